From an optimization exercise on the open Yosys and OpenROAD flow, aimed at small area and a short achievable clock period; shortcuts taken in it are not production practice. RTL that was checked went through simulation tests only; none was proved equivalent to the original. Order is by start time. A run may have started before the one above it ended, and the first run may already hold edits. The series may have gaps, and a smaller design here may also do less where the tests do not look. No functional check of the RTL was part of run 3.

--- config.mk ---
export PLATFORM = sky130hd
export DESIGN_NAME = LedCPUwithRAM
export DESIGN_NICKNAME = LedCPUwithRAM
export VERILOG_FILES = /design/flow/design.v
export SDC_FILE = /design/flow/constraint.sdc
export NUM_CORES = 4
export LEC_CHECK = 0
export CAP_MARGIN = 20
export CORE_MARGIN = 2
export CORE_UTILIZATION = 40
export SLEW_MARGIN = 20
export SYNTH_MEMORY_MAX_BITS = 8192
--- run.sh ---
#!/bin/bash
# synth_recipe.tcl (not shown) runs the flow's synth.tcl, then flattens the netlist and writes it again
# the make line also repeats each setting of config.mk as NAME=value (left out here)
make -C /OpenROAD-flow-scripts/flow DESIGN_CONFIG=/design/flow/config.mk WORK_HOME=/design/flow/orfs CLKGATE_MAP_FILE= SYNTH_SCRIPT=/design/flow/synth_recipe.tcl finish
--- design.v ---
module debounce (rst, clk, noisy, clean);
   input rst, clk, noisy;
   output clean;
   parameter NDELAY = 650000;
   parameter NBITS = 20;
   reg [NBITS-1:0] count;
   reg xnew, clean;
   always @(posedge clk)
		if(NDELAY != 0)
			if (rst) begin xnew <= noisy; clean <= noisy; count <= 0; end
			else if (noisy != xnew) begin xnew <= noisy; count <= 0; end
			else if (count == NDELAY) clean <= xnew;
			else count <= count+1;
		else
			clean <= noisy;
endmodule
`timescale 1ns / 1ps
module progLogic(clk,rst,switch,enter,dataWr,addrWr,wrEn);
input clk,rst,enter;
input [7:0] switch;
output reg [15:0] dataWr;
output reg [7:0] addrWr;
output reg wrEn;
reg wrEnNext;
reg [7:0] addrWrNext;
reg [15:0] dataWrNext;
reg count,countNext;
reg enterPrev;
wire PosButton;
assign PosButton= enterPrev & ~ enter;
always @(posedge clk)begin
	enterPrev <= enter;
	wrEn <= wrEnNext;
	dataWr <= dataWrNext;
	addrWr <= addrWrNext;
	count <= countNext;
end
always @(*)begin
	addrWrNext=addrWr;
	dataWrNext=dataWr;
	wrEnNext=wrEn;
	countNext=count;
	if(rst)begin
		wrEnNext=0;
		addrWrNext=0;
		dataWrNext=0;
		countNext=0;
	end
	else if(PosButton) begin
		if(count==0)begin
			dataWrNext[15:8]=switch; 
			addrWrNext=addrWr;
			countNext=count+1;
		end
		else if(count==1)begin
			dataWrNext[7:0]=switch; 
			addrWrNext=addrWr;
			wrEnNext=1;
		end
	end
	else if(wrEn)begin
		addrWrNext=addrWr+1;
		wrEnNext=0;
		countNext=0;
	end
end
endmodule
module mem1R1W(
		clk,
		addrRd,
		dataRd,
		addrWr,
		dataWr,
		wrEn
);
input clk;
input [7:0] addrRd;
output reg [15:0] dataRd;
input [7:0] addrWr;
input [15:0] dataWr;
input wrEn;
reg [15:0] array [0:255];
always@(posedge clk) begin
	dataRd <= array[addrRd];
	if(wrEn)
		array[addrWr] <= dataWr;
end
endmodule
`timescale 1ns / 1ps
module LedCPUcore(clk,rst,addrRd,dataRd,outPattern );
input  clk,rst;
output reg [7:0] addrRd;
input [15:0] dataRd;
output reg [7:0] outPattern; 
parameter FREQ = 5;
reg [7:0] addrRdNext;
reg [7:0] outPatternNext;
reg [7:0] count, countNext;
reg [7:0] processTime, processTimeNext;
always@(posedge clk) begin
	addrRd <= addrRdNext;
	outPattern <= outPatternNext;
	count <= countNext;
	processTime <= processTimeNext;
end
always@(*)begin
	outPatternNext = outPattern;
	countNext = count+1;
	processTimeNext = processTime;
	addrRdNext = addrRd;
	if(rst)begin
		addrRdNext = 0;
		outPatternNext = 0;
		countNext = 0;
		processTimeNext = 0;
	end
	else if(dataRd[7:0]!=0)begin
		outPatternNext=dataRd[15:8];	
		if(count==FREQ)begin
			countNext=0;
			processTimeNext=processTime+1;
		end
		if(processTime==dataRd[7:0]) begin
			addrRdNext=addrRd+1;
			processTimeNext=0;
		end
	end
	else if(dataRd[7:0]==0) begin
		addrRdNext=dataRd[15:8];
	end
end
endmodule
module LedCPUwithRAM(
	clk,
	rst,
	switch,
	enter,
	outPattern
);
input clk, rst;
input [7:0] switch;
input enter;
output [7:0] outPattern;
parameter NDELAY = 4;
parameter FREQ = 5;
wire enterDB, wrEn;
wire [7:0] addrWr,  addrRd;
wire [15:0] dataWr, dataRd;
debounce #(NDELAY)debounce_1(.rst(rst), .clk(clk), .noisy(enter), .clean(enterDB));
progLogic progLogic_1(.clk(clk), .rst(rst), .switch(switch), .enter(enterDB), .addrWr(addrWr), .dataWr(dataWr), .wrEn(wrEn));
mem1R1W mem1R1W_1(.clk(clk), .addrRd(addrRd), .dataRd(dataRd), .addrWr(addrWr), .dataWr(dataWr), .wrEn(wrEn));
LedCPUcore #(FREQ)LedCPUcore_1(.clk(clk), .rst(rst), .addrRd(addrRd), .dataRd(dataRd), .outPattern(outPattern));
endmodule
--- constraint.sdc ---
create_clock -name core_clock -period 5.5 [get_ports {clk}]
set_input_delay 1.1000 -clock core_clock [delete_from_list [all_inputs] [get_ports {clk}]]
set_output_delay 1.1000 -clock core_clock [all_outputs]
set_load 0.01 [all_outputs]
==> qor.txt, run 1 <==
Syn Area/Cell: 21.8 um2
PostCTS Resize Cnt: 0
CTS Hold Bufs: 0
most frequent cells in the layout: 4098 x edfxtp_1, 996 x mux4_2, 437 x buf_4
synthesized area: 0.162 mm2
relative slew slack: 8.64%
first-pass GRT wire length: 629 mm
Tcrit/Tclk final: 92.3%
most frequent CP cell: mux4_2
max_cap viols: 0
WP data arrival: 5.93 ns
Worst R2R End: mem1R1W_1.dataRd[10]
DR vias: 80900
Hold Path Class: reg2reg
post-route setup TNS: 0 ns
met1 WL: 180 mm
CTS buffer count: 415
worst flop-to-flop path startpoint: LedCPUcore_1.addrRd[1]
top layer in use: met5
FP Rows: 233
CTS sink cnt: 4193
Critical Path Max Stage Delay: 1.14 ns
RSZ-0062 raised after global routing: false
Die Span Y: 641 um
Post-synth ARST share: 0%
clock latency (worst-skew pair): 0.97 ns
Hold Fails Final Rpt: 0
critical path, cell by cell: buf_12, mux4_2, mux4_2, a211oi_1, a22oi_1, o211a_1
share of cells above drive strength 1: 26.9%
CP Class: reg2reg
# DRC: 0
Post-Route WL: 451 mm
number of I/O port buffers: 18
Mapped Cells: 7437
startpoint types: register
Detail Placement HPWL: 261 mm
Finished Core Util: 45.7%
largest area contributor in the netlist: edfxtp_1
DRT Pass-1 Iters: 6
CTS tree: yes
status: complete, no violations
vias in the first global route: 79800
placer's final routability congestion estimate: 0.874
Synth Warn #: 4
commonest non-fill, non-tap cell in the layout: edfxtp_1
Max Transition Viols Final: 0
clock root buffer: clkbuf_16
Reg clk slew, reported paths: 0.06 ns
EDFF count, synth: 4098
WL met3: 43.2 mm
Synth Net Count: 7458
DIE WIDTH: 641 um
boundary pin count: 19
Max Fclk: 0.197 GHz
overall routing resource usage: 21.7%
Initial Util: 40.2%
GRT overflow: 0
H-Tree Depth: 5
Synth Flop Type: edfxtp_1
maximum fanout along the worst path: 118
Reg2Reg Depth: 6
largest net degree at the start of global routing: 209
met2 routed WL: 211 mm
worst setup path end: mem1R1W_1.dataRd[10]
core area: 0.403 mm2
Yosys reg bits: 4193
antenna viol nets, final: 0
Worst Path Required: 6.35 ns
clock buffer depth: 4
Die Footprint: 0.410 mm2
nets: 7949
actual slew at the worst max-slew pin: 1.37 ns
launch point of the critical path: LedCPUcore_1.addrRd[1]
synth unique cells: 74
drt initial violations: 12200
worst reg2reg setup slack: 0.42 ns
Max Clock Skew: 0.0562 ns
endpoints failing setup: 0
top cells by area, synth: edfxtp_1 76%, mux4_2 14%, mux2i_1 2.3%
register area share after synthesis: 77.1%
Synth top area share: 75.9%
drt via density: 5.90
Final min period: 5.08 ns
WL/cell: 33.0 um
Setup Buffers After CTS: 0
Area Growth Syn to Fin: 13.6%
antenna violations before repair: 24
crit path capture type: register
Slowest-stage cell, CP: dfxtp_4
[synth_stat cells (all sizes together), types with 54 or more instances]
| library cell | instances |
|---|---|
| nand2 | 199 |
| nor2 | 377 |
| nand3 | 54 |
| mux2i | 376 |
| dfxtp | 95 |
| clkbuf | 185 |
| a22oi | 61 |
| a21oi | 158 |
| o21ai | 89 |
| buf | 251 |
| edfxtp | 4098 |
| mux4 | 996 |
| a221oi | 64 |
[cells by family (layout without fill, tap and decap cells)]
kind of cell,count (synthesis),in the layout,synth area share (%)
multiplexers,1390,1390,16.3
flip-flops,4193,4193,77.1
AND/OR/NAND/NOR,753,753,1.97
AO/OA/AOI/OAI,593,593,2.51
XOR/XNOR,51,51,0.276
other,0,8,0
adder cells (fa/ha/maj),10,10,0.0772
buffers and inverters,447,1295,1.77
[registers in the layout, indices dropped and copies added (netlist names)]
register and count:
mem1R1W_1.array 4096, debounce_1.count 20, mem1R1W_1.dataRd 16, progLogic_1.dataWr 16, LedCPUcore_1.addrRd 8, LedCPUcore_1.count 8, LedCPUcore_1.outPattern 8, LedCPUcore_1.processTime 8
progLogic_1.addrWr 8, debounce_1.clean 1, debounce_1.xnew 1, progLogic_1.count 1, progLogic_1.enterPrev 1, progLogic_1.wrEn 1
[area by class of cell]
type                    count  area, um2
diodes                      8       20.0
clock buffers             517      11000
clock inverters           257       2140
fillers                 33100     219000
inverters                  11       58.8
multi-input cells        2797      34500
flip-flops and latches   4193     125000
well taps                5405       6760
repair buffers            510       4590
[worst min path at each step]
stage | cells past startpoint | startpoint | to | slack [ns]
finish | 0 | debounce_1.clean | progLogic_1.enterPrev | 0.39
global route | 0 | debounce_1.clean | progLogic_1.enterPrev | 0.41
CTS | 0 | debounce_1.clean | progLogic_1.enterPrev | 0.39
detailed placement | 0 | debounce_1.clean | progLogic_1.enterPrev | 0.38
global placement | 0 | debounce_1.clean | progLogic_1.enterPrev | 0.37
floorplan | 0 | debounce_1.clean | progLogic_1.enterPrev | 0.36
[routing by layer]
layer | GRT usage (%) | vias to the layer above
li1 | - | 32200
met1 | 30.7 | 43800
met2 | 33.9 | 4244
met3 | 4.18 | 678
met4 | 7.41 | 2
met5 | 0 | -
[critical path: cells and delay by family (launching register included)]
family / cells / cell delay [ns]
AOI/OAI and AO/OA: 3 / 1.94
buffers and inverters: 1 / 0.51
DFF: 1 / 1.14
muxes: 2 / 1.05
[metrics by stage]
step / hold slack, ns / setup WS (ns) / area (um2) / cells
2_1_floorplan: 0.362 / 1.25 / 162000 / 7437
3_3_place_gp: 0.373 / 0.561 / 171000 / 12900
3_5_place_dp: 0.376 / 0.764 / 171000 / 12900
4_1_cts: 0.389 / 0.721 / 184000 / 13700
5_1_grt: 0.412 / 0.422 / 184000 / 13700
6_report: 0.387 / 0.423 / 184000 / 13700
Power of run 1 is not shown: the default activity estimate is doubtful for this run.
==> run 2: changes to the inputs <==
==> design.v (replaced) <==
module debounce (rst, clk, noisy, clean);
   input rst, clk, noisy;
   output reg clean;
   parameter NDELAY = 4;
   parameter NBITS = 3;
   reg [NBITS-1:0] count;
   reg xnew;
   always @(posedge clk)
      if (rst) begin xnew <= noisy; clean <= noisy; count <= 0; end
      else if (noisy != xnew) begin xnew <= noisy; count <= 0; end
      else if (count == NDELAY) clean <= xnew;
      else count <= count+1;
endmodule
module progLogic(clk,rst,switch,enter,dataWr,addrWr,wrEn);
input clk,rst,enter;
input [7:0] switch;
output reg [15:0] dataWr;
output reg [7:0] addrWr;
output reg wrEn;
reg [7:0] hi;
reg count;
reg enterPrev;
wire press = enterPrev & ~enter;
always @(posedge clk) begin
	enterPrev <= enter;
	if (rst) begin
		wrEn <= 1'b0;
		addrWr <= 8'd0;
		count <= 1'b0;
	end else if (press) begin
		if (!count) begin
			hi <= switch;
			count <= 1'b1;
		end else begin
			dataWr <= {hi, switch};
			wrEn <= 1'b1;
		end
	end else if (wrEn) begin
		addrWr <= addrWr + 8'd1;
		wrEn <= 1'b0;
		count <= 1'b0;
	end
end
endmodule
module mem1R1W(clk, rst, jump, step, target, dataRd, addrWr, dataWr, wrEn);
input clk, rst;
input jump;              
input step;              
input [7:0] target;
output reg [15:0] dataRd;
input [7:0] addrWr;
input [15:0] dataWr;
input wrEn;
localparam K = 8;
reg [4095:0] ring;
reg [7:0] rot;           
reg [7:0] physRd;        
reg [7:0] pphys;         
reg pv;                  
wire [7:0] nrot = ~rot;   
always @(posedge clk)
	dataRd <= (pv && physRd == pphys) ? dataWr : ring[physRd*16 +: 16];
always @(posedge clk) begin
	rot <= rot + 8'd1;
	if (rst)
		physRd <= nrot;
	else if (jump)
		physRd <= target + nrot;
	else if (!step)
		physRd <= physRd - 8'd1;
end
wire land = pphys[2:0] == 3'd1;
always @(posedge clk) begin
	pv <= wrEn | (pv & ~land);
	pphys <= wrEn ? addrWr + nrot : pphys - 8'd1;
end
integer j;
always @(posedge clk) begin
	ring <= {ring[15:0], ring[4095:16]};
	for (j = 0; j < 256; j = j + K)
		if (pv && land && pphys[7:3] == j/K)
			ring[j*16 +: 16] <= dataWr;
end
endmodule
module LedCPUcore(clk,rst,dataRd,jump,step,target,outPattern);
input  clk,rst;
input [15:0] dataRd;
output jump, step;
output [7:0] target;
output reg [7:0] outPattern;
parameter FREQ = 5;
reg [7:0] count;
reg [7:0] processTime;
wire show = dataRd[7:0] != 0;
wire done = processTime == dataRd[7:0];
assign jump = !show;
assign step = show && done;
assign target = dataRd[15:8];
always @(posedge clk) begin
	if (rst) begin
		outPattern <= 0;
		count <= 0;
		processTime <= 0;
	end else if (show) begin
		outPattern <= dataRd[15:8];
		count <= (count == FREQ) ? 8'd0 : count + 8'd1;
		if (done)
			processTime <= 0;
		else if (count == FREQ)
			processTime <= processTime + 8'd1;
	end else
		count <= count + 8'd1;
end
endmodule
module LedCPUwithRAM(
	clk,
	rst,
	switch,
	enter,
	outPattern
);
input clk, rst;
input [7:0] switch;
input enter;
output [7:0] outPattern;
parameter NDELAY = 4;
parameter FREQ = 5;
wire enterDB, wrEn, jump, step;
wire [7:0] addrWr, target;
wire [15:0] dataWr, dataRd;
debounce #(NDELAY) debounce_1(.rst(rst), .clk(clk), .noisy(enter), .clean(enterDB));
progLogic progLogic_1(.clk(clk), .rst(rst), .switch(switch), .enter(enterDB), .addrWr(addrWr), .dataWr(dataWr), .wrEn(wrEn));
mem1R1W mem1R1W_1(.clk(clk), .rst(rst), .jump(jump), .step(step), .target(target), .dataRd(dataRd), .addrWr(addrWr), .dataWr(dataWr), .wrEn(wrEn));
LedCPUcore #(FREQ) LedCPUcore_1(.clk(clk), .rst(rst), .dataRd(dataRd), .jump(jump), .step(step), .target(target), .outPattern(outPattern));
endmodule
==> run 2 against run 1 <==
Effect of this change:
- cell count is 9.8% lower
- area after synthesis fell by 22%
- die area shrank 22%
- final area decreased by 21%
- hold slack got worse by 0.072 ns
- synthesized cell count grew 3.5%
- clock-buffer cell count is 87 higher
- register-to-register slack better by 0.62 ns
- sequential share of layout area shrank 9.8 points
- via count down 19%
- maximum frequency is 14% higher
==> qor.txt, run 2 <==
status: complete, no violations
Filler Cells Inserted: 26700 (-19%)
actual slew at the worst max-slew pin: 1.11 ns (-0.256 ns)
Cell Area, Placed: 0.131 mm2 (-23%)
H-Tree Depth: 5 (unchanged)
WL/cell: 26.6 um (-19%)
EDFF count, synth: 34 (-99%)
most used standard cell by instance count after synthesis: dfxtp_1
RSZ-0062 raised after global routing: false
drt via density: 5.32 (-9.9%)
Final min period: 4.46 ns (-0.622 ns)
Top reg by flops: mem1R1W_1.ring
Die Span Y: 565 um (-12%)
Initial Util: 40.1% (-0.11 points)
PostCTS Resize Cnt: 0 (unchanged)
Max Fclk: 0.224 GHz (+14%)
antenna violations before repair: 23 (-4.2%)
Synth Flop Type: dfxtp_1
GRT overflow: 0 (unchanged)
post-route setup TNS: 0 ns (unchanged)
most frequent cells in the layout: 4167 x dfxtp_1, 974 x mux4_2, 531 x mux2_2
DR vias: 65800 (-19%)
maximum fanout along the worst path: 40 (-66%)
Multi-input gate area: 0.0391 mm2 (+13%)
Area Growth Syn to Fin: 15.4%
antenna viol nets, final: 0 (unchanged)
clock root buffer: clkbuf_16
vias in the first global route: 69800 (-13%)
startpoint types: register
synth unique cells: 69 (-6.8%)
Syn Area/Cell: 16.4 um2 (-25%)
drt initial violations: 5007 (-59%)
Post-Route WL: 329 mm (-27%)
DRT Pass-1 Iters: 5 (-1)
Die Footprint: 0.319 mm2 (-22%)
WP data arrival: 5.24 ns (-0.69 ns)
Synth Warn #: 4 (unchanged)
Post-synth ARST share: 0% (unchanged)
Setup Buffers After CTS: 0 (unchanged)
Worst Path Required: 6.28 ns (-0.07 ns)
share of cells above drive strength 1: 29.7% (+2.8 points)
FP Rows: 206 (-12%)
core area: 0.314 mm2 (-22%)
worst reg2reg setup slack: 1.04 ns (+0.62 ns)
commonest non-fill, non-tap cell in the layout: dfxtp_1
DIE WIDTH: 565 um (-12%)
first-pass GRT wire length: 482 mm (-23%)
synthesized area: 0.126 mm2 (-22%)
# DRC: 0 (unchanged)
placer's final routability congestion estimate: 0.826 (-5.6%)
Max Transition Viols Final: 0 (unchanged)
top flop regs: mem1R1W_1.ring (4096), mem1R1W_1.dataRd (16), progLogic_1.dataWr (16)
clock buffer depth: 4 (unchanged)
largest area contributor in the netlist: dfxtp_1
Reg clk slew, reported paths: 0.06 ns (about the same)
boundary pin count: 19 (unchanged)
CTS sink cnt: 4201 (+0.19%)
top cells by area, synth: dfxtp_1 66%, mux4_2 17%, mux2_2 4.7%
nets: 7886 (-0.79%)
CP Class: reg2reg
Synth top cells by count: 4167 x dfxtp_1, 974 x mux4_2, 531 x mux2_2, 341 x mux2i_1, 226 x clkbuf_1
overall routing resource usage: 20.5% (-1.2 points)
crit path capture type: register
Hold Path Class: reg2reg
largest net degree at the start of global routing: 120 (-43%)
Synth Net Count: 7738 (+3.8%)
CTS buffer count: 410 (-1.2%)
number of flip-flops under the largest register name: 4096 (unchanged)
endpoints failing setup: 0 (unchanged)
Tcrit/Tclk final: 81.0% (-11 points)
number of I/O port buffers: 18 (unchanged)
Detail Placement HPWL: 197 mm (-25%)
CTS tree: yes
Yosys reg bits: 4201 (+0.19%)
Max Clock Skew: 0.0636 ns (+0.00748 ns)
design area: 0.145 mm2 (-21%)
register area share after synthesis: 67.0% (-10 points)
relative slew slack: 25.7% (+17 points)
Reg area: 0.0844 mm2 (-32%)
Synth top area share: 66.2% (-9.7 points)
CTS Hold Bufs: 0 (unchanged)
clock latency (worst-skew pair): 0.92 ns (-0.05 ns)
Mapped Cells: 7701 (+3.5%)
max_cap viols: 0 (unchanged)
Hold Fails Final Rpt: 0 (unchanged)
run 2: cell types whose count changed in the layout (fill, tap and decap cells not counted), sizes merged, moves of 35 or more:
cell	previous run	this run
dfxtp	95	4167
clkbuf	517	604
o22ai	23	58
a22oi	61	140
nand2	199	119
mux2i	376	341
nor2	377	100
clkinv	209	78
mux2	18	531
o21ai	89	46
edfxtp	4098	34
buf	493	198
run 2: worst max-delay path, stage by stage, from the launching register on:
cell	delay, ns
edfxtp_1	1.05
buf_12	0.29
buf_12	0.20
buf_12	0.29
mux4_2	0.55
mux2i_1	0.26
o22ai_1	0.14
a2111oi_0	0.83
nand3_1	0.39
nand3_1	0.18
nand3_1	0.09
run 2: cells by family after synthesis:
family	count (synthesis)	synth area share (%)
flops	4201	67.0
mux	1846	24.9
compound gates	644	3.59
buf+inv	506	2.20
simple gates	413	1.57
xor+xnor	65	0.452
fa+ha+maj	26	0.270
run 2: final cells by class:
cell class	count	area share, %
Multi-Input combinational cell	2994	26.9
Sequential cell	4201	58.1
Timing Repair Buffer	216	1.48
Clock buffer	604	8.33
Antenna cell	11	0.0189
Clock inverter	150	1.50
Inverter	26	0.0732
Tap cell	4160	3.58
run 2: worst paths after layout:
kind                                      startpoint                   end  depth (start not counted)
worst max-delay path             mem1R1W_1.physRd[1]  mem1R1W_1.dataRd[15]                         10
worst min-delay path            mem1R1W_1.ring[4069]  mem1R1W_1.ring[4053]                          0
worst max register to register   mem1R1W_1.physRd[1]  mem1R1W_1.dataRd[15]                         10
worst min register to register  mem1R1W_1.ring[4069]  mem1R1W_1.ring[4053]                          0
run 2: stage by stage:
step	util (%)	instances	worst slack (ns)	hold WS [ns]
2_1_floorplan	-	7701	2.87	0.324
3_3_place_gp	41.7	11600	1.18	0.327
3_5_place_dp	41.7	11600	1.15	0.329
4_1_cts	46.2	12400	1.10	0.307
5_1_grt	46.2	12400	1.10	0.306
6_report	46.2	12400	1.04	0.315
run 2: per-layer routing:
| metal | up-vias | share of wire [%] | wire length (um) | global-route usage, % |
|---|---|---|---|---|
| li1 | 28900 | - | - | - |
| met1 | 34600 | 46 | 150000 | 29.0 |
| met2 | 1827 | 46 | 152000 | 32.5 |
| met3 | 479 | 5.5 | 18100 | 3.16 |
| met4 | 0 | 2.6 | 8550 | 5.93 |
| met5 | - | 0 | 0 | 0 |
Power of run 2 is not shown: the default activity estimate is doubtful for this run.
==> run 3: changes to the inputs <==
--- a/design.v
+++ b/design.v
@@ -52,5 +52,5 @@
 input [15:0] dataWr;
 input wrEn;
-localparam K = 8;
+localparam NP = 22;
 reg [4095:0] ring;
 reg [7:0] rot;           
@@ -59,6 +59,20 @@
 reg pv;                  
 wire [7:0] nrot = ~rot;   
-always @(posedge clk)
-	dataRd <= (pv && physRd == pphys) ? dataWr : ring[physRd*16 +: 16];
+wire [255:0] sel = 256'd1 << physRd;
+reg [63:0] part;
+reg byp;
+reg [15:0] g;
+integer i, k;
+always @(posedge clk) begin
+	byp <= pv && physRd == pphys;
+	for (k = 0; k < 4; k = k + 1) begin
+		g = 16'd0;
+		for (i = 64*k; i < 64*k + 64; i = i + 1)
+			g = g | (ring[i*16 +: 16] & {16{sel[i]}});
+		part[k*16 +: 16] <= g;
+	end
+end
+always @(*)
+	dataRd = byp ? dataWr : part[15:0] | part[31:16] | part[47:32] | part[63:48];
 always @(posedge clk) begin
 	rot <= rot + 8'd1;
@@ -70,15 +84,24 @@
 		physRd <= physRd - 8'd1;
 end
-wire land = pphys[2:0] == 3'd1;
+function [7:0] port(input integer j);
+	port = (j * 256) / NP;
+endfunction
+reg land;
+integer j;
+always @(*) begin
+	land = 1'b0;
+	for (j = 0; j < NP; j = j + 1)
+		if (pphys == port(j) + 8'd1)
+			land = 1'b1;
+end
 always @(posedge clk) begin
 	pv <= wrEn | (pv & ~land);
 	pphys <= wrEn ? addrWr + nrot : pphys - 8'd1;
 end
-integer j;
 always @(posedge clk) begin
 	ring <= {ring[15:0], ring[4095:16]};
-	for (j = 0; j < 256; j = j + K)
-		if (pv && land && pphys[7:3] == j/K)
-			ring[j*16 +: 16] <= dataWr;
+	for (j = 0; j < NP; j = j + 1)
+		if (pv && pphys == port(j) + 8'd1)
+			ring[port(j)*16 +: 16] <= dataWr;
 end
 endmodule
--- a/config.mk
+++ b/config.mk
@@ -8,5 +8,8 @@
 export CAP_MARGIN = 20
 export CORE_MARGIN = 2
-export CORE_UTILIZATION = 40
+export CORE_UTILIZATION = 55
+export CTS_BUF_LIST = sky130_fd_sc_hd__clkbuf_8
+export CTS_CLUSTER_SIZE = 30
+export SETUP_SLACK_MARGIN = 2.5
 export SLEW_MARGIN = 20
 export SYNTH_MEMORY_MAX_BITS = 8192
==> run 3 against run 2 <==
Effect of this change:
- now fails the layout checks on max-capacitance violations, max-slew violations
- final area down 1.8%
- die area down 32%
- routed wire length up 56%
- cell count up 4.4%
- non-clock buffer count up 468
- register-to-register slack better by 0.51 ns
- first-iteration DRC count rose to 2.7 times the previous value
- highest routed layer is now met5
==> qor.txt, run 3 <==
top flop regs: mem1R1W_1.ring (4096), mem1R1W_1.part (64), progLogic_1.dataWr (16)
Max Fclk: 0.254 GHz (+13%)
FP Rows: 169 (-18%)
Final Non-Filler Cells: 12900 (+4.4%)
met1 GRT Util: 58.1% (+29 points)
CP Class: reg2reg
Synth Warn #: 4 (unchanged)
EDFF count, synth: 34 (unchanged)
Filler Cells Inserted: 15500 (-42%)
RSZ-0062 raised after global routing: true
Tcrit/Tclk final: 71.7% (-9.3 points)
Top reg by flops: mem1R1W_1.ring
vias in the first global route: 85600 (+23%)
clock latency (worst-skew pair): 1.13 ns (+0.21 ns)
Die Footprint: 0.217 mm2 (-32%)
top cells by area, synth: dfxtp_1 72%, a22oi_1 6.4%, mux2_2 3.3%
boundary pin count: 19 (unchanged)
share of cells above drive strength 1: 23.3% (-6.5 points)
commonest non-fill, non-tap cell in the layout: dfxtp_1
antenna violations before repair: 62 (+170%)
Worst Path Required: 6.00 ns (-0.28 ns)
actual slew at the worst max-slew pin: 1.52 ns (+0.406 ns)
maximum fanout along the worst path: 43 (+7.5%)
drt via density: 6.83 (+28%)
WP data arrival: 4.45 ns (-0.79 ns)
Hold Fails Final Rpt: 0 (unchanged)
max_cap viols: 1 (+1)
Post-synth ARST share: 0% (unchanged)
Max Transition Viols Final: 9 (+9)
met2 global-route usage: 64.6% (+32 points)
Finished Core Util: 67.2% (+21 points)
Yosys reg bits: 4250 (+1.2%)
clock root buffer: clkbuf_8
DRT Pass-1 Iters: 9 (+4)
GRT overflow: 0 (unchanged)
register area share after synthesis: 72.7% (+5.6 points)
CTS buffer count: 645 (+57%)
routing usage on met3: 15.9% (+13 points)
Die Span Y: 466 um (-17%)
relative slew slack: -1.64% (-27 points)
busiest grt layer: met2
CTS sink cnt: 4250 (+1.2%)
endpoints failing setup: 0 (unchanged)
Detail Placement HPWL: 268 mm (+36%)
largest area contributor in the netlist: dfxtp_1
startpoint types: register
Reg clk slew, reported paths: 0.07 ns (about the same)
synthesized area: 0.118 mm2 (-6.7%)
Synth Flop Type: dfxtp_1
Mapped Cells: 8833 (+15%)
Max Clock Skew: 0.0614 ns (-0.00223 ns)
Synth Net Count: 8876 (+15%)
placed cells: 11400 (-2.1%)
first-pass GRT wire length: 690 mm (+43%)
DR vias: 88200 (+34%)
Syn Area/Cell: 13.3 um2 (-19%)
overall routing resource usage: 45.6% (+25 points)
number of flip-flops under the largest register name: 4096 (unchanged)
post-route setup TNS: 0 ns (unchanged)
Synth top cells by count: 4216 x dfxtp_1, 999 x a22oi_1, 374 x a221oi_1, 348 x mux2_2, 289 x a22o_1
number of I/O port buffers: 18 (unchanged)
Initial Util: 55.4% (+15 points)
Area Growth Syn to Fin: 21.4%
WL/cell: 39.8 um (+50%)
most used standard cell by instance count after synthesis: dfxtp_1
synth unique cells: 82 (+19%)
most frequent cells in the layout: 4212 x dfxtp_1, 949 x a22oi_1, 818 x clkbuf_8
largest net degree at the start of global routing: 71 (-41%)
CTS tree: yes
Post-Route WL: 513 mm (+56%)
H-Tree Depth: 6 (+1)
status: finished with violations
nets: 9631 (+22%)
Hold Path Class: in2reg
clock buffer depth: 4 (unchanged)
DIE WIDTH: 466 um (-17%)
Failed Checks: max-capacitance violations, max-slew violations
# DRC: 0 (unchanged)
crit path capture type: register
drt initial violations: 13700 (+170%)
antenna viol nets, final: 0 (unchanged)
Synth top area share: 71.8% (+5.6 points)
placer's final routability congestion estimate: 0.926 (+12%)
Final min period: 3.94 ns (-0.511 ns)
core area: 0.212 mm2 (-32%)
-- run 3: cell type report --
class                      instances  area (um2)  share of cell area, %
sequential                      4250       85400                   59.9
antenna                           40         100                 0.0701
inverter                          28         115                 0.0807
tap                             2821        3530                   2.47
clock buffer                     817       11200                   7.88
multi-input combinational       3979       32000                   22.4
timing repair buffer             684        8940                   6.26
clock inverter                   289        1370                  0.957
-- run 3: final timing paths --
kind / endpoint / cells past startpoint / slack [ns] / from
max: mem1R1W_1.part[41] / 8 / 1.56 / mem1R1W_1.physRd[0]
min: progLogic_1.wrEn / 3 / 0.24 / rst
max reg2reg: mem1R1W_1.part[41] / 8 / 1.56 / mem1R1W_1.physRd[0]
min reg2reg: mem1R1W_1.ring[704] / 0 / 0.30 / mem1R1W_1.ring[720]
-- run 3: logic make-up (layout without fill, tap and decap cells) --
logic type	Yosys count	after routing	synth area share, %
flops	4250	4250	72.7
buf+inv	619	1818	2.30
compound gates	2435	2435	15.9
fa+ha+maj	32	32	0.353
other cells	0	40	0
mux	366	366	3.49
simple gates	1074	1089	4.83
xor+xnor	57	57	0.425
-- run 3: repair_timing --
| action | CTS | global route |
|---|---|---|
| pin swaps | 163 | 174 |
| hold buffers | 0 | 0 |
| setup buffers | 269 | 64 |
| hold endpoints to repair | 0 | 0 |
| gates resized for setup | 500 | 242 |
| gates cloned | 60 | 11 |
| setup endpoints to repair | 103 | 73 |
-- run 3: through the flow --
step                      setup WS (ns)  area, um2  hold slack, ns
final                              1.56     143000           0.237
after detailed placement          0.858     122000           0.335
after floorplan                    2.52     118000           0.323
after CTS                          2.08     141000           0.179
after global placement            0.821     122000           0.329
after global routing               1.95     143000           0.240
-- run 3: critical path, stage by stage (launching register included) --
cell and delay [ns]:
edfxtp_1 0.49, ha_4 0.27, buf_12 0.15, nor4bb_4 0.18, buf_12 0.19, a22oi_2 0.26
a41oi_1 0.14, nor3_2 0.25, nand4_1 1.16
-- run 3: per-layer routing --
layer | vias up | share of wire, %
met5 | - | 0.051
met3 | 2092 | 14
li1 | 35000 | -
met4 | 38 | 9.0
met1 | 43500 | 36
met2 | 7574 | 40
Power of run 3 is not shown: the default activity estimate is doubtful for this run.
==> run 4: changes to the inputs <==
--- a/design.v
+++ b/design.v
@@ -48,5 +48,5 @@
 input step;              
 input [7:0] target;
-output reg [15:0] dataRd;
+output [15:0] dataRd;
 input [7:0] addrWr;
 input [15:0] dataWr;
@@ -55,52 +55,58 @@
 reg [4095:0] ring;
 reg [7:0] rot;           
-reg [7:0] physRd;        
+reg [15:0] selLo;        
+reg [15:0] selHi;        
 reg [7:0] pphys;         
 reg pv;                  
 wire [7:0] nrot = ~rot;   
-wire [255:0] sel = 256'd1 << physRd;
+wire [7:0] jt = target + nrot;
+always @(posedge clk) begin
+	rot <= rot + 8'd1;
+	if (rst) begin
+		selLo <= 16'd1 << nrot[3:0];
+		selHi <= 16'd1 << nrot[7:4];
+	end else if (jump) begin
+		selLo <= 16'd1 << jt[3:0];
+		selHi <= 16'd1 << jt[7:4];
+	end else if (!step) begin
+		selLo <= {selLo[0], selLo[15:1]};
+		if (selLo[0])
+			selHi <= {selHi[0], selHi[15:1]};
+	end
+end
 reg [63:0] part;
 reg byp;
 reg [15:0] g;
 integer i, k;
+wire [15:0] pLo = 16'd1 << pphys[3:0];
+wire [15:0] pHi = 16'd1 << pphys[7:4];
 always @(posedge clk) begin
-	byp <= pv && physRd == pphys;
+	byp <= pv && (selLo & pLo) != 0 && (selHi & pHi) != 0;
 	for (k = 0; k < 4; k = k + 1) begin
 		g = 16'd0;
 		for (i = 64*k; i < 64*k + 64; i = i + 1)
-			g = g | (ring[i*16 +: 16] & {16{sel[i]}});
+			g = g | (ring[i*16 +: 16] & {16{selLo[i%16] & selHi[i/16]}});
 		part[k*16 +: 16] <= g;
 	end
 end
-always @(*)
-	dataRd = byp ? dataWr : part[15:0] | part[31:16] | part[47:32] | part[63:48];
-always @(posedge clk) begin
-	rot <= rot + 8'd1;
-	if (rst)
-		physRd <= nrot;
-	else if (jump)
-		physRd <= target + nrot;
-	else if (!step)
-		physRd <= physRd - 8'd1;
-end
+assign dataRd = byp ? dataWr : part[15:0] | part[31:16] | part[47:32] | part[63:48];
 function [7:0] port(input integer j);
 	port = (j * 256) / NP;
 endfunction
-reg land;
+wire [7:0] pphysNext = wrEn ? addrWr + nrot : pphys - 8'd1;
+wire land = en != 0;
+wire pvNext = wrEn | (pv & ~land);
+reg [NP-1:0] en;
 integer j;
-always @(*) begin
-	land = 1'b0;
+always @(posedge clk) begin
+	pv <= pvNext;
+	pphys <= pphysNext;
 	for (j = 0; j < NP; j = j + 1)
-		if (pphys == port(j) + 8'd1)
-			land = 1'b1;
-end
-always @(posedge clk) begin
-	pv <= wrEn | (pv & ~land);
-	pphys <= wrEn ? addrWr + nrot : pphys - 8'd1;
+		en[j] <= pvNext && pphysNext == port(j) + 8'd1;
 end
 always @(posedge clk) begin
 	ring <= {ring[15:0], ring[4095:16]};
 	for (j = 0; j < NP; j = j + 1)
-		if (pv && pphys == port(j) + 8'd1)
+		if (en[j])
 			ring[port(j)*16 +: 16] <= dataWr;
 end
--- a/config.mk
+++ b/config.mk
@@ -8,8 +8,8 @@
 export CAP_MARGIN = 20
 export CORE_MARGIN = 2
-export CORE_UTILIZATION = 55
-export CTS_BUF_LIST = sky130_fd_sc_hd__clkbuf_8
-export CTS_CLUSTER_SIZE = 30
-export SETUP_SLACK_MARGIN = 2.5
+export CORE_UTILIZATION = 60
+export CTS_CLUSTER_DIAMETER = 80
+export CTS_CLUSTER_SIZE = 24
+export SETUP_SLACK_MARGIN = 3.0
 export SLEW_MARGIN = 20
 export SYNTH_MEMORY_MAX_BITS = 8192
==> run 4 against run 3 <==
Effect of this change:
- the run now finishes clean
- largest cell class unchanged
- global-route usage grew 0.089 points
- critical endpoint is now LedCPUcore_1.outPattern[0]
- highest routed layer unchanged
- critical path type unchanged
- routed wire length down 7.6%
- non-clock buffer count decreased by 225
==> qor.txt, run 4 <==
status: complete, no violations
Hold Path Class: reg2reg
Filler Cells Inserted: 14100 (-8.9%)
most frequent cells in the layout: 4199 x dfxtp_1, 1029 x a22o_1, 876 x a221oi_1
commonest non-fill, non-tap cell in the layout: dfxtp_1
antenna viol nets, final: 0 (unchanged)
startpoint types: register
antenna violations before repair: 38 (-39%)
share of cells above drive strength 1: 18.1% (-5.2 points)
endpoints failing setup: 0 (unchanged)
relative slew slack: 34.9% (+37 points)
CTS tree: yes
boundary pin count: 19 (unchanged)
number of flip-flops under the largest register name: 4096 (unchanged)
RSZ-0062 raised after global routing: true
DRT Pass-1 Iters: 9 (unchanged)
synth unique cells: 74 (-9.8%)
# DRC: 0 (unchanged)
Synth Warn #: 4 (unchanged)
WP data arrival: 3.67 ns (-0.78 ns)
CTS sink cnt: 4296 (+1.1%)
top flop regs: mem1R1W_1.ring (4096), mem1R1W_1.part (64), mem1R1W_1.en (22)
first-pass GRT wire length: 629 mm (-8.8%)
final worst slack: 2.62 ns (+1.06 ns)
Synth top cells by count: 4238 x dfxtp_1, 1029 x a22o_1, 1028 x a221oi_1, 613 x clkbuf_1, 355 x mux2_2
DIE WIDTH: 448 um (-3.9%)
WL/cell: 42.4 um (+6.6%)
clock root buffer: clkbuf_16
Die Footprint: 0.201 mm2 (-7.7%)
post-route setup TNS: 0 ns (unchanged)
nets: 8559 (-11%)
CP Class: reg2reg
largest net degree at the start of global routing: 44 (-38%)
Area Growth Syn to Fin: 11.2%
Tcrit/Tclk final: 52.4% (-19 points)
core area: 0.195 mm2 (-8.0%)
Hold Fails Final Rpt: 0 (unchanged)
FP Rows: 162 (-4.1%)
design area: 0.132 mm2 (-7.8%)
maximum fanout along the worst path: 2 (-95%)
Detail Placement HPWL: 271 mm (+1.1%)
Syn Area/Cell: 13.9 um2 (+4.7%)
EDFF count, synth: 58 (+71%)
register area share after synthesis: 73.2% (+0.52 points)
top cells by area, synth: dfxtp_1 72%, a22o_1 7.6%, a221oi_1 7.6%
H-Tree Depth: 4 (-2)
most used standard cell by instance count after synthesis: dfxtp_1
actual slew at the worst max-slew pin: 0.975 ns (-0.545 ns)
Final min period: 2.88 ns (-1.06 ns)
Yosys reg bits: 4296 (+1.1%)
clock buffer depth: 3 (-1)
placer's final routability congestion estimate: 0.957 (+3.3%)
synthesized area: 0.118 mm2 (+0.64%)
crit path capture type: register
Post-Route WL: 475 mm (-7.6%)
clock latency (worst-skew pair): 0.91 ns (-0.22 ns)
Top reg by flops: mem1R1W_1.ring
Finished Core Util: 67.3% (+0.11 points)
Reg clk slew, reported paths: 0.09 ns (+0.02 ns)
largest area contributor in the netlist: dfxtp_1
CTS buffer count: 199 (-69%)
Max Clock Skew: 0.0397 ns (-0.0217 ns)
max_cap viols: 0 (-1)
Synth Flop Type: dfxtp_1
Place WS: 2.11 ns (+1.25 ns)
Max Fclk: 0.347 GHz (+37%)
vias in the first global route: 77400 (-9.7%)
GRT overflow: 0 (unchanged)
Post-synth ARST share: 0% (unchanged)
drt initial violations: 12400 (-8.9%)
Initial Util: 60.5% (+5.2 points)
Cell Area, Placed: 0.121 mm2 (-0.78%)
Synth top area share: 71.7% (-0.082 points)
number of I/O port buffers: 18 (unchanged)
DR vias: 80900 (-8.3%)
CTS Hold Bufs: 0 (unchanged)
overall routing resource usage: 45.7% (+0.089 points)
Die Span Y: 448 um (-3.9%)
drt via density: 7.23 (+5.8%)
Worst Path Required: 6.29 ns (+0.29 ns)
Mapped Cells: 8493 (-3.8%)
Synth Net Count: 8537 (-3.8%)
Max Transition Viols Final: 0 (-9)
## run 4: repair_timing
item                                    4_1_cts  5_1_grt
setup buffers                               151       88
gates cloned                                  4        8
gates resized for setup                     457      364
pin swaps                                    33       58
endpoints found under the setup margin      176      138
## run 4: layout make-up
cell class	count	area (um2)	area share, %
Clock buffer	214	5210	3.96
Inverter	29	123	0.0932
Antenna cell	28	70.1	0.0533
Timing Repair Buffer	459	4780	3.63
Multi-Input combinational cell	3530	31200	23.7
Sequential cell	4296	86700	65.9
Clock inverter	13	185	0.141
Tap cell	2624	3280	2.50
## run 4: cells by family after synthesis
kind of cell	share of synthesized area, %
DFF	73.2
AOI/OAI and AO/OA	16.0
adders and majority gates	0.362
muxes	3.52
xor gates and xnor gates	0.318
and+or+nand+nor	4.46
buffers and inverters	2.16
## run 4: worst max-delay path, cell delays in order, from the launching register on
cell and delay [ns]:
dfxtp_4 0.40, nor4_4 0.28, o21ai_2 0.09, buf_4 0.15
buf_4 0.12, buf_4 0.12, buf_4 0.12, buf_4 0.12
buf_4 0.12, buf_4 0.12, buf_4 0.12, buf_4 0.12
buf_4 0.13, buf_4 0.14, buf_6 0.11, buf_4 0.12
buf_4 0.12, buf_4 0.13, nand2_4 0.07, a21oi_2 0.05
## run 4: worst paths after layout
path              cells after the start                  from                    endpoint  slack (ns)
setup reg to reg                     19    mem1R1W_1.part[56]  LedCPUcore_1.outPattern[0]        2.62
setup / recovery                     19    mem1R1W_1.part[56]  LedCPUcore_1.outPattern[0]        2.62
hold reg to reg                       0  mem1R1W_1.ring[2646]        mem1R1W_1.ring[2630]        0.33
hold / removal                        0  mem1R1W_1.ring[2646]        mem1R1W_1.ring[2630]        0.33
## run 4: stage by stage
stage	cells	hold slack [ns]
finish	11200	0.326
global route	11200	0.341
CTS	11100	0.332
detailed placement	10700	0.335
global placement	10700	0.332
floorplan	8493	0.331
## run 4: metal layers
layer	GRT usage [%]	vias to the layer above	share of wire, %
met4	28.6	22	8.2
met2	65.1	6970	40
met1	59.3	39900	36
li1	-	31900	-
met3	16.0	2064	15
met5	0.120	-	0.043
Power of run 4 is not shown: the default activity estimate is doubtful for this run.
==> run 5: changes to the inputs <==
--- a/design.v
+++ b/design.v
@@ -12,8 +12,9 @@
       else count <= count+1;
 endmodule
-module progLogic(clk,rst,switch,enter,dataWr,addrWr,wrEn);
+module progLogic(clk,rst,switch,enter,dataWr,nDataWr,addrWr,wrEn);
 input clk,rst,enter;
 input [7:0] switch;
 output reg [15:0] dataWr;
+output reg [15:0] nDataWr;    
 output reg [7:0] addrWr;
 output reg wrEn;
@@ -34,4 +35,5 @@
 		end else begin
 			dataWr <= {hi, switch};
+			nDataWr <= ~{hi, switch};
 			wrEn <= 1'b1;
 		end
@@ -43,5 +45,5 @@
 end
 endmodule
-module mem1R1W(clk, rst, jump, step, target, dataRd, addrWr, dataWr, wrEn);
+module mem1R1W(clk, rst, jump, step, target, dataRd, addrWr, dataWr, nDataWr, wrEn);
 input clk, rst;
 input jump;              
@@ -51,4 +53,5 @@
 input [7:0] addrWr;
 input [15:0] dataWr;
+input [15:0] nDataWr;     
 input wrEn;
 localparam NP = 22;
@@ -60,5 +63,11 @@
 reg pv;                  
 wire [7:0] nrot = ~rot;   
-wire [7:0] jt = target + nrot;
+wire [3:0] jtLo = target[3:0] + nrot[3:0];
+wire [3:0] jtHi = target[7:4] + nrot[7:4];
+wire [15:0] tLo = 16'd1 << target[3:0];
+wire [15:0] leLo = ~(16'hfffe << rot[3:0]);    
+wire carry = (tLo & ~leLo) != 16'd0;
+wire [15:0] jHi0 = 16'd1 << jtHi;
+wire [15:0] jHi = carry ? {jHi0[14:0], jHi0[15]} : jHi0;
 always @(posedge clk) begin
 	rot <= rot + 8'd1;
@@ -67,6 +76,6 @@
 		selHi <= 16'd1 << nrot[7:4];
 	end else if (jump) begin
-		selLo <= 16'd1 << jt[3:0];
-		selHi <= 16'd1 << jt[7:4];
+		selLo <= 16'd1 << jtLo;
+		selHi <= jHi;
 	end else if (!step) begin
 		selLo <= {selLo[0], selLo[15:1]};
@@ -75,5 +84,5 @@
 	end
 end
-reg [63:0] part;
+reg [63:0] nPart;
 reg byp;
 reg [15:0] g;
@@ -87,8 +96,8 @@
 		for (i = 64*k; i < 64*k + 64; i = i + 1)
 			g = g | (ring[i*16 +: 16] & {16{selLo[i%16] & selHi[i/16]}});
-		part[k*16 +: 16] <= g;
+		nPart[k*16 +: 16] <= ~g;
 	end
 end
-assign dataRd = byp ? dataWr : part[15:0] | part[31:16] | part[47:32] | part[63:48];
+assign dataRd = byp ? ~nDataWr : ~(nPart[15:0] & nPart[31:16] & nPart[47:32] & nPart[63:48]);
 function [7:0] port(input integer j);
 	port = (j * 256) / NP;
@@ -157,8 +166,8 @@
 wire enterDB, wrEn, jump, step;
 wire [7:0] addrWr, target;
-wire [15:0] dataWr, dataRd;
+wire [15:0] dataWr, nDataWr, dataRd;
 debounce #(NDELAY) debounce_1(.rst(rst), .clk(clk), .noisy(enter), .clean(enterDB));
-progLogic progLogic_1(.clk(clk), .rst(rst), .switch(switch), .enter(enterDB), .addrWr(addrWr), .dataWr(dataWr), .wrEn(wrEn));
-mem1R1W mem1R1W_1(.clk(clk), .rst(rst), .jump(jump), .step(step), .target(target), .dataRd(dataRd), .addrWr(addrWr), .dataWr(dataWr), .wrEn(wrEn));
+progLogic progLogic_1(.clk(clk), .rst(rst), .switch(switch), .enter(enterDB), .addrWr(addrWr), .dataWr(dataWr), .nDataWr(nDataWr), .wrEn(wrEn));
+mem1R1W mem1R1W_1(.clk(clk), .rst(rst), .jump(jump), .step(step), .target(target), .dataRd(dataRd), .addrWr(addrWr), .dataWr(dataWr), .nDataWr(nDataWr), .wrEn(wrEn));
 LedCPUcore #(FREQ) LedCPUcore_1(.clk(clk), .rst(rst), .dataRd(dataRd), .jump(jump), .step(step), .target(target), .outPattern(outPattern));
 endmodule
--- a/config.mk
+++ b/config.mk
@@ -14,2 +14,3 @@
 export SLEW_MARGIN = 20
 export SYNTH_MEMORY_MAX_BITS = 8192
+export TNS_END_PERCENT = 10
==> run 5 against run 4 <==
Effect of this change:
- still clean on timing, DRC and antenna
- critical path type unchanged
- register-to-register slack better by 0.19 ns
- critical path depth is 13 lower
- non-clock buffer count is 6 lower
- cell count is 0.30% higher
- sequential share of layout area is 0.96 points higher
- hold slack better by 0.011 ns
- largest cell class unchanged
==> qor.txt, run 5 <==
Synth Flop Type: dfxtp_1
number of I/O port buffers: 18 (unchanged)
clock root buffer: clkbuf_16
vias in the first global route: 77100 (-0.43%)
Reg clk slew, reported paths: 0.10 ns (about the same)
top cells by area, synth: dfxtp_1 71%, a221oi_1 7.5%, a22o_1 7.5%
Synth Net Count: 8568 (+0.36%)
Critical Path Max Stage Delay: 0.57 ns (+0.17 ns)
hold slack: 0.338 ns (+0.0115 ns)
Synth top cells by count: 4238 x dfxtp_1, 1024 x a221oi_1, 1024 x a22o_1, 598 x clkbuf_1, 354 x mux2_2
Max Transition Viols Final: 0 (unchanged)
WP data arrival: 3.45 ns (-0.22 ns)
drt initial violations: 11500 (-7.5%)
top layer in use: met5
final worst slack: 2.81 ns (+0.192 ns)
status: complete, no violations
endpoints failing setup: 0 (unchanged)
CTS buffer count: 199 (unchanged)
antenna viol nets, final: 0 (unchanged)
met1 WL: 169 mm (-2.2%)
Post-Route WL: 456 mm (-3.8%)
WL/cell: 40.7 um (-4.1%)
Max Clock Skew: 0.0287 ns (-0.0109 ns)
Area Growth Syn to Fin: 9.70%
Yosys reg bits: 4312 (+0.37%)
Synth Warn #: 4 (unchanged)
Max Fclk: 0.372 GHz (+7.2%)
maximum fanout along the worst path: 16 (+14)
clock latency (worst-skew pair): 0.92 ns (about the same)
Final min period: 2.69 ns (-0.192 ns)
Final Non-Filler Cells: 11200 (+0.30%)
Hold Path Class: reg2reg
Place WS: 1.89 ns (-0.220 ns)
Mapped Cells: 8522 (+0.34%)
largest area contributor in the netlist: dfxtp_1
Hold Fails Final Rpt: 0 (unchanged)
Synth top area share: 71.4% (-0.33 points)
Die Span Y: 449 um (+0.23%)
top flop regs: mem1R1W_1.ring (4096), mem1R1W_1.nPart (64), mem1R1W_1.en (22)
Syn Area/Cell: 13.9 um2 (+0.13%)
largest net degree at the start of global routing: 33 (-25%)
commonest non-fill, non-tap cell in the layout: dfxtp_1
Detail Placement HPWL: 262 mm (-3.1%)
Slowest-stage cell, CP: edfxtp_1
boundary pin count: 19 (unchanged)
nets: 8574 (+0.18%)
DR vias: 80100 (-0.97%)
met2 routed WL: 189 mm (-1.5%)
first-pass GRT wire length: 617 mm (-1.9%)
post-route setup TNS: 0 ns (unchanged)
# DRC: 0 (unchanged)
startpoint types: register
critical path, cell by cell: and2_1, buf_4, a22o_1, a221oi_1, nand4_1, nor4_2
clock buffer depth: 3 (unchanged)
register area share after synthesis: 73.3% (about the same)
Die Footprint: 0.202 mm2 (+0.46%)
actual slew at the worst max-slew pin: 1.11 ns (+0.138 ns)
EDFF count, synth: 74 (+28%)
CP Class: reg2reg
Post-synth ARST share: 0% (unchanged)
DIE WIDTH: 449 um (+0.23%)
GRT overflow: 0 (unchanged)
number of flip-flops under the largest register name: 4096 (unchanged)
FP Rows: 163 (+0.62%)
most used standard cell by instance count after synthesis: dfxtp_1
crit path capture type: register
synth unique cells: 78 (+5.4%)
WL met3: 63.5 mm (-10%)
share of cells above drive strength 1: 14.9% (-3.2 points)
placed cells: 10800 (+1.3%)
core area: 0.197 mm2 (+0.83%)
Worst Path Required: 6.26 ns (-0.03 ns)
placer's final routability congestion estimate: 0.959 (+0.20%)
most frequent cells in the layout: 4200 x dfxtp_1, 1024 x a22o_1, 998 x a221oi_1
CTS sink cnt: 4312 (+0.37%)
Worst Path Buf+Inv: 1 (-14)
RSZ-0062 raised after global routing: true
max_cap viols: 0 (unchanged)
critical path's top delay family: simple AND/OR/NAND/NOR gates
CTS tree: yes
Initial Util: 60.3% (-0.22 points)
H-Tree Depth: 4 (unchanged)
antenna violations before repair: 31 (-18%)
Tcrit/Tclk final: 48.9% (-3.5 points)
DRT Pass-1 Iters: 8 (-1)
overall routing resource usage: 43.8% (-1.9 points)
relative slew slack: 25.9% (-9.1 points)
synthesized area: 0.119 mm2 (+0.47%)
drt via density: 7.14 (-1.3%)
Top reg by flops: mem1R1W_1.ring
CTS Hold Bufs: 0 (unchanged)
run 5: changes by cell type in the layout (fill, tap and decap cells not counted), sizes merged, moves of 16 or more:
cell / delta
a22oi: +22
nor4: +55
or4: -68
inv: +16
nand4: +16
nor2: -34
edfxtp: +16
run 5: layout make-up:
cell class | count | area (um2)
flip-flops and latches | 4312 | 87100
fillers | 14300 | 66600
multi-input cells | 3516 | 30200
clock buffers | 217 | 5210
repair buffers | 453 | 4020
well taps | 2640 | 3300
inverters | 46 | 193
clock inverters | 13 | 184
diodes | 30 | 75.1
run 5: routing by layer:
layer  global-route usage, %  vias to the layer above
li1                        -                    32000
met1                    57.1                    39700
met2                    63.3                     6549
met3                    14.3                     1860
met4                    27.0                       24
met5                       0                        -
run 5: timing repair:
item | 4_1_cts | 5_1_grt
gates resized for setup | 218 | 172
cloned | 1 | 0
endpoints found under the hold margin | 0 | 0
setup endpoints to repair | 214 | 160
buffers inserted | 100 | 41
pin swaps | 35 | 54
run 5: logic make-up after synthesis:
family / after synthesis / synth area share (%)
simple gates: 851 / 4.23
xor+xnor: 42 / 0.325
buf+inv: 695 / 2.26
flops: 4312 / 73.3
compound gates: 2224 / 16.1
fa+ha+maj: 35 / 0.387
mux: 363 / 3.44
run 5: path summary, 6_finish.rpt:
check                       start              endpoint  slack, ns  depth (start not counted)
max            mem1R1W_1.selHi[4]   mem1R1W_1.nPart[27]       2.81                          6
min          mem1R1W_1.ring[2180]  mem1R1W_1.ring[2164]       0.34                          0
max reg2reg    mem1R1W_1.selHi[4]   mem1R1W_1.nPart[27]       2.81                          6
min reg2reg  mem1R1W_1.ring[2180]  mem1R1W_1.ring[2164]       0.34                          0
run 5: worst register-to-register path: cells and delay by family, from the launching register on:
family	cells	cell delay [ns]
AO/OA/AOI/OAI	2	0.71
buffers and inverters	1	0.28
flip-flops	1	0.57
AND/OR/NAND/NOR	3	0.99
run 5: stage by stage:
| stage | cell area (um2) | util, % |
|---|---|---|
| global route | 130000 | 66.1 |
| CTS | 129000 | 65.6 |
| global placement | 122000 | 62.0 |
| detailed placement | 122000 | 62.0 |
| floorplan | 119000 | - |
| finish | 130000 | 66.2 |
Power of run 5 is not shown: the default activity estimate is doubtful for this run.
==> run 6: changes to the inputs <==
--- a/config.mk
+++ b/config.mk
@@ -8,5 +8,5 @@
 export CAP_MARGIN = 20
 export CORE_MARGIN = 2
-export CORE_UTILIZATION = 60
+export CORE_UTILIZATION = 66
 export CTS_CLUSTER_DIAMETER = 80
 export CTS_CLUSTER_SIZE = 24
==> run 6 against run 5 <==
Effect of this change:
- routed wire length decreased by 1.5%
- worst setup slack got worse by 0.17 ns
- global-route usage increased by 3.7 points
- hold slack got worse by 0.0091 ns
- largest cell class unchanged
- die area decreased by 9.0%
- clock-buffer cell count decreased by 1
- area after synthesis unchanged
==> qor.txt, run 6 <==
clock buffer depth: 3 (unchanged)
relative slew slack: 30.0% (+4.1 points)
top flop regs: mem1R1W_1.ring (4096), mem1R1W_1.nPart (64), mem1R1W_1.en (22)
CP Class: reg2reg
Initial Util: 66.5% (+6.2 points)
met2 global-route usage: 67.0% (+3.7 points)
boundary pin count: 19 (unchanged)
drt initial violations: 13200 (+15%)
Top reg by flops: mem1R1W_1.ring
Syn Area/Cell: 13.9 um2 (unchanged)
nets: 8555 (-0.22%)
EDFF count, synth: 74 (unchanged)
Hold Fails Final Rpt: 0 (unchanged)
Hold Path Class: reg2reg
Max Clock Skew: 0.0362 ns (+0.00745 ns)
number of I/O port buffers: 18 (unchanged)
antenna violations before repair: 39 (+26%)
WL/cell: 41.2 um (+1.4%)
DRT Pass-1 Iters: 10 (+2)
overall routing resource usage: 47.5% (+3.7 points)
worst reg2reg setup slack: 2.64 ns (-0.17 ns)
Worst Hold Path Cells: 0 (unchanged)
Worst Path Required: 6.25 ns (about the same)
Area Growth Syn to Fin: 8.95%
routing usage on met3: 18.0% (+3.6 points)
Worst R2R End: mem1R1W_1.nPart[18]
DIE WIDTH: 428 um (-4.6%)
placer's final routability congestion estimate: 0.998 (+4.1%)
Die Footprint: 0.183 mm2 (-9.0%)
Yosys reg bits: 4312 (unchanged)
startpoint types: register
placed cells: 10600 (-2.5%)
number of flip-flops under the largest register name: 4096 (unchanged)
max_cap viols: 0 (unchanged)
DR vias: 81000 (+1.0%)
Synth Warn #: 4 (unchanged)
Post-synth ARST share: 0% (unchanged)
maximum fanout along the worst path: 9 (-7)
most frequent cells in the layout: 4204 x dfxtp_1, 1024 x a22o_1, 1015 x a221oi_1
clock latency (worst-skew pair): 0.91 ns (about the same)
first-pass GRT wire length: 611 mm (-1.1%)
met1 GRT Util: 61.3% (+4.2 points)
largest area contributor in the netlist: dfxtp_1
Max Transition Viols Final: 0 (unchanged)
Tcrit/Tclk final: 52.0% (+3.1 points)
Synth Net Count: 8568 (unchanged)
CTS buffer count: 199 (unchanged)
hold path start: mem1R1W_1.ring[738]
Max Fclk: 0.350 GHz (-6.0%)
vias in the first global route: 78300 (+1.6%)
# DRC: 0 (unchanged)
busiest grt layer: met2
endpoints failing setup: 0 (unchanged)
share of cells above drive strength 1: 15.1% (+0.16 points)
Detail Placement HPWL: 266 mm (+1.6%)
top cells by area, synth: dfxtp_1 71%, a221oi_1 7.5%, a22o_1 7.5%
worst flop-to-flop path startpoint: mem1R1W_1.selLo[9]
Synth top cells by count: 4238 x dfxtp_1, 1024 x a221oi_1, 1024 x a22o_1, 598 x clkbuf_1, 354 x mux2_2
actual slew at the worst max-slew pin: 1.05 ns (-0.0617 ns)
commonest non-fill, non-tap cell in the layout: dfxtp_1
status: complete, no violations
antenna viol nets, final: 0 (unchanged)
Synth top area share: 71.4% (unchanged)
drt via density: 7.42 (+4.0%)
Synth Flop Type: dfxtp_1
crit path capture type: register
clock root buffer: clkbuf_16
post-route setup TNS: 0 ns (unchanged)
CTS sink cnt: 4312 (unchanged)
synth unique cells: 78 (unchanged)
Final Non-Filler Cells: 10900 (-2.8%)
Die Span Y: 428 um (-4.6%)
core area: 0.179 mm2 (-9.3%)
register area share after synthesis: 73.3% (unchanged)
Final min period: 2.86 ns (+0.172 ns)
RSZ-0062 raised after global routing: true
FP Rows: 155 (-4.9%)
Reg clk slew, reported paths: 0.10 ns (about the same)
Reg2Reg Depth: 7 (+1)
H-Tree Depth: 4 (unchanged)
Post-Route WL: 450 mm (-1.5%)
WP data arrival: 3.61 ns (+0.16 ns)
synthesized area: 0.119 mm2 (unchanged)
GRT overflow: 0 (unchanged)
Mapped Cells: 8522 (unchanged)
CTS Hold Bufs: 0 (unchanged)
CTS tree: yes
most used standard cell by instance count after synthesis: dfxtp_1
largest net degree at the start of global routing: 36 (+9.1%)
hold path endpoint: mem1R1W_1.ring[722]
run 6: cell counts after synthesis:
No cell type changed its count.
run 6: layer usage:
metal  wire length (um)  share of wire [%]  vias to the layer above
met5                332              0.074                        -
met4              38300                8.5                       38
met3              70100                 16                     2204
met2             180000                 40                     7347
met1             161000                 36                    39400
li1                   -                  -                    32000
run 6: kinds of logic after synthesis:
family	share of synthesized area, %
compound gates	16.1
xor+xnor	0.325
fa+ha+maj	0.387
buf+inv	2.26
flops	73.3
mux	3.44
simple gates	4.23
run 6: how the worst max path moves through the flow:
stage / start / end / slack (ns) / cells after the start
final: mem1R1W_1.selLo[9] / mem1R1W_1.nPart[18] / 2.64 / 7
after global placement: mem1R1W_1.selLo[14] / mem1R1W_1.nPart[36] / 0.74 / 6
after CTS: LedCPUcore_1.outPattern[5] / outPattern[5] / 2.85 / 1
after floorplan: mem1R1W_1.rot[1] / mem1R1W_1.en[15] / 2.82 / 10
after detailed placement: mem1R1W_1.nPart[37] / mem1R1W_1.selLo[5] / 1.91 / 7
after global routing: mem1R1W_1.selHi[8] / mem1R1W_1.nPart[35] / 2.66 / 8
run 6: what timing repair did:
item	CTS	global route
endpoints found under the hold margin	0	0
endpoints found under the setup margin	185	155
buffers inserted	85	27
pin swaps	26	44
resized for setup	199	114
run 6: layout make-up:
| cell class | count | area (um2) |
|---|---|---|
| Antenna cell | 16 | 40.0 |
| Clock buffer | 216 | 5190 |
| Clock inverter | 13 | 170 |
| Fill cell | 11900 | 49100 |
| Inverter | 46 | 193 |
| Multi-Input combinational cell | 3515 | 30100 |
| Sequential cell | 4312 | 87100 |
| Tap cell | 2355 | 2950 |
| Timing Repair Buffer | 435 | 3660 |
run 6: critical path, stage by stage (launching register included):
cell	delay [ns]
edfxtp_1	0.54
buf_4	0.21
and2_2	0.36
buf_4	0.33
a22o_1	0.26
a221oi_1	0.30
nand4_1	0.20
nor4_4	0.48
run 6: stage by stage:
step / util [%] / setup WS, ns / hold WS, ns / cell area [um2]
after floorplan: - / 2.82 / 0.331 / 119000
after global placement: 68.2 / 0.744 / 0.332 / 122000
after detailed placement: 68.3 / 1.91 / 0.336 / 122000
after CTS: 72.0 / 2.85 / 0.334 / 129000
after global routing: 72.5 / 2.66 / 0.344 / 129000
final: 72.5 / 2.64 / 0.329 / 129000
Power of run 6 is not shown: the default activity estimate is doubtful for this run.
==> run 7: changes to the inputs <==
--- a/design.v
+++ b/design.v
@@ -12,10 +12,11 @@
       else count <= count+1;
 endmodule
-module progLogic(clk,rst,switch,enter,dataWr,nDataWr,addrWr,wrEn);
+module progLogic(clk,rst,switch,enter,dataWr,nDataWr,addrWrNext,wrEn);
 input clk,rst,enter;
 input [7:0] switch;
 output reg [15:0] dataWr;
 output reg [15:0] nDataWr;    
-output reg [7:0] addrWr;
+output [7:0] addrWrNext;
+reg [7:0] addrWr;
 output reg wrEn;
 reg [7:0] hi;
@@ -23,4 +24,5 @@
 reg enterPrev;
 wire press = enterPrev & ~enter;
+assign addrWrNext = rst ? 8'd0 : (!press && wrEn) ? addrWr + 8'd1 : addrWr;
 always @(posedge clk) begin
 	enterPrev <= enter;
@@ -45,5 +47,5 @@
 end
 endmodule
-module mem1R1W(clk, rst, jump, step, target, dataRd, addrWr, dataWr, nDataWr, wrEn);
+module mem1R1W(clk, rst, jump, step, target, dataRd, addrWrNext, dataWr, nDataWr, wrEn);
 input clk, rst;
 input jump;              
@@ -51,5 +53,5 @@
 input [7:0] target;
 output [15:0] dataRd;
-input [7:0] addrWr;
+input [7:0] addrWrNext;  
 input [15:0] dataWr;
 input [15:0] nDataWr;     
@@ -103,5 +105,7 @@
 	port = (j * 256) / NP;
 endfunction
-wire [7:0] pphysNext = wrEn ? addrWr + nrot : pphys - 8'd1;
+reg [7:0] wpos;
+always @(posedge clk)
+	wpos <= addrWrNext + ~(rot + 8'd1);
 wire land = en != 0;
 wire pvNext = wrEn | (pv & ~land);
@@ -110,7 +114,7 @@
 always @(posedge clk) begin
 	pv <= pvNext;
-	pphys <= pphysNext;
+	pphys <= wrEn ? wpos : pphys - 8'd1;
 	for (j = 0; j < NP; j = j + 1)
-		en[j] <= pvNext && pphysNext == port(j) + 8'd1;
+		en[j] <= wrEn ? wpos == port(j) + 8'd1 : pv && !land && pphys == port(j) + 8'd2;
 end
 always @(posedge clk) begin
@@ -165,9 +169,9 @@
 parameter FREQ = 5;
 wire enterDB, wrEn, jump, step;
-wire [7:0] addrWr, target;
+wire [7:0] addrWrNext, target;
 wire [15:0] dataWr, nDataWr, dataRd;
 debounce #(NDELAY) debounce_1(.rst(rst), .clk(clk), .noisy(enter), .clean(enterDB));
-progLogic progLogic_1(.clk(clk), .rst(rst), .switch(switch), .enter(enterDB), .addrWr(addrWr), .dataWr(dataWr), .nDataWr(nDataWr), .wrEn(wrEn));
-mem1R1W mem1R1W_1(.clk(clk), .rst(rst), .jump(jump), .step(step), .target(target), .dataRd(dataRd), .addrWr(addrWr), .dataWr(dataWr), .nDataWr(nDataWr), .wrEn(wrEn));
+progLogic progLogic_1(.clk(clk), .rst(rst), .switch(switch), .enter(enterDB), .addrWrNext(addrWrNext), .dataWr(dataWr), .nDataWr(nDataWr), .wrEn(wrEn));
+mem1R1W mem1R1W_1(.clk(clk), .rst(rst), .jump(jump), .step(step), .target(target), .dataRd(dataRd), .addrWrNext(addrWrNext), .dataWr(dataWr), .nDataWr(nDataWr), .wrEn(wrEn));
 LedCPUcore #(FREQ) LedCPUcore_1(.clk(clk), .rst(rst), .dataRd(dataRd), .jump(jump), .step(step), .target(target), .outPattern(outPattern));
 endmodule
--- a/config.mk
+++ b/config.mk
@@ -8,5 +8,5 @@
 export CAP_MARGIN = 20
 export CORE_MARGIN = 2
-export CORE_UTILIZATION = 66
+export CORE_UTILIZATION = 60
 export CTS_CLUSTER_DIAMETER = 80
 export CTS_CLUSTER_SIZE = 24
==> run 7 against run 6 <==
Effect of this change:
- via count is 0.25% lower
- flip-flop and latch count increased by 8
- clock-buffer cell count up 5
- cell count is 3.9% higher
- routed wire length is 4.6% higher
- critical path depth rose by 1
- clock skew shrank 0.0064 ns
- die area rose by 10%
- utilization down 5.8 points
- sequential share of layout area decreased by 0.90 points
- hold slack better by 0.011 ns
- global-route usage decreased by 2.6 points
- critical path type unchanged
- critical endpoint is now mem1R1W_1.nPart[44]
==> qor.txt, run 7 <==
WP data arrival: 3.51 ns (-0.10 ns)
Top reg by flops: mem1R1W_1.ring
Max Transition Viols Final: 0 (unchanged)
largest net degree at the start of global routing: 35 (-2.8%)
Hold Path Class: reg2reg
antenna violations before repair: 37 (-5.1%)
Detail Placement HPWL: 274 mm (+3.0%)
worst reg2reg setup slack: 2.83 ns (+0.19 ns)
number of flip-flops under the largest register name: 4096 (unchanged)
Synth top area share: 71.4% (about the same)
Worst Path Required: 6.34 ns (+0.09 ns)
most frequent cells in the layout: 4215 x dfxtp_1, 1004 x a22o_1, 959 x a221oi_1
Synth Flop Type: dfxtp_1
Final Non-Filler Cells: 11300 (+3.9%)
first-pass GRT wire length: 630 mm (+3.2%)
CP Class: reg2reg
WL/cell: 41.5 um (+0.66%)
maximum fanout along the worst path: 16 (+7)
commonest non-fill, non-tap cell in the layout: dfxtp_1
Tcrit/Tclk final: 48.5% (-3.5 points)
Synth Warn #: 4 (unchanged)
most used standard cell by instance count after synthesis: dfxtp_1
Yosys reg bits: 4320 (+0.19%)
CTS sink cnt: 4320 (+0.19%)
Reg clk slew, reported paths: 0.10 ns (about the same)
actual slew at the worst max-slew pin: 1.10 ns (+0.0501 ns)
Initial Util: 60.4% (-6.1 points)
Area Growth Syn to Fin: 10.4%
Syn Area/Cell: 13.9 um2 (-0.48%)
Max Fclk: 0.375 GHz (+7.1%)
launch point of the critical path: mem1R1W_1.selLo[12]
Synth Net Count: 8628 (+0.70%)
worst flop-to-flop path startpoint: mem1R1W_1.selLo[12]
Finished Core Util: 66.6% (-5.8 points)
CTS Hold Bufs: 0 (unchanged)
crit path capture type: register
Die Footprint: 0.202 mm2 (+10%)
# DRC: 0 (unchanged)
nets: 8685 (+1.5%)
Filler Cells Inserted: 14400 (+21%)
top cells by area, synth: dfxtp_1 71%, a221oi_1 7.4%, a22o_1 7.4%
DRT Pass-1 Iters: 12 (+2)
DIE WIDTH: 450 um (+5.0%)
register area share after synthesis: 73.2% (about the same)
core area: 0.197 mm2 (+10%)
drt via density: 7.12 (-4.0%)
Hold Fails Final Rpt: 0 (unchanged)
clock latency (worst-skew pair): 0.91 ns (about the same)
CTS buffer count: 200 (+0.50%)
placed cells: 10900 (+3.3%)
Mapped Cells: 8582 (+0.70%)
Die Span Y: 450 um (+5.0%)
antenna viol nets, final: 0 (unchanged)
Post-Route WL: 471 mm (+4.6%)
RSZ-0062 raised after global routing: true
share of cells above drive strength 1: 15.7% (+0.66 points)
clock root buffer: clkbuf_16
EDFF count, synth: 74 (unchanged)
number of I/O port buffers: 18 (unchanged)
GRT overflow: 0 (unchanged)
top flop regs: mem1R1W_1.ring (4096), mem1R1W_1.nPart (64), mem1R1W_1.en (22)
Synth top cells by count: 4246 x dfxtp_1, 1005 x a221oi_1, 1005 x a22o_1, 614 x clkbuf_1, 353 x mux2_2
vias in the first global route: 77900 (-0.45%)
relative slew slack: 26.6% (-3.3 points)
CTS tree: yes
DR vias: 80700 (-0.25%)
status: complete, no violations
post-route setup TNS: 0 ns (unchanged)
clock buffer depth: 3 (unchanged)
max_cap viols: 0 (unchanged)
startpoint types: register
Worst R2R End: mem1R1W_1.nPart[44]
boundary pin count: 19 (unchanged)
worst setup path end: mem1R1W_1.nPart[44]
Final min period: 2.67 ns (-0.190 ns)
synthesized area: 0.119 mm2 (+0.22%)
synth unique cells: 67 (-14%)
FP Rows: 163 (+5.2%)
Reg2Reg Depth: 8 (+1)
Post-synth ARST share: 0% (unchanged)
overall routing resource usage: 44.9% (-2.6 points)
H-Tree Depth: 4 (unchanged)
largest area contributor in the netlist: dfxtp_1
Max Clock Skew: 0.0297 ns (-0.00644 ns)
placer's final routability congestion estimate: 0.980 (-1.9%)
endpoints failing setup: 0 (unchanged)
drt initial violations: 12500 (-5.6%)
run 7: critical path, cell delays in order (launching register included):
cell	delay (ns)
edfxtp_1	0.39
buf_4	0.18
buf_4	0.17
and2_2	0.44
a22o_1	0.31
a221oi_1	0.27
nand4_1	0.18
nor4_1	0.44
buf_4	0.21
run 7: worst min path at each step:
stage,startpoint,endpoint,slack [ns],cells after the start
after floorplan,mem1R1W_1.ring[1016],mem1R1W_1.ring[1000],0.33,0
after global placement,mem1R1W_1.ring[1491],mem1R1W_1.ring[1475],0.33,0
after detailed placement,mem1R1W_1.ring[2692],mem1R1W_1.ring[2676],0.34,0
after CTS,mem1R1W_1.ring[1381],mem1R1W_1.ring[1365],0.34,0
after global routing,mem1R1W_1.ring[1649],mem1R1W_1.ring[1633],0.35,0
final,mem1R1W_1.ring[2782],mem1R1W_1.ring[2766],0.34,0
run 7: cell type report:
type | instances | area (um2) | area share (%)
Sequential cell | 4320 | 87300 | 66.4
Multi-Input combinational cell | 3553 | 30400 | 23.1
Antenna cell | 26 | 65.1 | 0.0495
Inverter | 53 | 199 | 0.151
Tap cell | 2640 | 3300 | 2.51
Timing Repair Buffer | 511 | 4740 | 3.60
Clock buffer | 221 | 5320 | 4.05
Clock inverter | 12 | 156 | 0.119
run 7: cells by family after synthesis:
| family | synth area share, % |
|---|---|
| compound gates | 15.9 |
| simple gates | 4.34 |
| fa+ha+maj | 0.404 |
| xor+xnor | 0.367 |
| buf+inv | 2.25 |
| mux | 3.48 |
| flops | 73.2 |
run 7: repair_timing:
| action | in CTS | in global routing |
|---|---|---|
| pin swaps | 28 | 51 |
| endpoints found under the setup margin | 186 | 157 |
| setup buffers | 87 | 89 |
| resized for setup | 185 | 248 |
| cloned | 2 | 4 |
run 7: layer usage:
layer / GRT usage [%] / part of all wire, % / wire length [um] / vias to the layer above
met5: 0 / 0.051 / 239 / -
met4: 29.7 / 8.3 / 38900 / 28
met3: 13.6 / 14 / 63700 / 1929
met2: 65.7 / 42 / 196000 / 6660
met1: 57.7 / 36 / 171000 / 39900
li1: - / - / - / 32300
run 7: through the flow:
step	hold WS (ns)	worst slack, ns	cell area (um2)
3_5_place_dp	0.335	1.98	123000
5_1_grt	0.346	2.79	131000
4_1_cts	0.343	2.91	130000
2_1_floorplan	0.331	2.71	119000
3_3_place_gp	0.332	0.545	122000
6_report	0.339	2.83	131000
Power of run 7 is not shown: the default activity estimate is doubtful for this run.
==> run 8: changes to the inputs <==
--- a/config.mk
+++ b/config.mk
@@ -10,5 +10,5 @@
 export CORE_UTILIZATION = 60
 export CTS_CLUSTER_DIAMETER = 80
-export CTS_CLUSTER_SIZE = 24
+export CTS_CLUSTER_SIZE = 28
 export SETUP_SLACK_MARGIN = 3.0
 export SLEW_MARGIN = 20
==> run 8 against run 7 <==
Effect of this change:
- still clean
- cell count decreased by 1.0%
- non-clock buffer count down 81
- area after synthesis unchanged
- hold slack worse by 0.016 ns
- routed wire length down 0.80%
- final area down 1.5%
- maximum frequency fell by 2.1%
- clock-buffer cell count fell by 32
- first-iteration DRC count down 4.7%
- global-route usage is 0.073 points lower
- via count down 0.59%
==> qor.txt, run 8 <==
status: complete, no violations
startpoint types: register
antenna viol nets, final: 0 (unchanged)
Critical Path Stages: 8 (unchanged)
Top reg by flops: mem1R1W_1.ring
nets: 8579 (-1.2%)
register area share after synthesis: 73.2% (unchanged)
Die Footprint: 0.202 mm2 (unchanged)
Final min period: 2.73 ns (+0.0574 ns)
top flop regs: mem1R1W_1.ring (4096), mem1R1W_1.nPart (64), mem1R1W_1.en (22)
largest net degree at the start of global routing: 35 (unchanged)
overall routing resource usage: 44.8% (-0.073 points)
top cells by area, synth: dfxtp_1 71%, a221oi_1 7.4%, a22o_1 7.4%
clock root buffer: clkbuf_16
relative slew slack: 24.3% (-2.3 points)
Tcrit/Tclk final: 49.6% (+1.0 points)
crit path capture type: register
Post-Route WL: 467 mm (-0.80%)
Post-synth ARST share: 0% (unchanged)
core area: 0.197 mm2 (unchanged)
Reg2Reg Depth: 8 (unchanged)
worst reg2reg setup slack: 2.77 ns (-0.06 ns)
Max Transition Viols Final: 0 (unchanged)
Synth Warn #: 4 (unchanged)
Finished Core Util: 65.7% (-0.98 points)
Hold Path Class: reg2reg
Synth top cells by count: 4246 x dfxtp_1, 1005 x a221oi_1, 1005 x a22o_1, 614 x clkbuf_1, 353 x mux2_2
Compound-Gate Fraction of Synth Area: 15.9% (unchanged)
Initial Util: 60.4% (unchanged)
Critical Path Max Stage Delay: 0.45 ns (about the same)
CP Class: reg2reg
clock latency (worst-skew pair): 0.91 ns (about the same)
Hold Fails Final Rpt: 0 (unchanged)
H-Tree Depth: 4 (unchanged)
DR vias: 80300 (-0.59%)
most frequent CP cell: buf_4
WL/cell: 41.6 um (+0.20%)
Synth Flop Type: dfxtp_1
RSZ-0062 raised after global routing: true
DRT Pass-1 Iters: 9 (-3)
Mapped Cells: 8582 (unchanged)
placer's final routability congestion estimate: 0.980 (unchanged)
# DRC: 0 (unchanged)
synthesized area: 0.119 mm2 (unchanged)
worst flop-to-flop path startpoint: mem1R1W_1.selLo[3]
number of flip-flops under the largest register name: 4096 (unchanged)
share of cells above drive strength 1: 14.4% (-1.3 points)
GRT overflow: 0 (unchanged)
Max Fclk: 0.367 GHz (-2.1%)
commonest non-fill, non-tap cell in the layout: dfxtp_1
critical path's top delay family: simple AND/OR/NAND/NOR gates
Syn Area/Cell: 13.9 um2 (unchanged)
Reg clk slew, reported paths: 0.10 ns (about the same)
EDFF count, synth: 74 (unchanged)
worst setup path end: mem1R1W_1.nPart[22]
Simple-Gate Fraction of Synth Area: 4.34% (unchanged)
Die Span Y: 450 um (unchanged)
Synth top area share: 71.4% (unchanged)
clock buffer depth: 3 (unchanged)
antenna violations before repair: 40 (+8.1%)
actual slew at the worst max-slew pin: 1.14 ns (+0.0350 ns)
number of I/O port buffers: 18 (unchanged)
Worst Path Required: 6.31 ns (-0.03 ns)
Slowest-stage cell, CP: edfxtp_1
CTS buffer count: 175 (-13%)
synth unique cells: 67 (unchanged)
largest area contributor in the netlist: dfxtp_1
most used standard cell by instance count after synthesis: dfxtp_1
max_cap viols: 0 (unchanged)
largest family of logic cells by synthesized area: compound AO/OA/AOI/OAI gates
Synth Net Count: 8628 (unchanged)
Yosys reg bits: 4320 (unchanged)
first-pass GRT wire length: 629 mm (-0.19%)
hold slack: 0.323 ns (-0.0164 ns)
Max Clock Skew: 0.0360 ns (+0.00622 ns)
post-route setup TNS: 0 ns (unchanged)
CTS tree: yes
endpoints failing setup: 0 (unchanged)
boundary pin count: 19 (unchanged)
xor/xnor share of the synthesized area: 0.367% (unchanged)
Worst Path Buf+Inv: 3 (unchanged)
most frequent cells in the layout: 4213 x dfxtp_1, 1005 x a22o_1, 987 x a221oi_1
vias in the first global route: 77500 (-0.53%)
FP Rows: 163 (unchanged)
WP data arrival: 3.54 ns (+0.03 ns)
mux contribution to synthesized area: 3.48% (unchanged)
drt via density: 7.15 (+0.42%)
drt initial violations: 11900 (-4.7%)
post-synthesis adder-cell area fraction: 0.404% (unchanged)
Area Growth Syn to Fin: 8.73%
Worst R2R End: mem1R1W_1.nPart[22]
CTS sink cnt: 4320 (unchanged)
launch point of the critical path: mem1R1W_1.selLo[3]
Detail Placement HPWL: 274 mm (unchanged)
maximum fanout along the worst path: 9 (-7)
critical path, cell by cell: buf_4, and2_2, buf_4, a22o_1, a221oi_1, nand4_1, nor4_4, buf_6
DIE WIDTH: 450 um (unchanged)
==> run 8: per-layer routing <==
metal / track usage, % / vias up / part of all wire [%]
met1: 57.9 / 39700 / 36
met4: 29.0 / 30 / 8.3
met3: 13.3 / 1891 / 13
li1: - / 32100 / -
met5: 0.142 / - / 0.051
met2: 65.8 / 6613 / 42
==> run 8: cell families after synthesis <==
kind of cell | count (synthesis)
XOR/XNOR | 49
flip-flops | 4320
adder cells (fa/ha/maj) | 37
buffers and inverters | 709
AND/OR/NAND/NOR | 889
multiplexers | 367
AO/OA/AOI/OAI | 2211
==> run 8: final cells by class <==
| class | count | area (um2) |
|---|---|---|
| repair buffers | 430 | 3630 |
| clock inverters | 20 | 267 |
| diodes | 17 | 42.5 |
| well taps | 2640 | 3300 |
| inverters | 53 | 199 |
| flip-flops and latches | 4320 | 87300 |
| clock buffers | 189 | 4560 |
| fillers | 14500 | 67700 |
| multi-input cells | 3553 | 30200 |
==> run 8: how the worst min path moves through the flow <==
stage / startpoint / to / slack [ns] / cells after the start
floorplan: mem1R1W_1.ring[1016] / mem1R1W_1.ring[1000] / 0.33 / 0
global placement: mem1R1W_1.ring[1491] / mem1R1W_1.ring[1475] / 0.33 / 0
detailed placement: mem1R1W_1.ring[2692] / mem1R1W_1.ring[2676] / 0.34 / 0
CTS: mem1R1W_1.ring[1762] / mem1R1W_1.ring[1746] / 0.33 / 0
global route: mem1R1W_1.ring[138] / mem1R1W_1.ring[122] / 0.33 / 0
finish: mem1R1W_1.ring[2978] / mem1R1W_1.ring[2962] / 0.32 / 0
==> run 8: repair_timing <==
item,CTS,global route
setup endpoints to repair,186,155
hold buffers,0,0
setup buffers,77,22
cloned,2,0
pin swaps,19,53
resized for setup,168,114
==> run 8: through the flow <==
step | instance area (um2) | setup WS [ns] | instances
2_1_floorplan | 119000 | 2.71 | 8582
6_report | 130000 | 2.77 | 11200
4_1_cts | 129000 | 2.89 | 11200
3_5_place_dp | 123000 | 1.98 | 10900
5_1_grt | 129000 | 2.75 | 11200
3_3_place_gp | 122000 | 0.545 | 10900
==> run 8: worst reg2reg max path, cell delays in order (launching register included) <==
cell and delay [ns]:
edfxtp_1 0.45, buf_4 0.22, and2_2 0.34, buf_4 0.30, a22o_1 0.25, a221oi_1 0.30
nand4_1 0.22, nor4_4 0.35, buf_6 0.22
Power of run 8 is not shown: the default activity estimate is doubtful for this run.
==> run 9: changes to the inputs <==
--- a/config.mk
+++ b/config.mk
@@ -11,5 +11,5 @@
 export CTS_CLUSTER_DIAMETER = 80
 export CTS_CLUSTER_SIZE = 28
-export SETUP_SLACK_MARGIN = 3.0
+export SETUP_SLACK_MARGIN = 3.3
 export SLEW_MARGIN = 20
 export SYNTH_MEMORY_MAX_BITS = 8192
==> run 9 against run 8 <==
Effect of this change:
- clock-buffer cell count unchanged
- still clean
- synthesized cell count stayed put
- final area grew 1.3%
- sequential share of layout area is 0.89 points lower
- maximum frequency grew 0.11%
==> qor.txt, run 9 <==
relative slew slack: 27.2% (+2.9 points)
Critical Path Max Stage Delay: 0.54 ns (+0.09 ns)
Multi-input gate area: 0.0305 mm2 (+1.0%)
antenna violations before repair: 35 (-13%)
Synth Flop Type: dfxtp_1
CTS Hold Bufs: 0 (unchanged)
CTS tree: yes
register area share after synthesis: 73.2% (unchanged)
Area Growth Syn to Fin: 10.2%
Die Span Y: 450 um (unchanged)
Reg2Reg Depth: 7 (-1)
Post-synth ARST share: 0% (unchanged)
Max Transition Viols Final: 0 (unchanged)
RSZ-0062 raised after global routing: true
Reg area: 0.0873 mm2 (about the same)
boundary pin count: 19 (unchanged)
clock root buffer: clkbuf_16
DIE WIDTH: 450 um (unchanged)
max_cap viols: 0 (unchanged)
status: complete, no violations
critical path's top delay family: simple AND/OR/NAND/NOR gates
met2 routed WL: 196 mm (+0.70%)
actual slew at the worst max-slew pin: 1.09 ns (-0.0440 ns)
startpoint types: register
Slowest-stage cell, CP: nor4_4
Max Clock Skew: 0.0432 ns (+0.00728 ns)
worst flop-to-flop path startpoint: mem1R1W_1.selHi[10]
Post-Route WL: 470 mm (+0.75%)
Initial Util: 60.4% (unchanged)
Cell Area, Placed: 0.123 mm2 (unchanged)
Tcrit/Tclk final: 49.5% (-0.055 points)
DRT Pass-1 Iters: 6 (-3)
overall routing resource usage: 44.9% (+0.050 points)
CP Class: reg2reg
commonest non-fill, non-tap cell in the layout: dfxtp_1
top cells by area, synth: dfxtp_1 71%, a221oi_1 7.4%, a22o_1 7.4%
core area: 0.197 mm2 (unchanged)
Final min period: 2.72 ns (-0.00300 ns)
endpoints failing setup: 0 (unchanged)
mux contribution to synthesized area: 3.48% (unchanged)
Die Footprint: 0.202 mm2 (unchanged)
nets: 8662 (+0.97%)
Syn Area/Cell: 13.9 um2 (unchanged)
WL met3: 63.1 mm (+0.49%)
Yosys reg bits: 4320 (unchanged)
Worst Path Required: 6.23 ns (-0.08 ns)
worst reg2reg setup slack: 2.78 ns (about the same)
Reg clk slew, reported paths: 0.11 ns (about the same)
share of cells above drive strength 1: 15.8% (+1.4 points)
post-synthesis adder-cell area fraction: 0.404% (unchanged)
GRT overflow: 0 (unchanged)
synth unique cells: 67 (unchanged)
crit path capture type: register
Compound-Gate Fraction of Synth Area: 15.9% (unchanged)
Hold Path Class: reg2reg
top layer in use: met5
# DRC: 0 (unchanged)
worst setup path end: mem1R1W_1.nPart[45]
xor/xnor share of the synthesized area: 0.367% (unchanged)
largest net degree at the start of global routing: 35 (unchanged)
H-Tree Depth: 4 (unchanged)
most frequent cells in the layout: 4210 x dfxtp_1, 1005 x a22o_1, 957 x a221oi_1
first-pass GRT wire length: 630 mm (about the same)
FP Rows: 163 (unchanged)
number of flip-flops under the largest register name: 4096 (unchanged)
top flop regs: mem1R1W_1.ring (4096), mem1R1W_1.nPart (64), mem1R1W_1.en (22)
Max Fclk: 0.367 GHz (+0.11%)
Detail Placement HPWL: 274 mm (unchanged)
launch point of the critical path: mem1R1W_1.selHi[10]
antenna viol nets, final: 0 (unchanged)
vias in the first global route: 77700 (+0.33%)
DR vias: 80900 (+0.79%)
post-route setup TNS: 0 ns (unchanged)
Synth top cells by count: 4246 x dfxtp_1, 1005 x a221oi_1, 1005 x a22o_1, 614 x clkbuf_1, 353 x mux2_2
Worst R2R End: mem1R1W_1.nPart[45]
Filler Cells Inserted: 14300 (-1.2%)
Hold Fails Final Rpt: 0 (unchanged)
Worst Path Buf+Inv: 2 (-1)
WP data arrival: 3.45 ns (-0.09 ns)
drt initial violations: 12100 (+1.9%)
maximum fanout along the worst path: 18 (+9)
Critical Path Stages: 7 (-1)
Synth Warn #: 4 (unchanged)
largest family of logic cells by synthesized area: compound AO/OA/AOI/OAI gates
synthesized area: 0.119 mm2 (unchanged)
EDFF count, synth: 74 (unchanged)
clock buffer depth: 3 (unchanged)
met1 WL: 172 mm (+0.87%)
drt via density: 7.15 (about the same)
clock latency (worst-skew pair): 0.91 ns (about the same)
Top reg by flops: mem1R1W_1.ring
Simple-Gate Fraction of Synth Area: 4.34% (unchanged)
design area: 0.131 mm2 (+1.3%)
largest area contributor in the netlist: dfxtp_1
WL/cell: 41.6 um (about the same)
CTS sink cnt: 4320 (unchanged)
number of I/O port buffers: 18 (unchanged)
critical path, cell by cell: buf_12, and2_2, buf_4, a22o_1, a221oi_1, nand4_1, nor4_4
Synth top area share: 71.4% (unchanged)
placer's final routability congestion estimate: 0.980 (unchanged)
most used standard cell by instance count after synthesis: dfxtp_1
Mapped Cells: 8582 (unchanged)
CTS buffer count: 175 (unchanged)
Synth Net Count: 8628 (unchanged)
run 9: worst reg2reg max path, cell delays in order (launching register included):
cell and delay, ns:
edfxtp_1 0.44, buf_12 0.18, and2_2 0.36, buf_4 0.31, a22o_1 0.22, a221oi_1 0.29, nand4_1 0.24, nor4_4 0.54
run 9: what timing repair did:
action                     CTS  global route
setup buffers               89            82
cloned                       5             8
resized for setup          222           329
hold endpoints to repair     0             0
pin swaps                   29            71
setup endpoints to repair  205           205
run 9: routing by layer:
metal | vias to the layer above | GRT usage (%)
met1 | 40000 | 58.0
met2 | 6684 | 65.9
li1 | 32200 | -
met4 | 32 | 28.7
met5 | - | 0.260
met3 | 1921 | 13.4
run 9: worst min-delay path by stage:
stage / end / cells after the start / startpoint / slack (ns)
after floorplan: mem1R1W_1.ring[1000] / 0 / mem1R1W_1.ring[1016] / 0.33
after global placement: mem1R1W_1.ring[1475] / 0 / mem1R1W_1.ring[1491] / 0.33
after detailed placement: mem1R1W_1.ring[2676] / 0 / mem1R1W_1.ring[2692] / 0.34
after CTS: mem1R1W_1.ring[1746] / 0 / mem1R1W_1.ring[1762] / 0.33
after global routing: mem1R1W_1.ring[122] / 0 / mem1R1W_1.ring[138] / 0.33
final: mem1R1W_1.ring[506] / 0 / mem1R1W_1.ring[522] / 0.32
run 9: kinds of logic (layout without fill, tap and decap cells):
group	count (synthesis)	after routing
multiplexers	367	367
XOR/XNOR	49	49
flip-flops	4320	4320
other	0	19
AO/OA/AOI/OAI	2211	2212
AND/OR/NAND/NOR	889	890
adder cells (fa/ha/maj)	37	37
buffers and inverters	709	773
run 9: per-stage QoR:
| step | worst slack [ns] | utilization, % | std cells | hold WS, ns |
|---|---|---|---|---|
| 2_1_floorplan | 2.71 | - | 8582 | 0.331 |
| 3_3_place_gp | 0.545 | 62.1 | 10900 | 0.332 |
| 3_5_place_dp | 1.98 | 62.3 | 10900 | 0.335 |
| 4_1_cts | 2.94 | 65.5 | 11200 | 0.331 |
| 5_1_grt | 2.81 | 66.5 | 11300 | 0.329 |
| 6_report | 2.78 | 66.6 | 11300 | 0.322 |
run 9: area by class of cell:
cell class	instances	share of cell area [%]
antenna	19	0.0362
clock buffer	189	3.47
clock inverter	20	0.203
inverter	53	0.152
multi-input combinational	3555	23.3
sequential	4320	66.5
tap	2640	2.52
timing repair buffer	511	3.84
Power of run 9 is not shown: the default activity estimate is doubtful for this run.

re-timing with driven ports:
In the flow no input, the clock included, has a driving cell. The finished layouts below were timed again as built, in two steps.
Step 1 (the two cells are an assumption about what drives the block):
set clk [get_ports {clk}]
set_driving_cell -lib_cell sky130_fd_sc_hd__clkbuf_16 $clk
set_driving_cell -lib_cell sky130_fd_sc_hd__buf_2 [delete_from_list [all_inputs] $clk]
Step 2 moves the port delays by t, midway between the first and last clock arrival at a register: inputs arrive t later, outputs are due t later. That takes back most of the time a late clock gives input paths.
a / b / c = ideal ports / drivers / drivers and shift; a / b = the first two.
| run | t (ns) | setup slack, ns | latest minus earliest clock arrival (ns) | pins driven straight from the clock port |
|---|---|---|---|---|
| run 1 | 1.070 | 0.423 / 0.423 / 0.423 | 0.081 / 0.081 | 1 |
| run 2 | 0.992 | 1.045 / 1.045 / 1.045 | 0.072 / 0.072 | 1 |
| run 3 | 1.206 | 1.556 / 1.556 / 1.556 | 0.074 / 0.075 | 1 |
| run 4 | 0.987 | 2.621 / 2.621 / 2.503 | 0.044 / 0.044 | 1 |
| run 5 | 1.002 | 2.813 / 2.813 / 2.129 | 0.038 / 0.037 | 1 |
| run 6 | 0.994 | 2.641 / 2.641 / 2.044 | 0.040 / 0.040 | 1 |
| run 7 | 0.976 | 2.831 / 2.831 / 2.231 | 0.033 / 0.033 | 1 |
| run 8 | 0.974 | 2.774 / 2.774 / 2.244 | 0.044 / 0.043 | 1 |
| run 9 | 0.978 | 2.777 / 2.777 / 2.190 | 0.047 / 0.048 | 1 |
The setup slack of run 5, which loses most, moves by 0.000 ns with the drivers and by -0.684 ns with both steps.
